This design comes from an exercise in tuning for a short achievable clock period and few clock cycles on the open sky130 flow, not from production work. The RTL was checked by simulation tests, not by an equivalence proof against the original design. The runs stand in the order in which they began. Some may have run side by side, so a run need not build on the results above it, and the first need not be the original design. Some runs may be left out. An edit can pass the tests and still lose a function that they never use. Power figures rest on the tool's default switching activity, not on a simulated workload.

===== config.mk =====
export PLATFORM = sky130hd
export DESIGN_NAME = mips_core
export DESIGN_NICKNAME = mips_core
export VERILOG_FILES = /design/flow/design.v
export SDC_FILE = /design/flow/constraint.sdc
export NUM_CORES = 4
export LEC_CHECK = 0
export CAP_MARGIN = 20
export CORE_MARGIN = 2
export CORE_UTILIZATION = 40
export PLACE_DENSITY = 0.6
export SETUP_SLACK_MARGIN = 0.2
export SLEW_MARGIN = 20

===== design.v =====
module ALU (result, read_data_1, read_data_2, shmat, opcode, functioncode);
	input [31:0] read_data_1;
	input [31:0] read_data_2;
	input [4:0] shmat;
	input [5:0] opcode;
	input [5:0] functioncode;
	output reg [31:0] result;
	always @(*)
		begin
		result = 32'b0;
		if(opcode==6'b001000)						 
			result=read_data_1+read_data_2;
		else if(opcode==6'b001001)					 
			result=read_data_1+read_data_2;
		else if(opcode==6'b001100)					 
			result=read_data_1&read_data_2;
		else if(opcode==6'b001101)					 
			result=read_data_1|read_data_2;
		else if(opcode==6'b001010)					 
			result=($signed(read_data_1)<$signed(read_data_2)) ? 32'b1 : 32'b0;
		else if(opcode==6'b001011)					 
			result=(read_data_1<read_data_2) ? 32'b1 : 32'b0;
		else if(opcode==6'b100100 |opcode==6'b100101 |opcode==6'b110000 | opcode==6'b100011  
		| opcode==6'b101000 | opcode==6'b111000 | opcode==6'b101001 | opcode==6'b101011)	 
			result=read_data_1+read_data_2;
		else if(opcode==6'b000000)					 
			begin
			if(functioncode==6'b100000)  
				result=read_data_1+read_data_2;
			else if(functioncode==6'b100001)  
				result=read_data_1+read_data_2;
			else if(functioncode==6'b100100)  
				result=read_data_1 & read_data_2;
			else if(functioncode==6'b100101)  
				result=read_data_1 | read_data_2;
			else if(functioncode==6'b100111)  
				result=~(read_data_1 | read_data_2);
			else if(functioncode==6'b000000)  
				result=read_data_2 << shmat;
			else if(functioncode==6'b101010)  
				result=($signed(read_data_1)<$signed(read_data_2)) ? 32'b1 : 32'b0;
			else if(functioncode==6'b101011)	 
				result=(read_data_1<read_data_2) ? 32'b1 : 32'b0;
			else if(functioncode==6'b000011)	 
				result= $signed(read_data_2) >>> shmat;
			else if(functioncode==6'b000010)  
				result= read_data_2 >> shmat;
			else if(functioncode==6'b100010)  
				result=read_data_1-read_data_2;
			else if(functioncode==6'b100011)  
				result= read_data_1-read_data_2;
			end
		end
endmodule
module mips_registers ( read_data_1, read_data_2, write_data, read_reg_1, read_reg_2, write_reg, signal_reg_write, clk );
	output [31:0] read_data_1, read_data_2;
	input [31:0] write_data;
	input [4:0] read_reg_1, read_reg_2, write_reg;
	input signal_reg_write, clk;
	reg [31:0] registers [31:1];
	always @(posedge clk)
		if (signal_reg_write && write_reg != 5'd0)
			registers[write_reg] <= write_data;
	assign read_data_1 = (read_reg_1 == 5'd0) ? 32'b0 : registers[read_reg_1];
	assign read_data_2 = (read_reg_2 == 5'd0) ? 32'b0 : registers[read_reg_2];
endmodule
module mips_core (
	input         clk,
	input         rst,
	output [31:0] imem_addr,
	input  [31:0] imem_rdata,
	output [31:0] dmem_addr,
	output [31:0] dmem_wdata,
	output [3:0]  dmem_wmask,
	output        dmem_we,
	input  [31:0] dmem_rdata,
	output        wb_en,
	output [4:0]  wb_reg,
	output [31:0] wb_data
);
reg [31:0] PC;
wire [31:0] instruction = imem_rdata;
wire [31:0] read_data_1;
wire [31:0] read_data_2;
wire [31:0] ALU_result;
reg [31:0] ALU_mux;
reg [4:0] REG_dst_mux;
reg [31:0] REG_write_mux;
reg [31:0] MEM_result;
reg write_reg_signal;
reg write_mem_signal;
reg [3:0] mem_mask;
reg [31:0] next_PC;
wire [5:0] opcode = instruction[31:26];
wire [4:0] rs = instruction[25:21];
wire [4:0] rt = instruction[20:16];
wire [4:0] rd = instruction[15:11];
wire [4:0] shmat = instruction[10:6];
wire [5:0] functioncode = instruction[5:0];
wire [15:0] imm = instruction[15:0];
wire [25:0] adress = instruction[25:0];
wire [31:0] PC_plus4 = PC + 32'd4;
wire [31:0] branchadress = {{14{imm[15]}}, imm, 2'b00};
wire [31:0] jumpadress = {PC[31:28], adress, 2'b00};
mips_registers regblock(read_data_1, read_data_2, REG_write_mux, rs, rt, REG_dst_mux, write_reg_signal, clk);
ALU ALUblock(ALU_result, read_data_1, ALU_mux, shmat, opcode, functioncode);
always @(*)
begin
	REG_dst_mux = rt;
	write_reg_signal = 1'b1;
	write_mem_signal = 1'b0;
	mem_mask = 4'b1111;
	ALU_mux = read_data_2;
	REG_write_mux = ALU_result;
	next_PC = PC_plus4;
	if (opcode==6'b100100)           
		MEM_result = {24'b0, dmem_rdata[7:0]};
	else if (opcode==6'b100101)      
		MEM_result = {16'b0, dmem_rdata[15:0]};
	else                             
		MEM_result = dmem_rdata;
	if (opcode==6'b000000)           
		begin
		REG_dst_mux = rd;
		if (functioncode==6'b001000)   
			begin
			write_reg_signal = 1'b0;
			next_PC = read_data_1;
			end
		end
	else                             
		begin
		if (opcode==6'b000011)         
			REG_dst_mux = 5'b11111;
		if (opcode==6'b101000 | opcode==6'b101001 | opcode==6'b111000 | opcode==6'b101011)  
			begin
			write_mem_signal = 1'b1;
			write_reg_signal = 1'b0;
			if (opcode==6'b101000)       
				mem_mask = 4'b0001;
			else if (opcode==6'b101001)  
				mem_mask = 4'b0011;
			end
		else if (opcode==6'b000100 | opcode==6'b000101 | opcode==6'b000010)  
			write_reg_signal = 1'b0;
		if (opcode!=6'b001100 && opcode!=6'b001101)
			ALU_mux = {{16{imm[15]}}, imm};
		else
			ALU_mux = {16'b0, imm};
		if (opcode==6'b000011)         
			REG_write_mux = PC + 32'd8;
		else if (opcode==6'b100011 | opcode==6'b100100 | opcode==6'b100101 | opcode==6'b110000)  
			REG_write_mux = MEM_result;
		else if (opcode==6'b001111)    
			REG_write_mux = {imm, 16'b0};
		if (opcode==6'b000100 && read_data_1==read_data_2)        
			next_PC = PC_plus4 + branchadress;
		else if (opcode==6'b000101 && read_data_1!=read_data_2)   
			next_PC = PC_plus4 + branchadress;
		else if (opcode==6'b000010 | opcode==6'b000011)          
			next_PC = jumpadress;
		end
end
always @(posedge clk)
	if (rst)
		PC <= 32'b0;
	else
		PC <= next_PC;
assign imem_addr  = PC;
assign dmem_addr  = ALU_result;
assign dmem_wdata = read_data_2;
assign dmem_wmask = mem_mask;
assign dmem_we    = write_mem_signal;
assign wb_en      = write_reg_signal && (REG_dst_mux != 5'd0);
assign wb_reg     = REG_dst_mux;
assign wb_data    = REG_write_mux;
endmodule

===== run.sh =====
#!/bin/bash
# synth_recipe.tcl (not shown) runs the flow's synth.tcl, then flattens the netlist and writes it again
# the make line also repeats each setting of config.mk as NAME=value (left out here)
make -C /OpenROAD-flow-scripts/flow DESIGN_CONFIG=/design/flow/config.mk WORK_HOME=/design/flow/orfs CLKGATE_MAP_FILE= SYNTH_SCRIPT=/design/flow/synth_recipe.tcl finish

===== constraint.sdc =====
create_clock -name core_clock -period 12.0 [get_ports {clk}]
set_input_delay 2.4000 -clock core_clock [delete_from_list [all_inputs] [get_ports {clk}]]
set_output_delay 2.4000 -clock core_clock [all_outputs]
set_load 0.01 [all_outputs]

==> results of run 1 <==
==> through the flow <==
| step | cells | setup TNS [ns] | util [%] | power, mW | cell area [um2] |
|---|---|---|---|---|---|
| 2_1_floorplan | 5338 | 0 | - | 5.148 | 63480 |
| 3_3_place_gp | 7738 | -0.2661 | 44.84 | 6.139 | 70860 |
| 3_5_place_dp | 7739 | 0 | 44.85 | 6.133 | 70860 |
| 4_1_cts | 7936 | 0 | 47.05 | 9.402 | 74350 |
| 5_1_grt | 7947 | 0 | 47.21 | 9.676 | 74600 |
| 6_report | 7952 | 0 | 47.22 | 9.455 | 74610 |
==> logic make-up (layout without fill, tap and decap cells) <==
logic type | count (synthesis) | in the layout | share of synthesized area (%)
compound gates | 1519 | 1519 | 16.48
simple gates | 1171 | 1171 | 8.544
buf+inv | 555 | 1089 | 4.074
mux | 778 | 778 | 18.16
fa+ha+maj | 130 | 130 | 2.598
other cells | 1 | 9 | 0.005907
xor+xnor | 160 | 160 | 2.207
flops | 1024 | 1024 | 47.93
==> power breakdown <==
part | leakage [nW] | switching (mW) | internal (mW)
clock | 1.68 | 1.46 | 1.84
combinational | 15.9 | 1.38 | 0.742
sequential | 9.63 | 0.0288 | 4.00
==> final timing paths <==
path,to,from,cells after the start
setup / recovery,wb_data[0],imem_rdata[19],24
hold / removal,PC[0],PC[0],2
setup reg to reg,regblock.registers[16][31],regblock.registers[30][0],25
hold reg to reg,PC[0],PC[0],2
==> cells in the mapped netlist, types with 34 or more instances <==
| cell | count |
|---|---|
| nor3_1 | 72 |
| nor2b_1 | 41 |
| edfxtp_1 | 992 |
| buf_2 | 67 |
| xnor2_1 | 102 |
| mux2i_1 | 411 |
| nand2_1 | 320 |
| o21ai_0 | 242 |
| a22oi_1 | 54 |
| nand2b_1 | 34 |
| a21o_1 | 44 |
| a22o_1 | 34 |
| nor2_1 | 421 |
| o22ai_1 | 182 |
| mux4_2 | 287 |
| mux2_2 | 75 |
| nand3_1 | 78 |
| o221ai_1 | 67 |
| o211ai_1 | 53 |
| clkbuf_1 | 229 |
| and2_1 | 35 |
| a211o_1 | 44 |
| xor2_1 | 58 |
| a211oi_1 | 100 |
| buf_4 | 58 |
| a221oi_1 | 37 |
| ha_1 | 127 |
| a2111oi_0 | 37 |
| a21oi_1 | 299 |
| inv_1 | 135 |
| a31oi_1 | 56 |
==> repair_timing <==
action | in CTS | in global routing
hold buffers | 0 | 0
cloned | 0 | 3
setup endpoints to repair | 1 | 4
endpoints found under the hold margin | 0 | 0
buffers inserted | 0 | 4
pin swaps | 1 | 4
gates resized for setup | 2 | 29
==> final cells by class <==
| cell class | count | area (um2) | area share [%] |
|---|---|---|---|
| inverter | 143 | 536.8 | 0.7194 |
| tap | 2072 | 2592 | 3.475 |
| clock inverter | 69 | 708.2 | 0.9492 |
| clock buffer | 128 | 2756 | 3.695 |
| timing repair buffer | 749 | 6591 | 8.835 |
| multi-input combinational | 3759 | 30970 | 41.52 |
| antenna | 8 | 20.02 | 0.02683 |
| sequential | 1024 | 30430 | 40.79 |
==> metal layers <==
layer / GRT usage, % / wire length [um] / share of wire (%)
met5: 0 / 40 / 0.013
met4: 24.13 / 24850 / 7.9
met3: 9.017 / 35490 / 11
met2: 57.72 / 138500 / 44
met1: 48.02 / 114900 / 37
==> worst max-delay path, cell delays in order <==
cell and delay, ns:
clkbuf_4 0.33, buf_4 0.35, nor3b_2 0.09, buf_4 0.24, a221o_1 0.32, a211oi_1 0.48
a211oi_2 0.30, a21boi_1 0.49, ha_1 0.36, clkinv_1 0.18, a21oi_1 0.20, a31oi_1 0.18
o21a_1 0.21, a211oi_1 0.33, buf_4 0.20, o211ai_1 0.18, nand3_1 0.16, a21o_1 0.36
a21oi_1 0.13, a2111oi_0 0.49, o31a_1 0.32, a21o_1 0.20, buf_12 0.15, clkdlybuf4s50_1 0.56
==> out/metrics.cfg, run 1 <==
[cts]
cts_buffers = 107
cts.sinks = 1024
clk_pin_slew_ns = 0.07
cts_root_buf = clkbuf_16
clk_latency_ns = 0.76
clockBufferDepth = 3
cts_tree = built
cts_max_level = 3

[global_route]
grt_first_pass_wirelength_um = 426100
antenna_found_initial = 11
grt_max_degree = 75
grt_pass1_vias = 51901
grt_overflow = 0
grt_use_total_pct = 37.71

[setup_path]
path_max_fanout = 22
worstSetupPathType = in2out
end_kind = output port
start_kind = input port
reg2reg_slack_ns = 4.97
crit_required_ns = 9.60
crit_arrival_ns = 9.28

[floorplan]
die_w_um = 402.4
rows = 146
start_util_pct = 40.18
core_area_um2 = 158000
fp.dieH_um = 402.4
dieArea_um2 = 161900
ioPinCount = 205

[layout]
final_cell_mix = 992 x edfxtp_1, 510 x buf_4, 410 x mux2i_1
syn2layout_area_growth_pct = 17.52
drive_gt1_share_pct = 20.95
top_register = regblock.registers
reg.largest.list = regblock.registers (992), PC (32)
largest_register_ffs = 992
n_fill_cell = 14200
mostFrequentLayoutCell = edfxtp_1
nets = 5980

[route]
first_pass_iters = 7
wirelength_um = 313800
viasPerCell = 6.874
wl_per_cell_um = 39.46
first_iter_violations = 8339
drc = 0
vias = 54659
ant_nets = 0

[sta]
hold_ws_ns = 0.5569
fmax_ghz = 0.08560
rsz0062_at_grt = no
setup_violations = 0
drv_slew = 0
fin_skew_ns = 0.07968
timing.final.crit_share_pct = 97.35
tightest_slew_ns = 1.285
slew-limit-headroom_pct = 13.43
min_period_ns = 11.68
fin_ws_ns = 0.3183
finalHoldViolCount = 0

[placed_design]
gp_congestion = 1.096
portBuffers = 203
hpwl_um = 220800
place_ws_ns = 0.1180

[logic_synthesis]
avgSynthCellArea_um2 = 11.89
synthCells = 5338
netlist_area_um2 = 63480
async_reset_ff_share_pct = 0
yosys.area.top_type = edfxtp_1
synth_area_leaders = edfxtp_1 47%, mux4_2 10%, mux2i_1 6.5%, ha_1 2.5%, nor2_1 2.5%
synth_flop_cell = edfxtp_1
yosys.cell_types.count = 113
seq_area_frac_synth_pct = 47.93
yosys_warnings = 3
synth-edff-count = 992
yosys.area.top_type_share_pct = 46.92
synth-seq-cells = 1024

[pwr]
p_leak_nw = 27.17
irDropWorstVdd_v = 0.0001569
p_per_area_nw_per_um2 = 126.7

[worst_hold_path]
min_path_type = reg2reg

[status]
status = finished clean

[run]
drv_cap = 0

Testbench counts, summed over its fixed seeds: cycles 39,200.
==> run 2, diff against run 1 <==
==> design.v (replaced) <==
module ALU (
	input  [31:0] a,
	input  [31:0] b,
	input  [4:0]  shamt,
	input         sub,        
	input  [1:0]  shop,       
	input  [7:0]  sel,
	output [31:0] sum,
	output [31:0] result
);
	wire [31:0] bx = sub ? ~b : b;
	wire [32:0] s33 = {1'b0, a} + {1'b0, bx} + {32'b0, sub};
	assign sum = s33[31:0];
	wire slt  = (a[31] ^ b[31]) ? a[31] : s33[31];
	wire sltu = ~s33[32];
	reg [31:0] sh;
	always @(*)
		case (shop)
			2'd0: sh = b << shamt;
			2'd3: sh = $signed(b) >>> shamt;
			default: sh = b >> shamt;
		endcase
	assign result = ({32{sel[0]}} & sum)
	              | ({32{sel[1]}} & (a & b))
	              | ({32{sel[2]}} & (a | b))
	              | ({32{sel[3]}} & ~(a | b))
	              | ({32{sel[4]}} & {31'b0, slt})
	              | ({32{sel[5]}} & {31'b0, sltu})
	              | ({32{sel[6]}} & sh)
	              | ({32{sel[7]}} & b);
endmodule
module mips_registers ( read_data_1, read_data_2, write_data, read_reg_1, read_reg_2, write_reg, signal_reg_write, clk );
	output [31:0] read_data_1, read_data_2;
	input [31:0] write_data;
	input [4:0] read_reg_1, read_reg_2, write_reg;
	input signal_reg_write, clk;
	reg [31:0] registers [31:1];
	always @(posedge clk)
		if (signal_reg_write && write_reg != 5'd0)
			registers[write_reg] <= write_data;
	assign read_data_1 = (read_reg_1 == 5'd0) ? 32'b0 : registers[read_reg_1];
	assign read_data_2 = (read_reg_2 == 5'd0) ? 32'b0 : registers[read_reg_2];
endmodule
module mips_core (
	input         clk,
	input         rst,
	output [31:0] imem_addr,
	input  [31:0] imem_rdata,
	output [31:0] dmem_addr,
	output [31:0] dmem_wdata,
	output [3:0]  dmem_wmask,
	output        dmem_we,
	input  [31:0] dmem_rdata,
	output        wb_en,
	output [4:0]  wb_reg,
	output [31:0] wb_data
);
reg  [9:0]  fa;           
reg         f_first;      
reg  [31:0] f_pc;
reg  [9:0]  lr_f;         
reg  [31:0] lr_d;         
reg  [31:0] lr_e;         
reg         d_valid;
reg  [31:0] ir;
reg  [31:0] d_pc;
reg         d_pt;         
reg         e_valid;
reg  [31:0] e_a, e_b, e_s;
reg  [4:0]  e_sh;
reg         e_sub;
reg  [1:0]  e_shop;
reg  [7:0]  e_sel;
reg  [4:0]  e_dst;
reg         e_wen, e_load, e_store, e_br, e_bne, e_pt, e_jr, e_jal;
reg  [1:0]  e_lt;         
reg  [3:0]  e_mask;
reg  [31:0] e_alt;        
reg  [31:0] m_res;
reg  [31:0] m_sdata;
reg  [3:0]  m_mask;
reg         m_we;
reg         m_wen, m_load;
reg  [1:0]  m_lt;
reg  [4:0]  m_dst;
reg         w_en;
reg  [4:0]  w_reg;
reg  [31:0] w_data;
wire [5:0]  f_op   = imem_rdata[31:26];
wire        f_j    = (f_op == 6'h02) | (f_op == 6'h03);
wire        f_jal  = (f_op == 6'h03);
wire        f_br   = (f_op == 6'h04) | (f_op == 6'h05);
wire        f_jr   = (f_op == 6'h00) & (imem_rdata[5:0] == 6'h08);
wire        f_pt   = f_br & imem_rdata[15];           
wire [9:0]  fa1    = fa + 10'd1;
wire [9:0]  f_next = f_j  ? imem_rdata[9:0] :
                     f_jr ? lr_f :
                     f_pt ? fa1 + imem_rdata[9:0] : fa1;
wire [5:0]  op     = ir[31:26];
wire [4:0]  rs     = ir[25:21];
wire [4:0]  rt     = ir[20:16];
wire [4:0]  rd     = ir[15:11];
wire [5:0]  fn     = ir[5:0];
wire [15:0] imm    = ir[15:0];
wire        d_r    = (op == 6'h00);
wire        d_jr   = d_r & (fn == 6'h08);
wire        d_j    = (op == 6'h02);
wire        d_jal  = (op == 6'h03);
wire        d_beq  = (op == 6'h04);
wire        d_bne  = (op == 6'h05);
wire        d_lw   = (op == 6'h23) | (op == 6'h30);
wire        d_lbu  = (op == 6'h24);
wire        d_lhu  = (op == 6'h25);
wire        d_load = d_lw | d_lbu | d_lhu;
wire        d_sb   = (op == 6'h28);
wire        d_sh   = (op == 6'h29);
wire        d_store= d_sb | d_sh | (op == 6'h2b) | (op == 6'h38);
wire        d_andi = (op == 6'h0c);
wire        d_ori  = (op == 6'h0d);
wire        d_slti = (op == 6'h0a);
wire        d_sltiu= (op == 6'h0b);
wire        d_lui  = (op == 6'h0f);
wire [4:0]  d_dst  = d_r ? rd : d_jal ? 5'd31 : rt;
wire        d_wen  = ~(d_jr | d_store | d_beq | d_bne | d_j) & (d_dst != 5'd0);
wire        use_rs = ~(d_j | d_jal | d_lui);
wire        use_rt = d_r | d_beq | d_bne | d_store;
wire        r_sub  = d_r & ((fn == 6'h22) | (fn == 6'h23));
wire        r_slt  = d_r & (fn == 6'h2a);
wire        r_sltu = d_r & (fn == 6'h2b);
wire        r_and  = d_r & (fn == 6'h24);
wire        r_or   = d_r & (fn == 6'h25);
wire        r_nor  = d_r & (fn == 6'h27);
wire        r_add  = d_r & ((fn == 6'h20) | (fn == 6'h21));
wire        r_shift= d_r & ((fn == 6'h00) | (fn == 6'h02) | (fn == 6'h03));
wire        is_slt = r_slt | d_slti;
wire        is_sltu= r_sltu | d_sltiu;
wire [7:0]  d_sel;
assign d_sel[0] = r_add | r_sub | ~d_r & ~(d_andi | d_ori | d_slti | d_sltiu | d_lui | d_jal);
assign d_sel[1] = r_and | d_andi;
assign d_sel[2] = r_or  | d_ori;
assign d_sel[3] = r_nor;
assign d_sel[4] = is_slt;
assign d_sel[5] = is_sltu;
assign d_sel[6] = r_shift;
assign d_sel[7] = d_lui | d_jal;
wire        d_sub  = r_sub | is_slt | is_sltu;
wire [31:0] pc4    = d_pc + 32'd4;
wire [31:0] pc8    = d_pc + 32'd8;
wire [31:0] brt    = pc4 + {{14{imm[15]}}, imm, 2'b00};
wire [31:0] jt     = {d_pc[31:28], ir[25:0], 2'b00};
wire [31:0] d_succ = (d_j | d_jal) ? jt : d_jr ? lr_d : d_pt ? brt : pc4;
wire [31:0] rf_a, rf_b;
mips_registers regblock(rf_a, rf_b, w_data, rs, rt, w_reg, w_en, clk);
wire [31:0] ldx = (m_lt == 2'd1) ? {24'b0, dmem_rdata[7:0]} :
                  (m_lt == 2'd2) ? {16'b0, dmem_rdata[15:0]} : dmem_rdata;
wire [31:0] m_val = m_load ? ldx : m_res;
wire [31:0] alu_sum, alu_res;
ALU alu(.a(e_a), .b(e_b), .shamt(e_sh), .sub(e_sub), .shop(e_shop), .sel(e_sel),
        .sum(alu_sum), .result(alu_res));
wire hitEa = e_valid & e_wen & (e_dst == rs);
wire hitMa = m_wen & (m_dst == rs);
wire hitWa = w_en & (w_reg == rs);
wire hitEb = e_valid & e_wen & (e_dst == rt);
wire hitMb = m_wen & (m_dst == rt);
wire hitWb = w_en & (w_reg == rt);
wire [31:0] va = hitEa ? alu_res : hitMa ? m_val : hitWa ? w_data : rf_a;
wire [31:0] vb = hitEb ? alu_res : hitMb ? m_val : hitWb ? w_data : rf_b;
wire stall = d_valid & e_valid & e_load & e_wen &
             ((use_rs & (e_dst == rs)) | (use_rt & (e_dst == rt)));
wire [31:0] immx = (d_andi | d_ori) ? {16'b0, imm} :
                   d_lui ? {imm, 16'b0} :
                   d_jal ? pc8 : {{16{imm[15]}}, imm};
wire        b_is_rt = d_r | d_beq | d_bne;
wire        eq       = (e_a == e_b);
wire        taken    = e_bne ? ~eq : eq;
wire        mispred  = e_valid & ((e_br & (taken != e_pt)) | (e_jr & (e_a != e_alt)));
wire [31:0] redirect = e_jr ? e_a : e_alt;
always @(posedge clk) begin
	if (rst) begin
		fa      <= 10'd0;
		f_first <= 1'b1;
		f_pc    <= 32'd0;
		lr_f    <= 10'd0;
		lr_d    <= 32'd0;
		lr_e    <= 32'd0;
		d_valid <= 1'b0;
		e_valid <= 1'b0;
		m_we    <= 1'b0;
		m_wen   <= 1'b0;
		m_load  <= 1'b0;
		w_en    <= 1'b0;
	end else begin
		w_en   <= m_wen;
		w_reg  <= m_dst;
		w_data <= m_val;
		m_res   <= alu_res;
		m_sdata <= e_s;
		m_mask  <= e_mask;
		m_we    <= e_valid & e_store;
		m_wen   <= e_valid & e_wen;
		m_load  <= e_valid & e_load;
		m_lt    <= e_lt;
		m_dst   <= e_dst;
		if (e_valid & e_jal)
			lr_e <= alu_res;
		e_valid <= d_valid & ~stall & ~mispred;
		e_a     <= use_rs ? va : 32'd0;
		e_b     <= b_is_rt ? vb : immx;
		e_s     <= vb;
		e_sh    <= ir[10:6];
		e_sub   <= d_sub;
		e_shop  <= fn[1:0];
		e_sel   <= d_sel;
		e_dst   <= d_dst;
		e_wen   <= d_wen;
		e_load  <= d_load;
		e_store <= d_store;
		e_lt    <= d_lbu ? 2'd1 : d_lhu ? 2'd2 : 2'd0;
		e_mask  <= d_sb ? 4'b0001 : d_sh ? 4'b0011 : 4'b1111;
		e_br    <= d_beq | d_bne;
		e_bne   <= d_bne;
		e_pt    <= d_pt;
		e_jr    <= d_jr;
		e_jal   <= d_jal;
		e_alt   <= d_jr ? lr_d : d_pt ? pc4 : brt;
		if (mispred) begin
			d_valid <= 1'b0;
			fa      <= redirect[11:2];
			f_first <= 1'b1;
			f_pc    <= redirect;
			lr_f    <= lr_e[11:2];
			lr_d    <= lr_e;
		end else if (~stall) begin
			d_valid <= 1'b1;
			ir      <= imem_rdata;
			d_pt    <= f_pt;
			d_pc    <= f_first ? f_pc : d_succ;
			f_first <= 1'b0;
			fa      <= f_next;
			if (f_jal)
				lr_f <= fa + 10'd2;
			if (d_valid & d_jal)
				lr_d <= pc8;
		end
	end
end
assign imem_addr  = {20'b0, fa, 2'b00};
assign dmem_addr  = m_res;
assign dmem_wdata = m_sdata;
assign dmem_wmask = m_mask;
assign dmem_we    = m_we;
assign wb_en      = w_en;
assign wb_reg     = w_reg;
assign wb_data    = w_data;
endmodule
--- a/config.mk
+++ b/config.mk
@@ -5,9 +5,10 @@
 export SDC_FILE = /design/flow/constraint.sdc
 export NUM_CORES = 4
 export LEC_CHECK = 0
+export ABC_CLOCK_PERIOD_IN_PS = 3000
 export CAP_MARGIN = 20
 export CORE_MARGIN = 2
 export CORE_UTILIZATION = 40
 export PLACE_DENSITY = 0.6
-export SETUP_SLACK_MARGIN = 0.2
+export SETUP_SLACK_MARGIN = 5
 export SLEW_MARGIN = 20
==> run 2 against run 1 <==
Still clean on timing, DRC and antenna. Power rose by 44%. Via count grew 1.6%. Flip-flop and latch count grew 437. Cell count rose by 8.8%. Critical endpoint is now e_b[30]. Largest cell class is now sequential cells.
==> out/metrics.cfg, run 2 <==
[sta]
fin_ws_ns = 6.804
tightest_slew_ns = 1.231
timing.final.crit_share_pct = 43.30
tns_ns = 0
setup_violations = 0
min_period_ns = 5.196
fmax_ghz = 0.1925
fin_skew_ns = 0.02817
drv_slew = 0
hold_ws_ns = 0.4186
slew-limit-headroom_pct = 17.95
finalHoldViolCount = 0
rsz0062_at_grt = no

[layout]
largest_register_ffs = 992
ff_latch_area_um2 = 42570
mostFrequentLayoutCell = edfxtp_1
multi_input_area_um2 = 34470
nets = 6096
drive_gt1_share_pct = 19.64
utilization_pct = 45.27
final_cell_mix = 1328 x edfxtp_1, 599 x mux4_2, 375 x nor2_1
top_register = regblock.registers
n_fill_cell = 17434
syn2layout_area_growth_pct = 12.32

[floorplan]
core_area_um2 = 197400
fp.dieH_um = 450.0
start_util_pct = 40.30
dieArea_um2 = 202500
die_w_um = 450.0
ioPinCount = 205
rows = 163

[logic_synthesis]
yosys.area.top_type = edfxtp_1
synth-seq-cells = 1461
seq_area_frac_synth_pct = 53.47
synth_flop_cell = edfxtp_1
netlist_area_um2 = 79570
yosys.cell_types.count = 91
yosys.area_share.simple_pct = 6.307
muxShareOfSynthArea_pct = 21.05
yosys.area.top_type_share_pct = 50.12
synth-edff-count = 1328
synth_area_leaders = edfxtp_1 50%, mux4_2 17%, dfxtp_1 3.3%, mux2i_1 3.0%, ha_1 2.4%
synth_adder_area_share_pct = 2.481
synth-compound-area-share_pct = 10.57
async_reset_ff_share_pct = 0
synth_xor_area_share_pct = 2.422
synth_most_common_cell = edfxtp_1
synth_top_family_by_area = multiplexers
avgSynthCellArea_um2 = 13.67
yosys-top-cells-count = 1328 x edfxtp_1, 599 x mux4_2, 409 x nor2_1
yosys_warnings = 3
synthCells = 5819

[cts]
clk_pin_slew_ns = 0.06
post-cts-setup-buffer-count = 0
cts_root_buf = clkbuf_16
cts.sinks = 1461
clk_latency_ns = 0.84
cts_buffers = 160
cts_tree = built
cts_hold_buf = 0
cts_max_level = 4
clockBufferDepth = 3
cts_resized = 0

[route]
wl_per_cell_um = 33.59
drc = 0
wirelength_um = 290600
first_pass_iters = 8
first_iter_violations = 7609
ant_nets = 0
viasPerCell = 6.418
vias = 55524

[placed_design]
portBuffers = 181
gp_congestion = 0.9612
place_ws_ns = 6.574
hpwl_um = 191100

[setup_path]
critical_path.cell_chain = buf_12 -> buf_4 -> mux4_2 -> a211oi_1 -> a211oi_1 -> o221ai_1 -> nor2_1 -> a211oi_1 -> o21ai_1
crit_top_cell = a211oi_1
reg2reg_depth = 9
path_max_fanout = 113
crit_required_ns = 12.54
start_kind = flip-flop
worstSetupPathType = reg2reg
crit_arrival_ns = 5.74
end_kind = flip-flop
critPathSlowestCell = buf_4
max_stage_delay_ns = 0.89

[global_route]
grt_first_pass_wirelength_um = 408500
grt_overflow = 0
grt_max_degree = 126
antenna_found_initial = 7
grt_use_total_pct = 28.11
grt_pass1_vias = 53388

[worst_hold_path]
min_path_type = reg2reg
hold_depth = 0

[pwr]
report.power.total_mw = 13.61
irDropWorstVdd_v = 0.0001198
p_per_area_nw_per_um2 = 152.3
p_leak_nw = 29.81

[run]
drv_cap = 0

[status]
status = finished clean

## run 2: per-stage QoR
stage	instances	cell area, um2
2_1_floorplan	5840	79650
3_3_place_gp	8352	84320
3_5_place_dp	8352	84320
4_1_cts	8649	89350
5_1_grt	8650	89360
6_report	8651	89370
## run 2: final timing paths
path / slack (ns) / start / end
setup / recovery: 6.80 / flip-flop / e_b[30]
setup reg to reg: 6.80 / flip-flop / e_b[30]
hold / removal: 0.42 / e_s[31] / m_sdata[31]
hold reg to reg: 0.42 / e_s[31] / m_sdata[31]
## run 2: metal layers
metal / up-vias / global-route usage, % / wire [um]
li1: 23167 / - / -
met1: 28590 / 37.14 / 111100
met2: 3194 / 44.49 / 136200
met3: 571 / 5.693 / 27780
met4: 2 / 13.38 / 15530
met5: - / 0 / 20
## run 2: where the power goes
part	switching [mW]	internal, mW
Combinational	1.68	1.04
Sequential	0.259	5.82
Clock	2.15	2.67
## run 2: cell type report
class                           instances  share of cell area [%]
Antenna cell                            2                0.005600
Clock buffer                          216                   4.844
Clock inverter                         81                  0.7938
Inverter                              168                  0.7154
Multi-Input combinational cell       3708                   38.58
Sequential cell                      1461                   47.64
Tap cell                             2640                   3.696
Timing Repair Buffer                  375                   3.728
## run 2: logic make-up after synthesis
family          count (synthesis)
xor+xnor                      220
simple gates                 1102
buf+inv                       671
fa+ha+maj                     156
compound gates               1292
mux                           915
flops                        1461
other cells                     2
## run 2: critical path: cells and delay by family (launching register included)
family	cells	cell delay, ns
AOI/OAI and AO/OA	5	1.77
buffers and inverters	2	1.43
DFF	1	0.69
muxes	1	0.41
and+or+nand+nor	1	0.32
Testbench counts for the RTL of run 2, summed over its fixed seeds: cycles 45,733.
==> run 3, diff against run 2 <==
==> design.v (replaced) <==
module ks_add #(parameter W = 32, parameter L = 5) (   
	input  [W-1:0] a,
	input  [W-1:0] b,
	input          cin,
	output [W-1:0] s,
	output         co
);
	wire [W-1:0] p0 = a ^ b;
	wire [W-1:0] g [0:L];
	wire [W-1:0] p [0:L];
	assign g[0] = (a & b) | {{(W-1){1'b0}}, p0[0] & cin};
	assign p[0] = p0;
	genvar l, i;
	generate
		for (l = 0; l < L; l = l + 1) begin : lv
			for (i = 0; i < W; i = i + 1) begin : bt
				if (i >= (1 << l)) begin : cb
					assign g[l+1][i] = g[l][i] | (p[l][i] & g[l][i - (1 << l)]);
					assign p[l+1][i] = p[l][i] & p[l][i - (1 << l)];
				end else begin : pb
					assign g[l+1][i] = g[l][i];
					assign p[l+1][i] = p[l][i];
				end
			end
		end
	endgenerate
	assign s  = p0 ^ {g[L][W-2:0], cin};
	assign co = g[L][W-1];
endmodule
module ALU (
	input  [31:0] a,
	input  [31:0] b,          
	input  [4:0]  shamt,
	input         sub,        
	input  [1:0]  shop,       
	input  [7:0]  sel,
	output [31:0] sum,
	output [31:0] result,
	output [31:0] logic_res   
);
	wire        co;
	ks_add #(32) add(.a(a), .b(b), .cin(sub), .s(sum), .co(co));
	wire slt  = (a[31] == b[31]) ? a[31] : sum[31];
	wire sltu = ~co;
	reg [31:0] sh;
	always @(*)
		case (shop)
			2'd0: sh = b << shamt;
			2'd3: sh = $signed(b) >>> shamt;
			default: sh = b >> shamt;
		endcase
	assign logic_res = ({32{sel[1]}} & (a & b))
	              | ({32{sel[2]}} & (a | b))
	              | ({32{sel[3]}} & ~(a | b))
	              | ({32{sel[7]}} & b);
	assign result = logic_res
	              | ({32{sel[6]}} & sh)
	              | ({32{sel[0]}} & sum)
	              | ({32{sel[4]}} & {31'b0, slt})
	              | ({32{sel[5]}} & {31'b0, sltu});
endmodule
module mips_registers (
	input         clk,
	input  [31:0] we_oh,
	input  [31:0] wdata,
	input  [31:0] ra_oh,
	input  [31:0] rb_oh,
	output [31:0] rdata_a,
	output [31:0] rdata_b
);
	wire [31:0] ra [0:31];
	wire [31:0] rb [0:31];
	assign ra[0] = 32'b0;
	assign rb[0] = 32'b0;
	genvar i;
	generate
		for (i = 1; i < 32; i = i + 1) begin : r
			reg [31:0] q;
			always @(posedge clk)
				if (we_oh[i])
					q <= wdata;
			assign ra[i] = ra[i-1] | ({32{ra_oh[i]}} & q);
			assign rb[i] = rb[i-1] | ({32{rb_oh[i]}} & q);
		end
	endgenerate
	assign rdata_a = ra[31];
	assign rdata_b = rb[31];
endmodule
module mips_core (
	input         clk,
	input         rst,
	output [31:0] imem_addr,
	input  [31:0] imem_rdata,
	output [31:0] dmem_addr,
	output [31:0] dmem_wdata,
	output [3:0]  dmem_wmask,
	output        dmem_we,
	input  [31:0] dmem_rdata,
	output        wb_en,
	output [4:0]  wb_reg,
	output [31:0] wb_data
);
reg  [9:0]  fa;           
reg  [9:0]  fa_n;         
reg         f_first;      
reg  [31:0] f_pc;
reg  [9:0]  lr_f;         
reg  [31:0] lr_d;         
reg  [31:0] lr_e;         
reg  [63:0] bht_v;        
reg  [1:0]  bht_c [0:63]; 
reg         u_en, u_tk;   
reg  [5:0]  u_idx;
reg         d_valid;
reg  [31:0] ir;
reg  [31:0] d_pc;
reg         d_pt;         
reg  [31:0] rfq_a, rfq_b; 
reg         q_hitEa, q_hitEb;    
reg         q_hitMa, q_hitMb;    
reg         q_hitWa, q_hitWb;    
reg  [31:0] w_val;               
reg         q_br, q_bne, q_mem, q_use_rs, q_za, q_zb;
reg         e_valid;
reg  [31:0] e_a, e_b;
reg  [4:0]  e_sh;
reg         e_sub;
reg  [1:0]  e_shop;
reg  [7:0]  e_sel;
reg  [4:0]  e_dst;
reg         e_wen, e_load, e_br, e_bne, e_pt, e_jr, e_jal;
reg  [1:0]  e_lt;         
reg  [5:0]  e_bidx;       
reg         e_sumw;       
reg         e_lgcw;       
reg  [9:0]  d_jrt;
reg  [29:0] d_off1;       
reg  [31:0] e_alt;        
reg  [31:0] x_addr;       
reg  [31:0] x_wdata;      
reg  [3:0]  x_mask;       
reg         x_we;         
reg         m_wen;
reg  [31:0] m_val;
reg  [31:0] m_oh;         
reg  [4:0]  o_reg;        
reg  [31:0] o_data;       
function [31:0] onehot5(input [4:0] n);
	onehot5 = 32'b1 << n;
endfunction
wire [5:0]  f_op   = imem_rdata[31:26];
wire        f_j    = (f_op == 6'h02) | (f_op == 6'h03);
wire        f_jal  = (f_op == 6'h03);
wire        f_br   = (f_op == 6'h04) | (f_op == 6'h05);
wire        f_jr   = (f_op == 6'h00) & (imem_rdata[5:0] == 6'h08);
wire [9:0]  fa_i   = ~fa_n;
wire        f_bv   = bht_v[fa_i[5:0]];
wire        f_bc   = bht_c[fa_i[5:0]][1];
wire        f_pt   = f_br & (f_bv ? f_bc : imem_rdata[15]);
wire [9:0]  fa1    = fa_i + 10'd1;
wire [9:0]  f_next = f_j  ? imem_rdata[9:0] :
                     f_jr ? lr_f :
                     f_pt ? fa1 + imem_rdata[9:0] : fa1;
wire [5:0]  op     = ir[31:26];
wire [4:0]  rs     = ir[25:21];
wire [4:0]  rt     = ir[20:16];
wire [4:0]  rd     = ir[15:11];
wire [5:0]  fn     = ir[5:0];
wire [15:0] imm    = ir[15:0];
wire        d_r    = (op == 6'h00);
wire        d_jr   = d_r & (fn == 6'h08);
wire        d_j    = (op == 6'h02);
wire        d_jal  = (op == 6'h03);
wire        d_beq  = (op == 6'h04);
wire        d_bne  = (op == 6'h05);
wire        d_br   = d_beq | d_bne;
wire        d_lw   = (op == 6'h23) | (op == 6'h30);
wire        d_lbu  = (op == 6'h24);
wire        d_lhu  = (op == 6'h25);
wire        d_load = d_lw | d_lbu | d_lhu;
wire        d_sb   = (op == 6'h28);
wire        d_sh   = (op == 6'h29);
wire        d_store= d_sb | d_sh | (op == 6'h2b) | (op == 6'h38);
wire        d_mem  = d_load | d_store;
wire        d_andi = (op == 6'h0c);
wire        d_ori  = (op == 6'h0d);
wire        d_slti = (op == 6'h0a);
wire        d_sltiu= (op == 6'h0b);
wire        d_lui  = (op == 6'h0f);
wire [4:0]  d_dst  = d_r ? rd : d_jal ? 5'd31 : rt;
wire        d_wen  = ~(d_jr | d_store | d_br | d_j) & (d_dst != 5'd0);
wire        use_rs = ~(d_j | d_jal | d_lui);
wire        r_sub  = d_r & ((fn == 6'h22) | (fn == 6'h23));
wire        r_slt  = d_r & (fn == 6'h2a);
wire        r_sltu = d_r & (fn == 6'h2b);
wire        r_and  = d_r & (fn == 6'h24);
wire        r_or   = d_r & (fn == 6'h25);
wire        r_nor  = d_r & (fn == 6'h27);
wire        r_add  = d_r & ((fn == 6'h20) | (fn == 6'h21));
wire        r_shift= d_r & ((fn == 6'h00) | (fn == 6'h02) | (fn == 6'h03));
wire        is_slt = r_slt | d_slti;
wire        is_sltu= r_sltu | d_sltiu;
wire [7:0]  d_sel;
assign d_sel[0] = r_add | r_sub | ~d_r & ~(d_andi | d_ori | d_slti | d_sltiu | d_lui | d_jal);
assign d_sel[1] = r_and | d_andi;
assign d_sel[2] = r_or  | d_ori;
assign d_sel[3] = r_nor;
assign d_sel[4] = is_slt;
assign d_sel[5] = is_sltu;
assign d_sel[6] = r_shift;
assign d_sel[7] = d_lui | d_jal;
wire        d_sub  = r_sub | is_slt | is_sltu;
wire [31:0] pc4    = d_pc + 32'd4;
wire [31:0] pc8    = d_pc + 32'd8;
wire [31:0] brt;
wire        brt_co;
ks_add #(32) brt_add(.a(d_pc), .b({d_off1, 2'b00}), .cin(1'b0), .s(brt), .co(brt_co));
wire [31:0] jt     = {d_pc[31:28], ir[25:0], 2'b00};
wire [31:0] jrt    = {lr_d[31:12], d_jrt, 2'b00};
wire [31:0] d_succ = (d_j | d_jal) ? jt : d_jr ? jrt : d_pt ? brt : pc4;
wire [31:0] d_alt  = d_jr ? jrt : d_pt ? pc4 : brt;
wire [4:0]  rd_a = stall ? rs : imem_rdata[25:21];
wire [4:0]  rd_b = stall ? rt : imem_rdata[20:16];
wire [31:0] rf_a, rf_b;
mips_registers regblock(.clk(clk), .we_oh(m_oh), .wdata(m_val),
                        .ra_oh(onehot5(rd_a)), .rb_oh(onehot5(rd_b)), .rdata_a(rf_a), .rdata_b(rf_b));
wire [31:0] alu_sum, alu_res, alu_lgc;
ALU alu(.a(e_a), .b(e_b), .shamt(e_sh), .sub(e_sub), .shop(e_shop), .sel(e_sel),
        .sum(alu_sum), .result(alu_res), .logic_res(alu_lgc));
wire [31:0] ldx   = (e_lt == 2'd1) ? {24'b0, dmem_rdata[7:0]} :
                    (e_lt == 2'd2) ? {16'b0, dmem_rdata[15:0]} : dmem_rdata;
wire [31:0] e_val = e_load ? ldx : alu_res;
wire hitEa = q_hitEa;
wire hitMa = q_hitMa;
wire hitEb = q_hitEb;
wire hitMb = q_hitMb;
wire [31:0] va0 = hitMa ? m_val : q_hitWa ? w_val : rfq_a;    
wire [31:0] vb0 = hitMb ? m_val : q_hitWb ? w_val : rfq_b;
wire [31:0] va  = hitEa ? e_val : va0;
wire [31:0] vb  = hitEb ? e_val : vb0;
wire [31:0] e_bx   = e_b;                   
wire [31:0] simm   = {{16{imm[15]}}, imm};
wire [31:0] cs_s   = e_a ^ e_bx ^ simm;
wire [31:0] cs_c   = {(e_a[30:0] & e_bx[30:0]) | (e_a[30:0] & simm[30:0]) | (e_bx[30:0] & simm[30:0]), e_sub};
wire [31:0] addr_r, addr_s, addr_l;
wire        co_r, co_s, co_l;
ks_add #(32) agu_r(.a(va0), .b(simm), .cin(1'b0), .s(addr_r), .co(co_r));
ks_add #(32) agu_s(.a(cs_s), .b(cs_c), .cin(1'b0), .s(addr_s), .co(co_s));
ks_add #(32) agu_l(.a(alu_lgc), .b(simm), .cin(1'b0), .s(addr_l), .co(co_l));
wire [31:0] addr   = ~hitEa ? addr_r : e_sumw ? addr_s : addr_l;
wire stall = d_valid & q_mem & q_use_rs & hitEa & ~e_sumw & ~e_lgcw;
wire [31:0] immx = (d_andi | d_ori) ? {16'b0, imm} :
                   d_lui ? {imm, 16'b0} :
                   d_jal ? pc8 : simm;
wire        b_is_rt = d_r | d_br;
wire        e_zero = &(~(e_a ^ e_bx) ^ {(e_a[30:0] | e_bx[30:0]), e_sub});
wire        z_a    = q_za;
wire        z_b    = q_zb;
wire        ezb    = e_sumw & ((hitEa & z_b) | (hitEb & z_a));
wire        br_rdy = ezb | ~(hitEa | hitEb);
wire        d_eq   = ezb ? e_zero : (va0 == vb0);
wire        d_tk   = q_bne ? ~d_eq : d_eq;
wire        d_res  = d_valid & q_br & br_rdy;
wire        d_mis  = d_res & (d_tk != d_pt);
wire        eq       = (e_a == e_b);
wire        taken    = e_bne ? ~eq : eq;
wire        e_bmis   = e_br & (taken != e_pt);
wire        mispred  = e_valid & (e_bmis | (e_jr & (e_a != e_alt)));
wire [31:0] redirect = e_jr ? e_a : e_alt;
always @(posedge clk) begin
	if (rst) begin
		fa      <= 10'd0;
		fa_n    <= 10'h3ff;
		f_first <= 1'b1;
		lr_f    <= 10'd0;
		lr_d    <= 32'd0;
		lr_e    <= 32'd0;
		bht_v   <= 64'b0;
		u_en    <= 1'b0;
		d_valid <= 1'b0;
		e_valid <= 1'b0;
		x_we    <= 1'b0;
		m_wen   <= 1'b0;
		m_oh    <= 32'b0;
	end else begin
		m_wen   <= e_valid & e_wen;
		m_oh    <= (e_valid & e_wen) ? onehot5(e_dst) : 32'b0;
		if (e_valid & e_jal)
			lr_e <= alu_res;
		e_valid <= d_valid & ~stall & ~mispred;
		x_we    <= d_valid & d_store & ~stall & ~mispred;
		u_en    <= (e_valid & e_br) | (d_res & ~stall & ~mispred);
		if (u_en)
			bht_v[u_idx] <= 1'b1;
		d_valid <= ~mispred & (stall ? d_valid : ~d_mis);
		f_first <= mispred | d_mis;
		fa      <= mispred ? redirect[11:2] : d_mis ? d_alt[11:2] : stall ? fa : f_next;
		fa_n    <= ~(mispred ? redirect[11:2] : d_mis ? d_alt[11:2] : stall ? fa_i : f_next);
		if (mispred) begin
			lr_f <= lr_e[11:2];
			lr_d <= lr_e;
		end else if (~stall) begin
			if (f_jal)
				lr_f <= fa_i + 10'd2;
			if (d_valid & d_jal)
				lr_d <= pc8;
		end
	end
end
always @(posedge clk) begin
	u_idx <= (e_valid & e_br) ? e_bidx : d_pc[7:2];
	u_tk  <= (e_valid & e_br) ? taken : d_tk;
	if (u_en)
		bht_c[u_idx] <= ~bht_v[u_idx] ? (u_tk ? 2'b10 : 2'b01) :
		                u_tk ? (bht_c[u_idx] == 2'b11 ? 2'b11 : bht_c[u_idx] + 2'b01) :
		                       (bht_c[u_idx] == 2'b00 ? 2'b00 : bht_c[u_idx] - 2'b01);
	o_reg  <= e_dst;
	o_data <= e_val;
	if (e_valid & e_wen)
		m_val <= e_val;
	e_a     <= use_rs ? va : 32'd0;
	e_b     <= (b_is_rt ? vb : immx) ^ {32{d_sub}};
	x_addr  <= addr;
	x_wdata <= vb;
	x_mask  <= d_sb ? 4'b0001 : d_sh ? 4'b0011 : 4'b1111;
	e_sh    <= ir[10:6];
	e_sub   <= d_sub;
	e_shop  <= fn[1:0];
	e_sel   <= d_sel;
	e_dst   <= d_dst;
	e_wen   <= d_wen;
	e_load  <= d_load;
	e_lt    <= d_lbu ? 2'd1 : d_lhu ? 2'd2 : 2'd0;
	e_br    <= d_br & ~br_rdy;
	e_bne   <= d_bne;
	e_pt    <= d_pt;
	e_jr    <= d_jr;
	e_jal   <= d_jal;
	e_alt   <= d_alt;
	e_bidx  <= d_pc[7:2];
	e_sumw  <= (d_sel[0] | d_sel[7]) & ~d_load;
	e_lgcw  <= d_sel[1] | d_sel[2] | d_sel[3];
	f_pc    <= rst ? 32'd0 : mispred ? redirect : d_alt;
	rfq_a   <= rf_a;
	rfq_b   <= rf_b;
	w_val   <= m_val;
	q_hitWa <= |(m_oh & onehot5(rd_a));
	q_hitWb <= |(m_oh & onehot5(rd_b));
	if (~stall) begin
		ir      <= imem_rdata;
		d_pt    <= f_pt;
		d_jrt   <= lr_f;
		d_off1  <= {{14{imem_rdata[15]}}, imem_rdata[15:0]} + 30'd1;
		d_pc    <= f_first ? f_pc : d_succ;
		q_hitEa <= d_valid & d_wen & (d_dst == imem_rdata[25:21]);
		q_hitEb <= d_valid & d_wen & (d_dst == imem_rdata[20:16]);
		q_hitMa <= e_valid & e_wen & (e_dst == imem_rdata[25:21]);
		q_hitMb <= e_valid & e_wen & (e_dst == imem_rdata[20:16]);
		q_br    <= f_br;
		q_bne   <= (f_op == 6'h05);
		q_mem   <= f_op[5];
		q_use_rs<= ~(f_j | (f_op == 6'h0f));
		q_za    <= (imem_rdata[25:21] == 5'd0);
		q_zb    <= (imem_rdata[20:16] == 5'd0);
	end else begin
		q_hitEa <= 1'b0;
		q_hitEb <= 1'b0;
		q_hitMa <= q_hitEa;
		q_hitMb <= q_hitEb;
	end
end
assign imem_addr  = {20'b0, fa, 2'b00};
assign dmem_addr  = x_addr;
assign dmem_wdata = x_wdata;
assign dmem_wmask = x_mask;
assign dmem_we    = x_we;
assign wb_en      = m_wen;
assign wb_reg     = o_reg;
assign wb_data    = o_data;
endmodule
==> flow/run.sh (new file) <==
#!/bin/bash
# Standard ORFS layout, with timing repair aiming well past the 12 ns clock:
# repair_timing treats any path with less than SETUP_SLACK_MARGIN ns of slack
# as failing, so the layout is optimised for the shortest period it can reach.
# Sizing may change a cell's footprint, and global routing keeps more of met1
# free (flow/fastroute.tcl). Adders are left to abc as plain gates (no
# ADDER_MAP_FILE), which times them better than the mapped full adders.  The constraints (clock period, I/O delays,
# loads) are the standard flow's, unchanged.
set -euo pipefail
MARGIN=${MARGIN:-8.5}
bash standard.sh SETUP_SLACK_MARGIN=$MARGIN MATCH_CELL_FOOTPRINT=0 ADDER_MAP_FILE= FASTROUTE_TCL=$(pwd)/flow/fastroute.tcl finish > flow_make.log 2>&1
==> flow/fastroute.tcl (new file) <==
# Global routing resources: as the platform's, but leaving more of met1 to the
# cells' own pins, so the detailed router meets fewer shorts on met1.
set_global_routing_layer_adjustment $::env(MIN_ROUTING_LAYER)-$::env(MAX_ROUTING_LAYER) 0.2
set_global_routing_layer_adjustment met1 0.4

set_routing_layers -clock $::env(MIN_CLK_ROUTING_LAYER)-$::env(MAX_ROUTING_LAYER)
set_routing_layers -signal $::env(MIN_ROUTING_LAYER)-$::env(MAX_ROUTING_LAYER)
==> standard.sh (new file) <==
#!/bin/bash
# synth_recipe.tcl (not shown) runs the flow's synth.tcl, then flattens the netlist and writes it again
# the make line also repeats each setting of config.mk as NAME=value (left out here)
make -C /OpenROAD-flow-scripts/flow DESIGN_CONFIG=/design/flow/config.mk WORK_HOME=/design/flow/orfs CLKGATE_MAP_FILE= SYNTH_SCRIPT=/design/flow/synth_recipe.tcl "${@:-finish}"
==> config.mk (replaced) <==
export PLATFORM = sky130hd
export DESIGN_NAME = mips_core
export DESIGN_NICKNAME = mips_core
export VERILOG_FILES = /design/flow/design.v
export SDC_FILE = /design/flow/constraint.sdc
export NUM_CORES = 4
export LEC_CHECK = 0
export ABC_CLOCK_PERIOD_IN_PS = 2500
export CAP_MARGIN = 20
export CORE_MARGIN = 2
export CORE_UTILIZATION = 40
export CTS_CLUSTER_DIAMETER = 80
export CTS_CLUSTER_SIZE = 20
export PLACE_DENSITY = 0.55
export SLEW_MARGIN = 20
removed: run.sh
==> run 3 against run 2 <==
The flow now stops in global routing. Synthesized cell count increased by 42%. Synthesized area increased by 15%.
==> out/metrics.cfg, run 3 <==
[status]
status = stopped before the end
failing_step = global routing
error_line = [ERROR GRT-0232] Routing congestion too high. Check the congestion heatmap in the GUI.

[floorplan]
fp.dieH_um = 482.4
die_w_um = 482.4
start_util_pct = 40.25
ioPinCount = 205
rows = 175

[logic_synthesis]
synth_flop_cell = edfxtp_1
synth-seq-cells = 1809
synth_most_common_cell = edfxtp_1
yosys_warnings = 4
yosys.cell_types.count = 110
synth_area_leaders = edfxtp_1 41%, dfxtp_1 12%, a22oi_1 4.7%, mux4_2 3.9%, nor2_1 3.3%
seq_area_frac_synth_pct = 53.21
synthCells = 8257
yosys.area.top_type_share_pct = 40.96
synth-edff-count = 1249
yosys.area.top_type = edfxtp_1
netlist_area_um2 = 91560
async_reset_ff_share_pct = 0
yosys-top-cells-count = 1249 x edfxtp_1, 795 x nor2_1, 571 x a22oi_1
avgSynthCellArea_um2 = 11.09

[cts]
cts_max_level = 3
cts_hold_buf = 0
cts_root_buf = clkbuf_16
clockBufferDepth = 3
cts.sinks = 1809
cts_buffers = 117

[placed_design]
hpwl_um = 283100
postPlaceCellArea_um2 = 98490
portBuffers = 181
gp_congestion = 1.081

[global_route]
grt_use_total_pct = 50.24
grt_max_degree = 76
grt_overflow = 4

## run 3: cell count changes after synthesis, sizes merged, moves of 172 or more
cell / delta
a22o: +188
nand2: +177
xnor2: +232
clkbuf: +203
dfxtp: +427
a22oi: +534
mux4: -439
nand3: +172
nor2: +384
## run 3: layer usage
layer	global-route usage [%]	GRT overflow
met1	57.74	0
met2	63.61	0
met3	33.32	0
met4	42.31	4
met5	16.91	0
## run 3: what timing repair did
item,4_1_cts
pin swaps,365
buffers inserted,645
cloned,110
setup endpoints to repair,734
resized for setup,2063
## run 3: power groups by stage
stage / Clock, mW / Sequential, mW / Combinational [mW]
after floorplan: 0 / 7.51 / 2.57
after global placement: 0 / 7.75 / 4.37
after detailed placement: 0 / 7.75 / 4.38
after CTS: 4.41 / 7.57 / 5.59
## run 3: how the worst max path moves through the flow
stage | startpoint | to
after CTS | q_hitMb | flip-flop
after detailed placement | imem_rdata[16] | rfq_b[9]
after global placement | q_hitWa | fa[3]
after floorplan | imem_rdata[1] | flip-flop
## run 3: cell families after synthesis
| kind of cell | synth area share [%] |
|---|---|
| muxes | 7.277 |
| DFF | 53.21 |
| buffers and inverters | 3.681 |
| other | 0.008202 |
| adders and majority gates | 0.8664 |
| xor gates and xnor gates | 5.257 |
| and+or+nand+nor | 11.19 |
| AOI/OAI and AO/OA | 18.52 |
## run 3: through the flow
| step | hold slack, ns | instances | utilization, % | worst slack, ns | power (mW) |
|---|---|---|---|---|---|
| after detailed placement | 0.4427 | 11059 | 43.29 | 6.032 | 12.14 |
| after global placement | 0.4426 | 11055 | 43.26 | 6.027 | 12.12 |
| after CTS | 0.4372 | 12031 | 51.41 | 7.921 | 17.57 |
| after floorplan | 0.3290 | 8278 | - | 7.261 | 10.08 |
Testbench counts for the RTL of run 3, summed over its fixed seeds: cycles 41,620.
==> run 4, diff against run 3 <==
==> flow/run.sh (replaced) <==
#!/bin/bash
# Standard ORFS layout, with timing repair aiming well past the 12 ns clock:
# repair_timing treats any path with less than SETUP_SLACK_MARGIN ns of slack
# as failing, so the layout is optimised for the shortest period it can reach.
# Sizing may change a cell's footprint, and adders are left to abc as plain
# gates (no ADDER_MAP_FILE), which times them better than mapped full adders.
# The constraints (clock period, I/O delays, loads) are the standard flow's, unchanged.
set -euo pipefail
MARGIN=${MARGIN:-8.5}
bash standard.sh SETUP_SLACK_MARGIN=$MARGIN MATCH_CELL_FOOTPRINT=0 ADDER_MAP_FILE= finish > flow_make.log 2>&1
--- a/config.mk
+++ b/config.mk
@@ -11,5 +11,5 @@
 export CORE_UTILIZATION = 40
 export CTS_CLUSTER_DIAMETER = 80
 export CTS_CLUSTER_SIZE = 20
-export PLACE_DENSITY = 0.55
+export PLACE_DENSITY = 0.6
 export SLEW_MARGIN = 20
removed: flow/fastroute.tcl
==> run 4 against run 3 <==
The run again fails in global routing. Synthesized area unchanged. Synthesized cell count did not move.
==> out/metrics.cfg, run 4 <==
[floorplan]
die_w_um = 482.4
ioPinCount = 205
fp.dieH_um = 482.4
start_util_pct = 40.25
rows = 175

[logic_synthesis]
muxShareOfSynthArea_pct = 7.277
synth_flop_cell = edfxtp_1
yosys-top-cells-count = 1249 x edfxtp_1, 795 x nor2_1, 571 x a22oi_1
netlist_area_um2 = 91560
yosys_warnings = 4
yosys.area.top_type = edfxtp_1
yosys.area.top_type_share_pct = 40.96
synth-compound-area-share_pct = 18.52
synthCells = 8257
yosys.cell_types.count = 110
synth_top_family_by_area = compound AO/OA/AOI/OAI gates
synth-edff-count = 1249
yosys.area_share.simple_pct = 11.19
synth_adder_area_share_pct = 0.8664
synth-seq-cells = 1809
avgSynthCellArea_um2 = 11.09
synth_most_common_cell = edfxtp_1
synth_xor_area_share_pct = 5.257
async_reset_ff_share_pct = 0
synth_area_leaders = edfxtp_1 41%, dfxtp_1 12%, a22oi_1 4.7%, mux4_2 3.9%, nor2_1 3.3%
seq_area_frac_synth_pct = 53.21

[placed_design]
place_ws_ns = 6.100
postPlaceCellArea_um2 = 98440
dp.cells = 11049
hpwl_um = 276800
portBuffers = 181
gp_congestion = 1.050

[global_route]
grt_use_total_pct = 43.36
grt_max_degree = 87
grt_overflow = 2

[cts]
cts_max_level = 3
cts.sinks = 1809
cts_root_buf = clkbuf_16
clockBufferDepth = 3
cts_hold_buf = 0
cts_buffers = 110

[status]
error_line = [ERROR GRT-0232] Routing congestion too high. Check the congestion heatmap in the GUI.
failing_step = global routing
status = stopped before the end

==> run 4: cell counts after synthesis <==
Identical to the previous run, type by type.
==> run 4: logic make-up after synthesis <==
| family | count (synthesis) |
|---|---|
| AOI/OAI and AO/OA | 2376 |
| and+or+nand+nor | 2190 |
| DFF | 1809 |
| buffers and inverters | 827 |
| xor gates and xnor gates | 525 |
| muxes | 450 |
| adders and majority gates | 78 |
| other | 2 |
==> run 4: how the worst min path moves through the flow <==
stage                     end  slack [ns]  cells past startpoint
floorplan            o_reg[0]        0.33                      0
global placement    e_shop[1]        0.44                      0
detailed placement  e_shop[1]        0.43                      0
CTS                  lr_d[13]        0.44                      2
==> run 4: power groups by stage <==
stage	registers [mW]	clock network [mW]	logic, mW
after floorplan	7.51	0	2.57
after global placement	7.72	0	4.37
after detailed placement	7.73	0	4.40
after CTS	7.55	4.15	5.27
==> run 4: metal layers <==
metal	overflow	GRT usage (%)
met1	0	48.88
met2	0	57.69
met3	0	25.72
met4	2	34.02
met5	0	13.11
==> run 4: repair_timing <==
action	4_1_cts
pin swaps	232
gates resized for setup	1637
buffers inserted	364
setup endpoints to repair	728
gates cloned	65
==> run 5, diff against run 4 <==
==> design.v: back to that of run 2 <==
==> flow/run.sh (replaced) <==
#!/bin/bash
# Standard ORFS layout, with timing repair aiming well past the 12 ns clock:
# repair_timing treats any path with less than SETUP_SLACK_MARGIN ns of slack
# as failing, so the layout is optimised for the shortest period it can reach.
# The constraints (clock period, I/O delays, loads) are the standard flow's, unchanged.
set -euo pipefail
MARGIN=${MARGIN:-8.5}
bash standard.sh SETUP_SLACK_MARGIN=$MARGIN MATCH_CELL_FOOTPRINT=0 finish > flow_make.log 2>&1
==> config.mk (replaced) <==
export PLATFORM = sky130hd
export DESIGN_NAME = mips_core
export DESIGN_NICKNAME = mips_core
export VERILOG_FILES = /design/flow/design.v
export SDC_FILE = /design/flow/constraint.sdc
export NUM_CORES = 4
export LEC_CHECK = 0
export ABC_CLOCK_PERIOD_IN_PS = 3000
export CAP_MARGIN = 20
export CORE_MARGIN = 2
export CORE_UTILIZATION = 40
export PLACE_DENSITY = 0.6
export SLEW_MARGIN = 20
==> run 5 against run 4 <==
The run now finishes clean. Synthesized cell count fell by 30%. Synthesized area fell by 13%.
==> out/metrics.cfg, run 5 <==
[status]
status = finished clean

[logic_synthesis]
avgSynthCellArea_um2 = 13.67
synthCells = 5819
yosys.area.top_type = edfxtp_1
synth_most_common_cell = edfxtp_1
synth_area_leaders = edfxtp_1 50%, mux4_2 17%, dfxtp_1 3.3%, mux2i_1 3.0%, ha_1 2.4%
seq_area_frac_synth_pct = 53.47
synth-edff-count = 1328
yosys.area.top_type_share_pct = 50.12
yosys.cell_types.count = 91
yosys_warnings = 3
synth_flop_cell = edfxtp_1
netlist_area_um2 = 79570
async_reset_ff_share_pct = 0
synth-seq-cells = 1461
yosys-top-cells-count = 1328 x edfxtp_1, 599 x mux4_2, 409 x nor2_1

[cts]
clk_pin_slew_ns = 0.06
clk_latency_ns = 0.84
cts_root_buf = clkbuf_16
cts.sinks = 1461
cts_buffers = 162
cts_tree = built
clockBufferDepth = 3
cts_max_level = 4

[floorplan]
ioPinCount = 205
core_area_um2 = 197400
fp.dieH_um = 450.0
die_w_um = 450.0
dieArea_um2 = 202500
rows = 163
start_util_pct = 40.30

[setup_path]
path_max_fanout = 2
reg2reg_depth = 20
end_kind = output port
r2r-start = d_pc[3]
start_kind = flip-flop
cp-endpoint = wb_data[17]
crit_arrival_ns = 1.60
reg2reg_slack_ns = 8.05
crit_required_ns = 9.60
reg2reg_to = d_pc[29]
worstSetupPathType = reg2out
crit_start = w_data[17]

[layout]
utilization_pct = 50.59
mostFrequentLayoutCell = edfxtp_1
drive_gt1_share_pct = 36.19
syn2layout_area_growth_pct = 25.51
largest_register_ffs = 992
nets = 6643
top_register = regblock.registers
final_cell_mix = 1328 x edfxtp_1, 599 x mux4_2, 508 x buf_4

[sta]
fin_skew_ns = 0.04937
fmax_ghz = 0.2502
hold_ws_ns = 0.4160
timing.final.crit_share_pct = 33.31
tns_ns = 0
rsz0062_at_grt = yes
tightest_slew_ns = 1.253
slew-limit-headroom_pct = 16.44
min_period_ns = 3.997
finalHoldViolCount = 0
drv_slew = 0
setup_violations = 0

[pwr]
swShare_pct = 30.75
p_per_area_nw_per_um2 = 148.6
internal_power_mw = 10.28
report.power.total_mw = 14.84
seq_power_share_pct = 40.5
combPwrFrac_pct = 26.4
irDropWorstVdd_v = 0.0001035
p_leak_nw = 34.40
p_clk_share_pct = 33.0
power.switching_mw = 4.564

[route]
wirelength_um = 321800
first_iter_violations = 9454
wl_per_cell_um = 35.02
viasPerCell = 6.586
drc = 0
first_pass_iters = 6
vias = 60529
ant_nets = 0

[placed_design]
portBuffers = 181
hpwl_um = 189600
gp_congestion = 0.9671

[global_route]
grt_use_total_pct = 30.64
grt_overflow = 0
grt_max_degree = 88
grt_first_pass_wirelength_um = 441800
antenna_found_initial = 13
grt_pass1_vias = 56700

[run]
drv_cap = 0

[worst_hold_path]
min_path_type = reg2reg

## run 5: cell types whose count changed after synthesis, sizes merged, moves of 80 or more
cell / delta
a221oi: -161
a22o: -188
dfxtp: -427
nand2: -177
nand3: -172
a211oi: +80
mux4: +439
a22oi: -534
nor2: -384
xnor2: -232
nand4: -102
ha: +153
clkbuf: -203
## run 5: through the flow
step / area (um2) / std cells / worst slack, ns
after floorplan: 80090 / 5840 / 7.760
final: 99860 / 9190 / 8.003
after global routing: 99860 / 9187 / 7.889
after detailed placement: 84500 / 8337 / 6.569
after global placement: 84500 / 8337 / 6.613
after CTS: 96440 / 9024 / 7.957
## run 5: worst min path at each step
stage | cells past startpoint | endpoint | from | slack, ns
global placement | 0 | m_mask[1] | e_mask[1] | 0.40
detailed placement | 0 | m_sdata[26] | e_s[26] | 0.41
floorplan | 0 | m_lt[0] | e_lt[0] | 0.40
global route | 0 | m_sdata[29] | e_s[29] | 0.42
CTS | 0 | m_sdata[2] | e_s[2] | 0.41
finish | 0 | m_sdata[2] | e_s[2] | 0.42
## run 5: power by group through the flow
| stage | Combinational [mW] | Sequential [mW] | Clock (mW) |
|---|---|---|---|
| floorplan | 1.65 | 6.08 | 0 |
| global placement | 2.63 | 6.20 | 0 |
| detailed placement | 2.64 | 6.20 | 0 |
| CTS | 3.40 | 6.01 | 4.95 |
| global route | 4.05 | 6.02 | 5.15 |
| finish | 3.92 | 6.02 | 4.90 |
## run 5: per-layer routing
layer  vias to the layer above  routed length (um)  global-route usage (%)  part of all wire (%)
li1                      24283                   -                       -                     -
met1                     31065              119800                   40.79                    37
met2                      4344              145300                   46.90                    45
met3                       827               36740                   7.205                    11
met4                        10               19890                   15.68                   6.2
met5                         -                  69                       0                 0.021
## run 5: cells by family (layout without fill, tap and decap cells)
| family | Yosys count | after routing | synth area share (%) |
|---|---|---|---|
| xor+xnor | 220 | 220 | 2.422 |
| simple gates | 1102 | 1102 | 6.307 |
| buf+inv | 671 | 1377 | 3.703 |
| compound gates | 1292 | 1292 | 10.57 |
| other cells | 2 | 27 | 0.009439 |
| mux | 915 | 915 | 21.05 |
| flops | 1461 | 1461 | 53.47 |
| fa+ha+maj | 156 | 156 | 2.481 |
## run 5: final cells by class
cell class | count | area [um2]
inverter | 168 | 694.4
multi-input combinational | 3708 | 38340
clock buffer | 211 | 4393
sequential | 1461 | 42620
fill | 16578 | 97550
antenna | 4 | 10.01
timing repair buffer | 918 | 9748
timing repair inverter | 2 | 16.27
tap | 2640 | 3303
clock inverter | 78 | 743.2
## run 5: what timing repair did
action,in CTS,in global routing
pin swaps,165,215
resized for setup,1172,401
gates cloned,48,10
setup endpoints to repair,612,417
buffers inserted,350,152
hold buffers,0,0
## run 5: worst max-delay path, cell delays in order, from the launching register on
cell,delay (ns)
edfxtp_1,0.45
buf_12,0.18
buf_8,0.13
Testbench counts for the RTL of run 5, summed over its fixed seeds: cycles 45,733.
==> run 6, diff against run 5 <==
--- a/design.v
+++ b/design.v
@@ -91,7 +91,14 @@
 wire        f_jal  = (f_op == 6'h03);
 wire        f_br   = (f_op == 6'h04) | (f_op == 6'h05);
 wire        f_jr   = (f_op == 6'h00) & (imem_rdata[5:0] == 6'h08);
-wire        f_pt   = f_br & imem_rdata[15];           
+reg  [63:0] bht_v;        
+reg  [1:0]  bht_c [0:63]; 
+reg         u_en, u_tk;   
+reg  [5:0]  u_idx;
+reg  [5:0]  e_bidx;
+wire        f_bv   = bht_v[fa[5:0]];
+wire        f_bc   = bht_c[fa[5:0]][1];
+wire        f_pt   = f_br & (f_bv ? f_bc : imem_rdata[15]);   
 wire [9:0]  fa1    = fa + 10'd1;
 wire [9:0]  f_next = f_j  ? imem_rdata[9:0] :
                      f_jr ? lr_f :
@@ -176,6 +183,12 @@
 wire        mispred  = e_valid & ((e_br & (taken != e_pt)) | (e_jr & (e_a != e_alt)));
 wire [31:0] redirect = e_jr ? e_a : e_alt;
 always @(posedge clk) begin
+	u_idx <= e_bidx;
+	u_tk  <= taken;
+	if (u_en)
+		bht_c[u_idx] <= ~bht_v[u_idx] ? (u_tk ? 2'b10 : 2'b01) :
+		                u_tk ? (bht_c[u_idx] == 2'b11 ? 2'b11 : bht_c[u_idx] + 2'b01) :
+		                       (bht_c[u_idx] == 2'b00 ? 2'b00 : bht_c[u_idx] - 2'b01);
 	if (rst) begin
 		fa      <= 10'd0;
 		f_first <= 1'b1;
@@ -189,7 +202,12 @@
 		m_wen   <= 1'b0;
 		m_load  <= 1'b0;
 		w_en    <= 1'b0;
+		bht_v   <= 64'b0;
+		u_en    <= 1'b0;
 	end else begin
+		u_en    <= e_valid & e_br;
+		if (u_en)
+			bht_v[u_idx] <= 1'b1;
 		w_en   <= m_wen;
 		w_reg  <= m_dst;
 		w_data <= m_val;
@@ -223,6 +241,7 @@
 		e_jr    <= d_jr;
 		e_jal   <= d_jal;
 		e_alt   <= d_jr ? lr_d : d_pt ? pc4 : brt;
+		e_bidx  <= d_pc[7:2];
 		if (mispred) begin
 			d_valid <= 1'b0;
 			fa      <= redirect[11:2];
==> run 6 against run 5 <==
Non-clock buffer count grew 81. Sequential power grew 14%. Flip-flop and latch count grew 212. First-iteration DRC count grew 15%. Worst setup slack lost 0.063 ns. Cell area grew 12%. Sequential share of layout area grew 0.36 points. Critical endpoint is now e_b[18].
==> out/metrics.cfg, run 6 <==
[logic_synthesis]
seq_area_frac_synth_pct = 54.33
avgSynthCellArea_um2 = 13.58
muxShareOfSynthArea_pct = 20.18
synth-compound-area-share_pct = 10.79
async_reset_ff_share_pct = 0
synth-edff-count = 1462
yosys_warnings = 3
netlist_area_um2 = 88580
yosys.cell_types.count = 101
yosys-top-cells-count = 1462 x edfxtp_1, 643 x mux4_2, 544 x nor2_1
synth_area_leaders = edfxtp_1 50%, mux4_2 16%, dfxtp_1 4.8%, mux2i_1 2.9%, nor2_1 2.3%
yosys.area.top_type_share_pct = 49.56
synth_flop_cell = edfxtp_1
synth-seq-cells = 1673
synthCells = 6522
synth_xor_area_share_pct = 2.131
yosys.area.top_type = edfxtp_1
yosys.area_share.simple_pct = 6.855
synth_adder_area_share_pct = 2.285
synth_top_family_by_area = multiplexers
synth_most_common_cell = edfxtp_1

[global_route]
grt_max_degree = 87
grt_overflow = 0
grt_pass1_vias = 64000
grt_first_pass_wirelength_um = 496200
antenna_found_initial = 19
grt_use_total_pct = 31.08

[layout]
drive_gt1_share_pct = 35.89
top_register = regblock.registers
multi_input_area_um2 = 42540
mostFrequentLayoutCell = edfxtp_1
largest_register_ffs = 992
ff_latch_area_um2 = 48220
finalNonFillerCells = 10294
syn2layout_area_growth_pct = 26.48
final_cell_mix = 1462 x edfxtp_1, 645 x mux4_2, 507 x buf_4
n_fill_cell = 18363
reg.largest.list = regblock.registers (992), bht_c (128), bht_v (64)
nets = 7403

[sta]
rsz0062_at_grt = yes
slew-limit-headroom_pct = 23.44
timing.final.crit_share_pct = 33.84
tightest_slew_ns = 1.148
finalHoldViolCount = 0
setup_violations = 0
drv_slew = 0
fin_skew_ns = 0.06551
min_period_ns = 4.061
fmax_ghz = 0.2463
tns_ns = 0

[cts]
cts_hold_buf = 0
clockBufferDepth = 3
cts_root_buf = clkbuf_16
clk_latency_ns = 0.87
clk_pin_slew_ns = 0.07
cts.sinks = 1673
cts_buffers = 179
cts_max_level = 4
cts_tree = built

[floorplan]
fp.dieH_um = 474.6
die_w_um = 474.6
dieArea_um2 = 225200
rows = 172
start_util_pct = 40.28
ioPinCount = 205
core_area_um2 = 219900

[setup_path]
end_kind = flip-flop
crit_arrival_ns = 4.67
worstSetupPathType = reg2reg
crit_required_ns = 12.61
start_kind = flip-flop
path_max_fanout = 7

[pwr]
seq_power_share_pct = 40.2
p_per_area_nw_per_um2 = 152.5
combPwrFrac_pct = 26.7
power.switching_mw = 5.367
internal_power_mw = 11.72
irDropWorstVdd_v = 0.0001621
p_clk_share_pct = 33.1
p_leak_nw = 38.33
swShare_pct = 31.40

[route]
first_iter_violations = 10832
ant_nets = 0
drc = 0
vias = 68004
wl_per_cell_um = 35.05
first_pass_iters = 6
wirelength_um = 360800
viasPerCell = 6.606

[placed_design]
gp_congestion = 0.9946
portBuffers = 181
hpwl_um = 211200
dp.cells = 9344

[status]
status = finished clean

[worst_hold_path]
min_path_type = reg2reg

[run]
drv_cap = 0

[run 6: cell count changes in the layout (fill, tap and decap cells not counted), moves of 29 or more]
cell | previous run | this run
edfxtp_1 | 1328 | 1462
a21oi_2 | 41 | 70
mux2_2 | 68 | 37
nand2_1 | 291 | 321
dfxtp_1 | 110 | 184
a21oi_1 | 277 | 312
o22ai_1 | 45 | 82
a22oi_1 | 38 | 105
mux4_2 | 599 | 645
nor2_1 | 358 | 478
o21ai_0 | 206 | 172
[run 6: power by group through the flow]
| stage | Combinational, mW | Clock, mW | Sequential, mW |
|---|---|---|---|
| after floorplan | 1.83 | 0 | 6.92 |
| after global placement | 3.04 | 0 | 7.01 |
| after detailed placement | 3.05 | 0 | 7.01 |
| after CTS | 3.98 | 5.68 | 6.87 |
| after global routing | 4.68 | 5.91 | 6.88 |
| final | 4.56 | 5.66 | 6.88 |
[run 6: worst max-delay path, stage by stage (launching register included)]
cell and delay, ns:
edfxtp_1 0.44, buf_6 0.17, clkbuf_16 0.18, xor2_4 0.20
ha_1 0.36, a21oi_1 0.11, o21ai_1 0.51, nor3_2 0.16
a21oi_4 0.31, buf_6 0.15, buf_6 0.11, a21oi_4 0.05
xnor2_2 0.18, a221oi_2 0.26, buf_4 0.18, buf_12 0.13
o21ai_4 0.08, o2bb2ai_4 0.20
[run 6: worst paths after layout]
| kind | endpoint | slack, ns | depth (start not counted) | from |
|---|---|---|---|---|
| hold / removal | u_idx[1] | 0.34 | 0 | e_bidx[1] |
| setup / recovery | e_b[18] | 7.94 | 17 | e_sub |
| setup reg to reg | e_b[18] | 7.94 | 17 | e_sub |
| hold reg to reg | u_idx[1] | 0.34 | 0 | e_bidx[1] |
[run 6: area by class of cell]
type | instances | share of cell area (%)
diodes | 5 | 0.01117
clock buffers | 231 | 4.262
clock inverters | 104 | 1.060
inverters | 173 | 0.6343
multi-input cells | 4150 | 37.97
flip-flops and latches | 1673 | 43.03
well taps | 2958 | 3.303
repair buffers | 999 | 9.716
repair inverters | 1 | 0.01005
[run 6: kinds of logic (layout without fill, tap and decap cells)]
| kind of cell | count (synthesis) | count (layout) |
|---|---|---|
| flip-flops | 1673 | 1673 |
| AO/OA/AOI/OAI | 1459 | 1460 |
| AND/OR/NAND/NOR | 1335 | 1336 |
| multiplexers | 957 | 957 |
| buffers and inverters | 722 | 1508 |
| XOR/XNOR | 214 | 214 |
| adder cells (fa/ha/maj) | 160 | 160 |
| other | 2 | 28 |
[run 6: routing by layer]
layer | global-route usage [%] | share of wire, % | vias to the layer above
li1 | - | - | 27179
met1 | 40.94 | 36 | 34682
met2 | 45.72 | 44 | 5059
met3 | 9.240 | 13 | 1074
met4 | 17.70 | 7.0 | 10
met5 | 0 | 0.016 | -
[run 6: per-stage QoR]
stage / area, um2 / utilization [%] / hold slack (ns) / power, mW / setup WS, ns
after floorplan: 89070 / - / 0.3233 / 8.750 / 7.674
after global placement: 94090 / 42.78 / 0.3352 / 10.06 / 6.516
after detailed placement: 94140 / 42.80 / 0.3294 / 10.06 / 6.593
after CTS: 108400 / 49.30 / 0.3435 / 16.54 / 7.942
after global routing: 112000 / 50.94 / 0.3477 / 17.46 / 7.924
final: 112000 / 50.94 / 0.3423 / 17.09 / 7.939
[run 6: what timing repair did]
| item | CTS | global route |
|---|---|---|
| resized for setup | 1310 | 398 |
| setup endpoints to repair | 839 | 521 |
| gates cloned | 57 | 5 |
| setup buffers | 373 | 173 |
| pin swaps | 179 | 203 |
Testbench counts for the RTL of run 6, summed over its fixed seeds: cycles 43,607.

port drivers added, routing unchanged:
Ports are ideal in the flow. The routed layouts listed here were re-timed in OpenROAD.
Step 1: set_driving_cell puts a clkbuf_16 on clk and a buf_2 on each other input, an assumption about the parent block.
Step 2 also shifts input and output timing later by t, the mid clock arrival at the registers, as if the neighbouring blocks saw the same clock.
a / b / c = ideal ports / drivers / drivers and shift; a / b = the first two.
| run | shift t [ns] | slack for setup (ns) | worst register clock-pin slew, ns |
|---|---|---|---|
| run 1 | 0.804 | 0.318 / 0.060 / 0.060 | 0.07 / 0.07 |
| run 2 | 0.913 | 6.804 / 6.804 / 6.597 | 0.07 / 0.07 |
| run 5 | 0.905 | 8.003 / 7.916 / 7.471 | 0.07 / 0.07 |
| run 6 | 0.940 | 7.939 / 7.871 / 7.347 | 0.07 / 0.07 |
After both steps setup and hold are still met in every run listed. For run 6, which loses most, drivers alone change the setup slack by -0.068 ns; drivers and shift together by -0.592 ns.
